Background: an optimization exercise with open tools, aiming at small area and a short achievable clock period. Do not read the settings as production practice. The RTL was checked by simulation tests, not by an equivalence proof against the original design. Order is by start time. A run may have started before the one above it ended, and the first run may already hold edits. The series may have gaps, and a smaller design here may also do less where the tests do not look. Power figures rest on the tool's default switching activity, not on a simulated workload.

## flow/design.v

```verilog
module AccumulateConfigLogic(
    input clk,
    input reset,
    input [63:0] instruction,
    input [63:0] data_in,
    output reg [63:0] accumulate_result,
    output reg bp_signal  
);
    reg [31:0] capacity_counter;
    reg [27:0] sum_candidate_counter;
    reg accumulate_enabled;
    wire [3:0] opcode = instruction[63:60];
    wire op_cfg = (opcode == 4'h1);
    wire op_acc = (opcode == 4'h2);
    wire op_dis = (opcode == 4'h3);
    wire can_acc = accumulate_enabled && (|capacity_counter) && (|sum_candidate_counter);
    wire do_acc = op_acc && can_acc;
    always @(posedge clk or posedge reset) begin
        if (reset) begin
            capacity_counter <= 32'd10;
            sum_candidate_counter <= 28'd5;
            accumulate_result <= 64'd0;
            bp_signal <= 1'b0;
            accumulate_enabled <= 1'b0;
        end else begin
            if (op_cfg) begin
                capacity_counter <= instruction[31:0];
                sum_candidate_counter <= instruction[59:32];
            end else if (do_acc) begin
                capacity_counter <= capacity_counter - 32'd1;
                sum_candidate_counter <= sum_candidate_counter - 28'd1;
            end
            if (do_acc)
                accumulate_result <= accumulate_result + data_in;
            if (op_cfg)
                accumulate_enabled <= 1'b1;
            else if (op_dis)
                accumulate_enabled <= 1'b0;
            if (op_cfg)
                bp_signal <= 1'b0;
            else if (op_acc)
                bp_signal <= !can_acc;
        end
    end
endmodule
module ProcessCore(
    input clk,
    input reset,
    input [63:0] instruction,
    output reg [63:0] mem_address,
    output reg mem_read_enable,
    output reg [63:0] data_to_accumulate,
    output reg accumulate_enable,
    output reg backpressure,
    output reg [63:0] to_on_switch_buffer,
    input [63:0] from_on_switch_buffer,
    output [63:0] accumulate_result,
    output reg write_enable_swap_reg,
    input [63:0] from_accumulate_logic,
    input [3:0] sum_sel,
    output reg [63:0] sum_value,
    output reg [31:0] sum_count
);
reg [3:0] opcode;
reg [43:0] address_field;
reg [15:0] data_field;
reg [15:0] sum_valid;
reg [63:0] SumValue[0:15];
reg [31:0] SumCandidateCounter[0:15];
reg [63:0] cur_sum;
reg [31:0] cur_cnt;
wire [3:0] upd_idx = data_field[3:0];
wire [3:0] nxt_idx = instruction[3:0];
wire [63:0] new_sum = cur_sum + from_accumulate_logic;
wire [31:0] new_cnt = cur_cnt + 32'd1;
wire nxt_fwd = accumulate_enable && (upd_idx == nxt_idx);
wire [63:0] nxt_sum_tab = sum_valid[nxt_idx] ? SumValue[nxt_idx] : 64'd0;
wire [31:0] nxt_cnt_tab = sum_valid[nxt_idx] ? SumCandidateCounter[nxt_idx] : 32'd0;
integer i;
always @(posedge clk) begin
    for (i = 0; i < 16; i = i + 1) begin
        if (accumulate_enable && upd_idx == i) begin
            SumValue[i] <= new_sum;
            SumCandidateCounter[i] <= new_cnt;
        end
    end
end
always @(posedge clk or posedge reset) begin
    if (reset) begin
        sum_valid <= 16'd0;
        cur_sum <= 64'd0;
        cur_cnt <= 32'd0;
        sum_value <= 64'd0;
        sum_count <= 32'd0;
    end else begin
        if (accumulate_enable)
            sum_valid[upd_idx] <= 1'b1;
        cur_sum <= nxt_fwd ? new_sum : nxt_sum_tab;
        cur_cnt <= nxt_fwd ? new_cnt : nxt_cnt_tab;
        sum_value <= sum_valid[sum_sel] ? SumValue[sum_sel] : 64'd0;
        sum_count <= sum_valid[sum_sel] ? SumCandidateCounter[sum_sel] : 32'd0;
    end
end
wire bp_from_accumulate_logic;
AccumulateConfigLogic accumulateConfigLogic(
    .clk(clk),
    .reset(reset),
    .instruction(instruction),
    .data_in(from_accumulate_logic),
    .accumulate_result(accumulate_result),
    .bp_signal(bp_from_accumulate_logic)
);
always @(posedge clk or posedge reset) begin
    if (reset) begin
        mem_read_enable <= 1'b0;
        mem_address <= 64'd0;
        data_to_accumulate <= 64'd0;
        accumulate_enable <= 1'b0;
        backpressure <= 1'b0;
        to_on_switch_buffer <= 64'd0;
        write_enable_swap_reg <= 1'b0;
        opcode <= 4'd0;
        address_field <= 44'd0;
        data_field <= 16'd0;
    end else begin
        opcode <= instruction[63:60];
        address_field <= instruction[59:16];
        data_field <= instruction[15:0];
        case (opcode)
            4'd1: begin
                mem_read_enable <= 1'b1;
                mem_address <= {address_field, 20'b0};
            end
            4'd2: write_enable_swap_reg <= 1'b1;
            4'd3: begin
                accumulate_enable <= 1'b1;
                data_to_accumulate <= {48'b0, data_field};
            end
            4'd4: ;
            4'd5: to_on_switch_buffer <= {48'b0, data_field};
            default: begin
                mem_read_enable <= 1'b0;
                write_enable_swap_reg <= 1'b0;
                accumulate_enable <= 1'b0;
            end
        endcase
        backpressure <= bp_from_accumulate_logic;
    end
end
endmodule
```

## flow/run.sh

```bash
#!/bin/bash
# synth_recipe.tcl (not shown) runs the flow's synth.tcl, then flattens the netlist and writes it again
# the make line also repeats each setting of config.mk as NAME=value (left out here)
make -C /OpenROAD-flow-scripts/flow DESIGN_CONFIG=/design/flow/config.mk WORK_HOME=/design/flow/orfs CLKGATE_MAP_FILE= SYNTH_SCRIPT=/design/flow/synth_recipe.tcl finish
```

## flow/config.mk

```make
export PLATFORM = sky130hd
export DESIGN_NAME = ProcessCore
export DESIGN_NICKNAME = ProcessCore
export VERILOG_FILES = /design/flow/design.v
export SDC_FILE = /design/flow/constraint.sdc
export NUM_CORES = 4
export LEC_CHECK = 0
export ABC_CLOCK_PERIOD_IN_PS = 2000
export CAP_MARGIN = 20
export CORE_MARGIN = 2
export CORE_UTILIZATION = 40
export SETUP_SLACK_MARGIN = 3.5
export SLEW_MARGIN = 20
```

## flow/constraint.sdc

```tcl
create_clock -name core_clock -period 6.0 [get_ports {clk}]
set_input_delay 1.2000 -clock core_clock [delete_from_list [all_inputs] [get_ports {clk}]]
set_output_delay 1.2000 -clock core_clock [all_outputs]
set_load 0.01 [all_outputs]
```

==> run summary, run 1 <==
* launch instance of the worst min-delay path: accumulateConfigLogic.bp_signal$_DFFE_PP0P_
* drt drc: 0
* class of the worst hold path: reg2reg
* mean number of vias per cell: 6.86
* Net count, final: 8199
* portion of the clock cycle consumed by the worst path in the final layout: 56.4%
* final period demand of the worst path: 3.38 ns
* routed wirelength normalized by instance count: 35.8 microns
* DP HPWL: 186 mm
* number of max-capacitance violations reported: 0
* outcome: timing/DRC/antenna clean
* highest ir drop seen on vdd: 308 uV
* depth of the worst hold-timing path: 0
* number of flops mapped to enable cells by yosys: 1536
* post-synthesis sequential element count: 2014
* number of different library cells in the post-synthesis netlist: 103
* post-synth design cell area: 0.0895 sq mm
* num rows: 173
* number of DRC violations after detailed-routing iteration 0: 13200
* critical path endpoint category: flop
* overall die width: 477 microns
* clock share of power: 32.4%
* unrepaired setup endpoints after global routing: yes
* Comb pwr share: 27.3%
* Crit Path Category: in2reg
* part of the Yosys area used for sequential elements: 64.9%
* placement-stage worst setup slack: 0.535 ns
* Routed Antenna Nets: 0
* highest clock frequency the design can meet: 295 MHz
* sum of overflow across all layers after global routing: 0
* core box area: 0.222 sq mm
* critical path data arrival time: 3.99 ns
* largest net degree at the start of global routing: 97
* number of primary I/O pins: 554
* area post-placement: 0.0978 sq mm
* global-route usage over all layers: 32.4%
* Async S/R FF share, synth: 23.7%
* detailed-route via count: 75700
* Ys Warns: 4
* die height: 477 microns
* startpoint of the most critical register-to-register path: cur_sum[14]$_DFF_PP0_
* initial core utilization: 40.3%
* share of power burned in registers: 40.3%
* Layout Skew: 0.0543 ns
* cell-internal power: 29.6 mW
* Longest Clk Path Bufs: 3
* leakage power: 42.8 nW
* worst-case headroom to the max-slew limit: 24.1%
* required time at the worst-slack endpoint: 6.60 ns
* latest clock arrival within the worst-skew pair: 0.90 ns
* Sw Share: 30.3%
* Hold Vio Cnt, Final: 0
* global-route wire length before repair: 534 mm
* gate count of the mapped netlist: 6812
* max FFs per register: 1024
* number of hold buffers added after CTS: 0
* proportion of layout cells with a drive suffix above 1: 30.9%
* area growth from synthesis to layout: 32.7%
* pwr dens: 358 mW/mm^2
* Final Instance Area: 0.119 sq mm
* most instantiated flip-flop cell in the synthesis netlist: edfxtp_1
* CTS Sinks: 2014
* Die Outline Area: 0.228 sq mm
* via count of the first global-routing pass: 72300
* Filler cells: 17900
* Tot Pwr: 42.5 mW
* Worst Reg-to-Reg Cells: 12
* TritonCTS clock tree: done
* endpoints failing setup: 0
* registers with the most flip-flops: SumValue: 1024 flops, SumCandidateCounter: 512 flops
* total of buffers placed on input and output ports: 373
* highest net fanout along the worst path: 8
* number of search-and-repair iterations in the first detailed-routing pass: 9
* clock tree root buffer cell: clkbuf_16
* H-tree depth: 4
* average cell area after synthesis: 13.1 sq um
* TritonCTS buffer count: 212
* net load switching power: 12.9 mW
* number of antenna violations at the first check in global routing: 18
* Worst setup SP type: input pin
* worst setup path startpoint: from_accumulate_logic[19]
* DRT Wirelength: 395 mm
* CTS clock-pin slew for the worst setup and hold paths: 0.06 ns
* placer's final routability congestion estimate: 0.928
* total count of max-transition violations in the final report: 0
* Worst Tran Pin Value: 1.14 ns
* setup slack after layout: 2.62 ns
* Reg with most FFs: SumValue
## path summary, 6_finish.rpt
kind	end	slack, ns
max in group asynchronous	cur_cnt[0]$_DFF_PP0_	3.96
worst max register to register	SumValue[11][40]$_DFFE_PP_	2.64
min in group asynchronous	accumulateConfigLogic.accumulate_result[24]$_DFFE_PP0P_	0.82
worst min register to register	backpressure$_DFF_PP0_	0.46
worst max-delay path	SumValue[12][60]$_DFFE_PP_	2.62
worst min-delay path	backpressure$_DFF_PP0_	0.46
## power by group through the flow
stage | sequential [mW] | combinational [mW] | clock, mW
CTS | 17.1 | 9.70 | 13.8
detailed placement | 17.4 | 7.26 | 0
floorplan | 17.4 | 4.10 | 0
finish | 17.1 | 11.6 | 13.8
global route | 17.2 | 12.1 | 14.4
global placement | 17.3 | 7.16 | 0
## synth_stat cells, types with 10 or more instances
| cell type | count | area [sq um] |
|---|---|---|
| a211oi_1 | 14 | 105 |
| a21o_1 | 69 | 518 |
| a21oi_1 | 377 | 1890 |
| a221o_1 | 11 | 110 |
| a221oi_1 | 191 | 1670 |
| a22o_1 | 189 | 1660 |
| a22oi_1 | 969 | 7270 |
| a31oi_1 | 22 | 138 |
| and2_1 | 20 | 125 |
| and3_1 | 17 | 106 |
| buf_1 | 77 | 289 |
| buf_2 | 94 | 470 |
| buf_4 | 118 | 886 |
| clkbuf_1 | 289 | 1080 |
| dfrtp_1 | 474 | 11900 |
| edfxtp_1 | 1536 | 46100 |
| ha_1 | 135 | 1690 |
| inv_1 | 44 | 165 |
| mux2_2 | 79 | 890 |
| nand2_1 | 339 | 1270 |
| nand2b_1 | 23 | 144 |
| nand3_1 | 232 | 1160 |
| nand4_1 | 233 | 1460 |
| nor2_1 | 263 | 987 |
| nor2b_1 | 16 | 100 |
| nor3_1 | 74 | 370 |
| nor4_1 | 11 | 68.8 |
| o211ai_1 | 18 | 135 |
| o21a_1 | 15 | 113 |
| o21ai_0 | 139 | 696 |
| o21ai_1 | 43 | 215 |
| o21bai_1 | 28 | 210 |
| o22ai_1 | 197 | 1230 |
| o2bb2ai_1 | 10 | 87.6 |
| o31ai_1 | 71 | 533 |
| or3_1 | 13 | 81.3 |
| xnor2_1 | 104 | 911 |
| xor2_1 | 76 | 666 |
## worst max-delay path: stages
cell and delay (ns):
buf_2 0.16, ha_4 0.23, a21oi_1 0.37, o211ai_1 0.22, a221o_1 0.41, o21ai_4 0.27
o31ai_4 0.12, a31oi_4 0.26, nand2_2 0.13, a41oi_2 0.21, xnor2_2 0.10, buf_6 0.15
buf_8 0.14
## cell type report
class | count | area (sq um) | share of cell area [%]
flip-flops and latches | 2014 | 58100 | 48.9
clock buffers | 270 | 5820 | 4.90
well taps | 2975 | 3720 | 3.13
inverters | 44 | 169 | 0.142
repair buffers | 1305 | 14700 | 12.4
multi-input cells | 4287 | 34800 | 29.3
diodes | 9 | 22.5 | 0.0189
clock inverters | 131 | 1480 | 1.25
## cell usage in the layout, fill, tap and decap left out, types with 33 or more instances in the layout
cell type,instances
edfxtp_1,1536
a22oi_1,968
buf_4,461
dfrtp_1,454
a21oi_1,307
buf_6,303
nand2_1,256
clkbuf_16,235
nand4_1,233
nand3_1,220
a22o_1,189
nor2_1,184
a221oi_1,179
buf_2,172
buf_12,150
o22ai_1,135
conb_1,116
ha_4,85
mux2_2,79
o21ai_1,69
a21o_1,69
o31ai_1,65
buf_16,63
clkdlybuf4s50_1,63
o21ai_2,60
nor2_4,55
a21oi_2,54
xnor2_1,51
nand2_2,50
o22ai_2,50
o21ai_0,49
xor2_1,48
clkinv_2,44
inv_1,40
ha_1,38
clkbuf_1,35
nor3_4,33
## metrics by stage
stage	util, %	hold WS (ns)	setup TNS [ns]	cells
after floorplan	-	0.375	-793.24	6927
after global placement	44.0	0.453	0	9932
after detailed placement	44.0	0.461	0	9934
after CTS	51.5	0.474	0	10800
after global routing	53.5	0.487	0	11000
final	53.5	0.465	0	11000
## metal layers
layer	global-route usage, %	share of wire, %
met3	8.76	15
met2	49.1	43
met4	18.7	7.6
met5	0	0.016
met1	41.8	34
## what timing repair did
action,4_1_cts,5_1_grt
gates cloned,89,27
endpoints found under the hold margin,0,0
pin swaps,279,258
gates resized for setup,2267,558
setup endpoints to repair,3230,1993
setup buffers,402,173
## cell families (layout without fill, tap and decap cells)
| group | Yosys count | count (layout) | synth area share (%) |
|---|---|---|---|
| flip-flops | 2014 | 2014 | 64.9 |
| buffers and inverters | 634 | 1750 | 3.36 |
| AND/OR/NAND/NOR | 1297 | 1304 | 7.17 |
| XOR/XNOR | 180 | 181 | 1.76 |
| AO/OA/AOI/OAI | 2454 | 2454 | 19.6 |
| adder cells (fa/ha/maj) | 137 | 137 | 1.93 |
| other | 1 | 125 | 0.00419 |
| multiplexers | 95 | 95 | 1.28 |
==> run 2, diff against run 1 <==
--- a/flow/design.v
+++ b/flow/design.v
@@ -1,3 +1,32 @@
+module sk_carry #(parameter W = 64, parameter L = 6) (
+    input  [W-1:0] a,
+    input  [W-1:0] b,
+    input          cin,
+    output [W-1:0] c,
+    output         cout
+);
+    reg [W:0] g, p, gn, pn;
+    integer l, i, j;
+    always @* begin
+        g = {a & b, cin};
+        p = {a ^ b, 1'b0};
+        for (l = 0; l < L; l = l + 1) begin
+            gn = g;
+            pn = p;
+            for (i = 0; i <= W; i = i + 1) begin
+                if (i & (1 << l)) begin
+                    j = ((i >> l) << l) - 1;
+                    gn[i] = g[i] | (p[i] & g[j]);
+                    pn[i] = p[i] & p[j];
+                end
+            end
+            g = gn;
+            p = pn;
+        end
+    end
+    assign c = g[W-1:0];
+    assign cout = g[W];
+endmodule
 module AccumulateConfigLogic(
     input clk,
     input reset,
@@ -15,6 +44,13 @@
     wire op_dis = (opcode == 4'h3);
     wire can_acc = accumulate_enabled && (|capacity_counter) && (|sum_candidate_counter);
     wire do_acc = op_acc && can_acc;
+    wire [63:0] acc_p = accumulate_result ^ data_in;
+    wire [63:0] acc_c;
+    wire acc_cout;
+    sk_carry #(64, 7) acc_carry (.a(accumulate_result), .b(data_in), .cin(1'b0), .c(acc_c), .cout(acc_cout));
+    wire [63:0] acc_t0 = do_acc ? acc_p : accumulate_result;
+    wire [63:0] acc_t1 = do_acc ? ~acc_p : accumulate_result;
+    wire [63:0] acc_next = (acc_c & acc_t1) | (~acc_c & acc_t0);
     always @(posedge clk or posedge reset) begin
         if (reset) begin
             capacity_counter <= 32'd10;
@@ -30,8 +66,7 @@
                 capacity_counter <= capacity_counter - 32'd1;
                 sum_candidate_counter <= sum_candidate_counter - 28'd1;
             end
-            if (do_acc)
-                accumulate_result <= accumulate_result + data_in;
+            accumulate_result <= acc_next;
             if (op_cfg)
                 accumulate_enabled <= 1'b1;
             else if (op_dis)
@@ -67,37 +102,60 @@
 reg [15:0] sum_valid;
 reg [63:0] SumValue[0:15];
 reg [31:0] SumCandidateCounter[0:15];
-reg [63:0] cur_sum;
+reg [31:0] cur_lo;
+reg [31:0] cur_hi;
 reg [31:0] cur_cnt;
+reg        pend_en;
+reg [3:0]  pend_idx;
+reg [31:0] pend_lo;
+reg        pend_k;
+reg [31:0] pend_xhi;
+reg [31:0] pend_chi;
 wire [3:0] upd_idx = data_field[3:0];
 wire [3:0] nxt_idx = instruction[3:0];
-wire [63:0] new_sum = cur_sum + from_accumulate_logic;
+wire [31:0] x_lo = from_accumulate_logic[31:0];
+wire [31:0] x_hi = from_accumulate_logic[63:32];
+wire [31:0] lo_c;
+wire lo_k;
+sk_carry #(32, 6) lo_carry (.a(cur_lo), .b(x_lo), .cin(1'b0), .c(lo_c), .cout(lo_k));
+wire [31:0] lo_new = cur_lo ^ x_lo ^ lo_c;
+wire [31:0] hi_new = pend_chi + pend_xhi + {31'd0, pend_k};
+wire [63:0] pend_sum = {hi_new, pend_lo};
 wire [31:0] new_cnt = cur_cnt + 32'd1;
-wire nxt_fwd = accumulate_enable && (upd_idx == nxt_idx);
+wire nxt_fwd1 = accumulate_enable && (upd_idx == nxt_idx);
+wire nxt_fwd2 = pend_en && (pend_idx == nxt_idx);
+wire cur_fwd = pend_en && (pend_idx == upd_idx);
 wire [63:0] nxt_sum_tab = sum_valid[nxt_idx] ? SumValue[nxt_idx] : 64'd0;
 wire [31:0] nxt_cnt_tab = sum_valid[nxt_idx] ? SumCandidateCounter[nxt_idx] : 32'd0;
+wire rd_fwd = pend_en && (pend_idx == sum_sel);
 integer i;
 always @(posedge clk) begin
     for (i = 0; i < 16; i = i + 1) begin
-        if (accumulate_enable && upd_idx == i) begin
-            SumValue[i] <= new_sum;
+        if (pend_en && pend_idx == i)
+            SumValue[i] <= pend_sum;
+        if (accumulate_enable && upd_idx == i)
             SumCandidateCounter[i] <= new_cnt;
-        end
-    end
+    end
+    cur_lo <= nxt_fwd1 ? lo_new : nxt_fwd2 ? pend_lo : nxt_sum_tab[31:0];
+    cur_hi <= nxt_fwd2 ? hi_new : nxt_sum_tab[63:32];
+    cur_cnt <= nxt_fwd1 ? new_cnt : nxt_cnt_tab;
+    pend_idx <= upd_idx;
+    pend_lo <= lo_new;
+    pend_k <= lo_k;
+    pend_xhi <= x_hi;
+    pend_chi <= cur_fwd ? hi_new : cur_hi;
 end
 always @(posedge clk or posedge reset) begin
     if (reset) begin
+        pend_en <= 1'b0;
         sum_valid <= 16'd0;
-        cur_sum <= 64'd0;
-        cur_cnt <= 32'd0;
         sum_value <= 64'd0;
         sum_count <= 32'd0;
     end else begin
+        pend_en <= accumulate_enable;
         if (accumulate_enable)
             sum_valid[upd_idx] <= 1'b1;
-        cur_sum <= nxt_fwd ? new_sum : nxt_sum_tab;
-        cur_cnt <= nxt_fwd ? new_cnt : nxt_cnt_tab;
-        sum_value <= sum_valid[sum_sel] ? SumValue[sum_sel] : 64'd0;
+        sum_value <= rd_fwd ? pend_sum : (sum_valid[sum_sel] ? SumValue[sum_sel] : 64'd0);
         sum_count <= sum_valid[sum_sel] ? SumCandidateCounter[sum_sel] : 32'd0;
     end
 end
@@ -110,6 +168,10 @@
     .accumulate_result(accumulate_result),
     .bp_signal(bp_from_accumulate_logic)
 );
+always @(posedge clk) begin
+    address_field <= instruction[59:16];
+    data_field <= instruction[15:0];
+end
 always @(posedge clk or posedge reset) begin
     if (reset) begin
         mem_read_enable <= 1'b0;
@@ -120,12 +182,8 @@
         to_on_switch_buffer <= 64'd0;
         write_enable_swap_reg <= 1'b0;
         opcode <= 4'd0;
-        address_field <= 44'd0;
-        data_field <= 16'd0;
     end else begin
         opcode <= instruction[63:60];
-        address_field <= instruction[59:16];
-        data_field <= instruction[15:0];
         case (opcode)
             4'd1: begin
                 mem_read_enable <= 1'b1;
--- a/flow/config.mk
+++ b/flow/config.mk
@@ -11,3 +11,4 @@
 export CORE_UTILIZATION = 40
 export SETUP_SLACK_MARGIN = 3.5
 export SLEW_MARGIN = 20
+export TNS_END_PERCENT = 5
==> run 2 against run 1 <==
Sequential power up 6%. Core utilization shrank 4.2 points. Critical endpoint is now pend_chi[26]$_DFF_P_. Combinational power fell by 42%. Critical path depth down 1. Still clean on timing, DRC and antenna. Register-to-register slack worse by 0.41 ns.
==> run summary, run 2 <==
* sum of overflow across all layers after global routing: 0, unchanged
* critical path endpoint category: flop
* cells along the critical path: fa_2 -> fa_2 -> a211o_1 -> a21o_1 -> a211oi_4 -> o31ai_4 -> a2111oi_4 -> buf_4 -> o21ai_2 -> a31oi_4 -> xnor2_4 -> mux2_4
* Largest delay share family, worst path: compound AO/OA/AOI/OAI gates
* clock share of power: 36.8%, +4.4 points
* area growth from synthesis to layout: 22.8%
* Bufs and invs on worst path: 1, -2
* H-tree depth: 4, unchanged
* Most common cell on crit path: fa_2
* number of search-and-repair iterations in the first detailed-routing pass: 10, +1
* proportion of layout cells with a drive suffix above 1: 17.5%, -13 points
* post-synthesis compound-gate area fraction: 19.0%, -0.57 points
* Net count, final: 7678, -6.4%
* Layout Skew: 0.0628 ns, +0.00844 ns
* unrepaired setup endpoints after global routing: yes
* Worst Tran Pin Value: 1.22 ns, +0.0839 ns
* library cell with the highest instance count after synthesis: edfxtp_1
* main combinational cell family by area after synthesis: compound AO/OA/AOI/OAI gates
* average cell area after synthesis: 13.3 sq um, +1.4%
* longest individual stage delay on the worst path: 0.41 ns, about the same
* TritonCTS buffer count: 221, +4.2%
* overall die width: 478 microns, +0.23%
* pwr dens: 356 mW/mm^2, -0.57%
* critical path data arrival time: 4.51 ns, +0.52 ns
* post-synthesis sequential element count: 2116, +5.1%
* clock tree root buffer cell: clkbuf_16
* TritonCTS clock tree: done
* total of buffers placed on input and output ports: 373, unchanged
* Comb pwr share: 17.2%, -10 points
* post-route insts no fill: 10500, -4.5%
* placer's final routability congestion estimate: 0.891, -3.9%
* number of DRC violations after detailed-routing iteration 0: 12000, -9.5%
* global-route wire length before repair: 488 mm, -8.6%
* top-area cell type share of the netlist area: 51.3%, -0.24 points
* number of hold buffers added after CTS: 0, unchanged
* Synth top cells by count: edfxtp_1 (1536), a22oi_1 (989), clkbuf_1 (370)
* number of primary I/O pins: 554, unchanged
* Routed Antenna Nets: 0, unchanged
* Die Outline Area: 0.229 sq mm, +0.46%
* worst hold slack after final layout: 0.437 ns, -0.0280 ns
* highest net fanout along the worst path: 5, -3
* mux cell area share after synthesis: 1.70%, +0.41 points
* latest clock arrival within the worst-skew pair: 0.89 ns, about the same
* highest clock frequency the design can meet: 265 MHz, -10%
* number of max-capacitance violations reported: 0, unchanged
* count of placed standard cells including taps: 9895, -0.39%
* commonest non-fill, non-tap cell in the layout: edfxtp_1
* Async S/R FF share, synth: 15.3%, -8.5 points
* Filler cells: 19000, +6.4%
* final period demand of the worst path: 3.77 ns, +0.383 ns
* total count of max-transition violations in the final report: 0, unchanged
* cell with the biggest individual delay on the critical path: fa_2
* post-synth design cell area: 0.0900 sq mm, +0.47%
* highest ir drop seen on vdd: 323 uV, +4.7%
* Crit Path Category: reg2reg
* number of antenna violations at the first check in global routing: 18, unchanged
* number of flops mapped to enable cells by yosys: 1536, unchanged
* largest net degree at the start of global routing: 126, +30%
* drt drc: 0, unchanged
* net load switching power: 10.8 mW, -16%
* cell-internal power: 28.5 mW, -3.9%
* share of synthesized cell area in and, or, nand and nor gates: 6.72%, -0.46 points
* worst-case headroom to the max-slew limit: 18.1%, -5.9 points
* portion of the clock cycle consumed by the worst path in the final layout: 62.8%, +6.4 points
* endpoints failing setup: 0, unchanged
* DRT Wirelength: 357 mm, -9.5%
* Longest Clk Path Bufs: 3, unchanged
* via count of the first global-routing pass: 68500, -5.2%
* num rows: 174, +0.58%
* post-synth top area cell: edfxtp_1
* registers with the most flip-flops: SumValue: 1024 flops, SumCandidateCounter: 512 flops, sum_value: 64 flops
* share of power burned in registers: 45.9%, +5.6 points
* setup TNS: 0 ns, unchanged
* max FFs per register: 1024, unchanged
* leading cell types in the layout, fill and taps excluded: edfxtp_1 (1536), a22oi_1 (988), clkdlybuf4s50_1 (323)
* placement-stage worst setup slack: 0.783 ns, +0.249 ns
* gate count of the mapped netlist: 6750, -0.91%
* DP HPWL: 185 mm, -0.67%
* leakage power: 38.3 nW, -11%
* initial core utilization: 40.1%, -0.16 points
* top post-synthesis cells by area: edfxtp_1 (51%), dfrtp_1 (8.9%), a22oi_1 (8.3%)
* core box area: 0.224 sq mm, +0.87%
* Worst setup SP type: flop
* Ys Warns: 6, +2
* CTS Sinks: 2116, +5.1%
* routed wirelength normalized by instance count: 33.9 microns, -5.3%
* mean number of vias per cell: 6.71, -2.2%
* CTS clock-pin slew for the worst setup and hold paths: 0.07 ns, about the same
* setup slack after layout: 2.23 ns, -0.383 ns
* die height: 478 microns, +0.23%
* number of different library cells in the post-synthesis netlist: 91, -12%
* Tot Pwr: 39.3 mW, -7.6%
* Sw Share: 27.6%, -2.8 points
* required time at the worst-slack endpoint: 6.74 ns, +0.14 ns
* Reg with most FFs: SumValue
* share of synthesized cell area in full adder, half adder and majority cells: 1.99%, +0.061 points
* outcome: timing/DRC/antenna clean
* Hold Vio Cnt, Final: 0, unchanged
* part of the Yosys area used for sequential elements: 66.0%, +1.1 points
* xor/xnor share of the synthesized area: 1.36%, -0.40 points
* detailed-route via count: 70700, -6.6%
* global-route usage over all layers: 29.1%, -3.2 points
* most instantiated flip-flop cell in the synthesis netlist: edfxtp_1
* class of the worst hold path: reg2reg
run 2: cell types whose count changed after synthesis, sizes merged, moves of 20 or more:
cell / change
a21oi: -96
a22oi: +20
buf: -90
clkbuf: +78
dfrtp: -155
dfxtp: +257
inv: +24
mux2: +28
nand2: -33
nor2: -65
o221ai: +59
o22ai: -65
xnor2: -26
run 2: logic make-up (layout without fill, tap and decap cells):
family / count (synthesis) / count (layout)
AO/OA/AOI/OAI: 2366 / 2366
adder cells (fa/ha/maj): 139 / 139
XOR/XNOR: 140 / 141
buffers and inverters: 646 / 1317
flip-flops: 2116 / 2116
AND/OR/NAND/NOR: 1215 / 1217
other: 1 / 123
multiplexers: 127 / 127
run 2: repair_timing:
action | in CTS | in global routing
pin swaps | 73 | 85
gates resized for setup | 323 | 268
buffers inserted | 85 | 101
endpoints found under the setup margin | 2473 | 2409
gates cloned | 5 | 21
run 2: power groups by stage:
stage	registers [mW]	clock network, mW	logic, mW
floorplan	18.1	0	3.04
global placement	18.2	0	5.51
detailed placement	18.2	0	5.60
CTS	18.0	14.6	6.05
global route	18.2	15.2	7.20
finish	18.1	14.5	6.78
run 2: per-layer routing:
layer	track usage (%)	up-vias	share of wire [%]	wire length, microns
met5	0	-	0.043	154
met4	12.9	14	5.7	20500
met3	8.96	1406	15	55200
met2	43.5	6441	43	152000
met1	39.0	34500	36	129000
li1	-	28300	-	-
run 2: path summary, 6_finish.rpt:
check                                                       startpoint                                                endpoint  slack, ns  cells past startpoint
max                                                     pend_k$_DFF_P_                                    pend_chi[26]$_DFF_P_       2.23                     12
min                        accumulateConfigLogic.bp_signal$_DFFE_PP0P_                                  backpressure$_DFF_PP0_       0.44                      0
max reg2reg                                             pend_k$_DFF_P_                                    pend_chi[26]$_DFF_P_       2.23                     12
min reg2reg                accumulateConfigLogic.bp_signal$_DFFE_PP0P_                                  backpressure$_DFF_PP0_       0.44                      0
max in group asynchronous                                        reset                                  sum_count[1]$_DFF_PP0_       4.35                      3
min in group asynchronous                                        reset  accumulateConfigLogic.accumulate_result[0]$_DFFE_PP0P_       0.83                      3
run 2: through the flow:
stage	area (sq um)	utilization, %
after floorplan	90400	-
after global placement	98400	43.9
after detailed placement	98400	43.9
after CTS	108000	48.2
after global routing	110000	49.3
final	111000	49.3
run 2: cell type report:
type	count	area (sq um)	area share, %
Antenna cell	7	17.5	0.0159
Clock buffer	278	6040	5.47
Clock inverter	143	1680	1.52
Inverter	68	265	0.240
Multi-Input combinational cell	4106	30800	27.9
Sequential cell	2116	59400	53.7
Tap cell	2992	3740	3.39
Timing Repair Buffer	826	8540	7.73
Timing Repair inverter	2	15.0	0.0136
run 2: worst register-to-register path, stage by stage, from the launching register on:
cell	delay (ns)
dfxtp_4	0.38
fa_2	0.42
fa_2	0.37
a211o_1	0.29
a21o_1	0.22
a211oi_4	0.32
o31ai_4	0.14
a2111oi_4	0.32
buf_4	0.20
o21ai_2	0.11
a31oi_4	0.28
xnor2_4	0.20
mux2_4	0.36
==> run 3, diff against run 2 <==
--- a/flow/design.v
+++ b/flow/design.v
@@ -42,8 +42,34 @@
     wire op_cfg = (opcode == 4'h1);
     wire op_acc = (opcode == 4'h2);
     wire op_dis = (opcode == 4'h3);
-    wire can_acc = accumulate_enabled && (|capacity_counter) && (|sum_candidate_counter);
+    reg can_acc;
     wire do_acc = op_acc && can_acc;
+    wire [31:0] cap_borrow;
+    wire [27:0] scc_borrow;
+    genvar gi;
+    generate
+        for (gi = 0; gi < 32; gi = gi + 1) begin : cb
+            if (gi == 0) begin : z
+                assign cap_borrow[gi] = 1'b1;
+            end else begin : nz
+                assign cap_borrow[gi] = ~|capacity_counter[gi-1:0];
+            end
+        end
+        for (gi = 0; gi < 28; gi = gi + 1) begin : sb
+            if (gi == 0) begin : z
+                assign scc_borrow[gi] = 1'b1;
+            end else begin : nz
+                assign scc_borrow[gi] = ~|sum_candidate_counter[gi-1:0];
+            end
+        end
+    endgenerate
+    wire [31:0] cap_dec = capacity_counter ^ cap_borrow;
+    wire [27:0] scc_dec = sum_candidate_counter ^ scc_borrow;
+    wire cap_dec_nz = |capacity_counter[31:1];
+    wire scc_dec_nz = |sum_candidate_counter[27:1];
+    wire next_en = op_cfg ? 1'b1 : op_dis ? 1'b0 : accumulate_enabled;
+    wire next_cap_nz = op_cfg ? (|instruction[31:0]) : do_acc ? cap_dec_nz : (|capacity_counter);
+    wire next_scc_nz = op_cfg ? (|instruction[59:32]) : do_acc ? scc_dec_nz : (|sum_candidate_counter);
     wire [63:0] acc_p = accumulate_result ^ data_in;
     wire [63:0] acc_c;
     wire acc_cout;
@@ -55,6 +81,7 @@
         if (reset) begin
             capacity_counter <= 32'd10;
             sum_candidate_counter <= 28'd5;
+            can_acc <= 1'b0;
             accumulate_result <= 64'd0;
             bp_signal <= 1'b0;
             accumulate_enabled <= 1'b0;
@@ -63,9 +90,10 @@
                 capacity_counter <= instruction[31:0];
                 sum_candidate_counter <= instruction[59:32];
             end else if (do_acc) begin
-                capacity_counter <= capacity_counter - 32'd1;
-                sum_candidate_counter <= sum_candidate_counter - 28'd1;
-            end
+                capacity_counter <= cap_dec;
+                sum_candidate_counter <= scc_dec;
+            end
+            can_acc <= next_en && next_cap_nz && next_scc_nz;
             accumulate_result <= acc_next;
             if (op_cfg)
                 accumulate_enabled <= 1'b1;
@@ -115,18 +143,38 @@
 wire [3:0] nxt_idx = instruction[3:0];
 wire [31:0] x_lo = from_accumulate_logic[31:0];
 wire [31:0] x_hi = from_accumulate_logic[63:32];
-wire [31:0] lo_c;
-wire lo_k;
-sk_carry #(32, 6) lo_carry (.a(cur_lo), .b(x_lo), .cin(1'b0), .c(lo_c), .cout(lo_k));
-wire [31:0] lo_new = cur_lo ^ x_lo ^ lo_c;
-wire [31:0] hi_new = pend_chi + pend_xhi + {31'd0, pend_k};
-wire [63:0] pend_sum = {hi_new, pend_lo};
-wire [31:0] new_cnt = cur_cnt + 32'd1;
 wire nxt_fwd1 = accumulate_enable && (upd_idx == nxt_idx);
 wire nxt_fwd2 = pend_en && (pend_idx == nxt_idx);
 wire cur_fwd = pend_en && (pend_idx == upd_idx);
 wire [63:0] nxt_sum_tab = sum_valid[nxt_idx] ? SumValue[nxt_idx] : 64'd0;
 wire [31:0] nxt_cnt_tab = sum_valid[nxt_idx] ? SumCandidateCounter[nxt_idx] : 32'd0;
+wire [31:0] lo_c;
+wire lo_k;
+sk_carry #(32, 6) lo_carry (.a(cur_lo), .b(x_lo), .cin(1'b0), .c(lo_c), .cout(lo_k));
+wire [31:0] lo_p = cur_lo ^ x_lo;
+wire [31:0] lo_new = (lo_c & ({32{accumulate_enable}} & ~lo_p)) | (~lo_c & ({32{accumulate_enable}} & lo_p));
+wire [31:0] nxt_lo_alt = nxt_fwd2 ? pend_lo : nxt_sum_tab[31:0];
+wire [31:0] nxt_lo_t0 = nxt_fwd1 ? lo_p : nxt_lo_alt;
+wire [31:0] nxt_lo_t1 = nxt_fwd1 ? ~lo_p : nxt_lo_alt;
+wire [31:0] nxt_lo = (lo_c & nxt_lo_t1) | (~lo_c & nxt_lo_t0);
+wire [31:0] hi_c;
+wire hi_cout;
+sk_carry #(32, 6) hi_carry (.a(pend_chi), .b(pend_xhi), .cin(pend_k), .c(hi_c), .cout(hi_cout));
+wire [31:0] hi_p = pend_chi ^ pend_xhi;
+wire [31:0] hi_new = (hi_c & ({32{pend_en}} & ~hi_p)) | (~hi_c & ({32{pend_en}} & hi_p));
+wire [63:0] pend_sum = {hi_new, pend_lo};
+wire [31:0] cnt_carry;
+genvar gi;
+generate
+    for (gi = 0; gi < 32; gi = gi + 1) begin : cc
+        if (gi == 0) begin : z
+            assign cnt_carry[gi] = 1'b1;
+        end else begin : nz
+            assign cnt_carry[gi] = &cur_cnt[gi-1:0];
+        end
+    end
+endgenerate
+wire [31:0] new_cnt = {32{accumulate_enable}} & (cur_cnt ^ cnt_carry);
 wire rd_fwd = pend_en && (pend_idx == sum_sel);
 integer i;
 always @(posedge clk) begin
@@ -136,7 +184,7 @@
         if (accumulate_enable && upd_idx == i)
             SumCandidateCounter[i] <= new_cnt;
     end
-    cur_lo <= nxt_fwd1 ? lo_new : nxt_fwd2 ? pend_lo : nxt_sum_tab[31:0];
+    cur_lo <= nxt_lo;
     cur_hi <= nxt_fwd2 ? hi_new : nxt_sum_tab[63:32];
     cur_cnt <= nxt_fwd1 ? new_cnt : nxt_cnt_tab;
     pend_idx <= upd_idx;
--- a/flow/config.mk
+++ b/flow/config.mk
@@ -9,6 +9,6 @@
 export CAP_MARGIN = 20
 export CORE_MARGIN = 2
 export CORE_UTILIZATION = 40
-export SETUP_SLACK_MARGIN = 3.5
+export SETUP_SLACK_MARGIN = 3.2
 export SLEW_MARGIN = 20
-export TNS_END_PERCENT = 5
+export TNS_END_PERCENT = 20
==> run 3 against run 2 <==
Still clean. Sequential power decreased by 7%. Core utilization about the same. Clock power about the same. Non-clock buffer count increased by 29. Largest cell class unchanged.
==> run summary, run 3 <==
* outcome: timing/DRC/antenna clean
* clock tree root buffer cell: clkbuf_16
* commonest non-fill, non-tap cell in the layout: edfxtp_1
* clock share of power: 38.1%, +1.3 points
* largest net degree at the start of global routing: 119, -5.6%
* top-area cell type share of the netlist area: 51.3%, about the same
* worst-case hold path end point: backpressure$_DFF_PP0_
* Crit Path Category: reg2reg
* latest clock arrival within the worst-skew pair: 0.93 ns, +0.04 ns
* post-synthesis sequential element count: 2117, +0.047%
* footprint of the flip-flops and latches: 0.0594 sq mm, +0.11%
* Worst Tran Pin Value: 1.34 ns, +0.120 ns
* pwr dens: 338 mW/mm^2, -5.0%
* Async S/R FF share, synth: 15.3%, +0.040 points
* part of the Yosys area used for sequential elements: 66.0%, about the same
* number of search-and-repair iterations in the first detailed-routing pass: 7, -3
* setup TNS: 0 ns, unchanged
* die height: 478 microns, about the same
* Comb pwr share: 16.8%, -0.4 points
* worst hold slack after final layout: 0.419 ns, -0.0176 ns
* Layout Skew: 0.107 ns, +0.0441 ns
* worst-case headroom to the max-slew limit: 10.7%, -7.5 points
* depth of the worst hold-timing path: 0, unchanged
* cell with the biggest individual delay on the critical path: dfxtp_4
* main combinational cell family by area after synthesis: compound AO/OA/AOI/OAI gates
* endpoints failing setup: 0, unchanged
* count of placed standard cells including taps: 9882, -0.13%
* global-route usage over all layers: 30.7%, +1.5 points
* critical path data arrival time: 4.12 ns, -0.39 ns
* Synth top cells by count: edfxtp_1 (1536), a22oi_1 (922), clkbuf_1 (355)
* H-tree depth: 4, unchanged
* worst reg2reg setup slack: 2.57 ns, +0.34 ns
* routed wirelength normalized by instance count: 34.7 microns, +2.5%
* initial core utilization: 40.1%, about the same
* mux cell area share after synthesis: 1.67%, -0.025 points
* Bufs and invs on worst path: 3, +2
* proportion of layout cells with a drive suffix above 1: 18.1%, +0.53 points
* Final Instance Area: 0.110 sq mm, -0.10%
* share of power burned in registers: 45.2%, -0.7 points
* cell-internal power: 27.3 mW, -4.0%
* highest net fanout along the worst path: 5, unchanged
* area growth from synthesis to layout: 22.7%, about the same
* drt drc: 0, unchanged
* post-synthesis compound-gate area fraction: 18.3%, -0.72 points
* max FFs per register: 1024, unchanged
* global-route wire length before repair: 507 mm, +3.9%
* Net count, final: 7701, +0.30%
* highest clock frequency the design can meet: 292 MHz, +9.9%
* Reg with most FFs: SumValue
* gate count of the mapped netlist: 6738, -0.18%
* TritonCTS clock tree: done
* longest individual stage delay on the worst path: 0.42 ns, about the same
* required time at the worst-slack endpoint: 6.70 ns, -0.04 ns
* average cell area after synthesis: 13.3 sq um, +0.16%
* Filler cells: 19200, +0.73%
* startpoint of the most critical register-to-register path: pend_xhi[0]$_DFF_P_
* highest ir drop seen on vdd: 263 uV, -19%
* leading cell types in the layout, fill and taps excluded: edfxtp_1 (1536), a22oi_1 (922), buf_4 (343)
* class of the worst hold path: reg2reg
* Worst setup SP type: flop
* DP HPWL: 196 mm, +5.9%
* TritonCTS buffer count: 220, -0.45%
* worst setup path startpoint: pend_xhi[0]$_DFF_P_
* DRT Wirelength: 367 mm, +2.7%
* via count of the first global-routing pass: 69200, +0.93%
* most instantiated flip-flop cell in the synthesis netlist: edfxtp_1
* number of different library cells in the post-synthesis netlist: 83, -8.8%
* total count of max-transition violations in the final report: 0, unchanged
* number of flops mapped to enable cells by yosys: 1536, unchanged
* leakage power: 38.2 nW, -0.20%
* placer's final routability congestion estimate: 0.888, -0.34%
* Largest delay share family, worst path: compound AO/OA/AOI/OAI gates
* sum of overflow across all layers after global routing: 0, unchanged
* core box area: 0.224 sq mm, unchanged
* detailed-route via count: 71100, +0.53%
* registers with the most flip-flops: SumValue: 1024 flops, SumCandidateCounter: 512 flops, sum_value: 64 flops
* post-synth top area cell: edfxtp_1
* cells along the critical path: ha_4 -> a21oi_4 -> o211ai_1 -> a32o_2 -> a21o_4 -> a211oi_4 -> o31ai_4 -> buf_12 -> a21oi_4 -> buf_12 -> o21bai_4 -> xnor2_2 -> buf_6 -> o21ai_4
* num rows: 174, unchanged
* Longest Clk Path Bufs: 3, unchanged
* final period demand of the worst path: 3.43 ns, -0.340 ns
* multi-input combinational cell area: 0.0306 sq mm, -0.79%
* number of DRC violations after detailed-routing iteration 0: 12500, +4.2%
* number of primary I/O pins: 554, unchanged
* unrepaired setup endpoints after global routing: yes
* overall die width: 478 microns, about the same
* number of max-capacitance violations reported: 0, unchanged
* portion of the clock cycle consumed by the worst path in the final layout: 57.1%, -5.7 points
* Sw Share: 26.8%, -0.81 points
* Routed Antenna Nets: 0, unchanged
* CTS clock-pin slew for the worst setup and hold paths: 0.06 ns, about the same
* launch instance of the worst min-delay path: accumulateConfigLogic.bp_signal$_DFFE_PP0P_
* Ys Warns: 6, unchanged
* area post-placement: 0.0983 sq mm, -0.17%
* critical path endpoint category: flop
* post-synth design cell area: 0.0899 sq mm, about the same
* share of synthesized cell area in full adder, half adder and majority cells: 2.03%, +0.039 points
* CTS Sinks: 2117, +0.047%
* Die Outline Area: 0.229 sq mm, about the same
* Hold Vio Cnt, Final: 0, unchanged
* Worst Reg-to-Reg Cells: 14, +2
* library cell with the highest instance count after synthesis: edfxtp_1
* capture point of the worst reg-to-reg path: sum_value[63]$_DFF_PP0_
* total of buffers placed on input and output ports: 373, unchanged
* number of antenna violations at the first check in global routing: 17, -1
* xor/xnor share of the synthesized area: 1.70%, +0.34 points
* post-route insts no fill: 10600, +0.21%
* top post-synthesis cells by area: edfxtp_1 (51%), dfrtp_1 (8.9%), a22oi_1 (7.7%)
* net load switching power: 10.0 mW, -7.8%
* mean number of vias per cell: 6.73, +0.33%
* number of hold buffers added after CTS: 0, unchanged
* share of synthesized cell area in and, or, nand and nor gates: 7.00%, +0.28 points
run 3: layout make-up:
cell class | count | share of cell area, %
timing repair buffer | 855 | 8.01
tap | 2992 | 3.39
sequential | 2117 | 53.8
antenna | 13 | 0.0295
timing repair inverter | 1 | 0.00680
multi-input combinational | 4104 | 27.7
clock inverter | 129 | 1.32
clock buffer | 291 | 5.49
inverter | 58 | 0.211
run 3: cell families (layout without fill, tap and decap cells):
logic type	after synthesis	count (layout)
AOI/OAI and AO/OA	2271	2271
DFF	2117	2117
and+or+nand+nor	1255	1270
buffers and inverters	647	1334
xor gates and xnor gates	175	175
adders and majority gates	146	146
muxes	126	126
other	1	129
run 3: per-stage QoR:
step	power (mW)	setup slack, ns	utilization, %
global route	38.5	2.56	49.2
CTS	36.9	2.69	48.7
global placement	22.2	0.905	43.8
detailed placement	22.2	0.915	43.8
floorplan	20.0	0.481	-
finish	37.3	2.57	49.2
run 3: worst max path at each step:
| stage | depth (start not counted) | to | slack [ns] |
|---|---|---|---|
| floorplan | 1 | async pin | 0.48 |
| CTS | 1 | sum_value[43] | 2.69 |
| finish | 14 | sum_value[63]$_DFF_PP0_ | 2.57 |
| detailed placement | 12 | flop | 0.92 |
| global route | 13 | pend_chi[10]$_DFF_P_ | 2.56 |
| global placement | 12 | flop | 0.91 |
run 3: metal layers:
metal  part of all wire (%)  wire (microns)  global-route usage [%]  vias up
met5                  0.037             136                       0        -
met4                    6.5           23800                    16.2       20
met3                     15           54200                    9.69     1638
met2                     43          159000                    46.2     6376
met1                     35          129000                    39.5    34900
li1                       -               -                       -    28200
run 3: what timing repair did:
action	CTS	global route
setup buffers	146	73
endpoints found under the hold margin	0	0
pin swaps	111	64
endpoints found under the setup margin	2080	2028
gates resized for setup	456	197
cloned	16	10
run 3: power by group through the flow:
stage	clock network, mW	logic, mW	registers, mW
CTS	14.3	5.81	16.9
finish	14.2	6.26	16.9
global placement	0	5.06	17.1
global route	14.9	6.65	16.9
detailed placement	0	5.13	17.1
floorplan	0	2.87	17.1
==> run 4, diff against run 3 <==
--- a/flow/design.v
+++ b/flow/design.v
@@ -130,38 +130,38 @@
 reg [15:0] sum_valid;
 reg [63:0] SumValue[0:15];
 reg [31:0] SumCandidateCounter[0:15];
-reg [31:0] cur_lo;
-reg [31:0] cur_hi;
+reg [39:0] cur_lo;
+reg [23:0] cur_hi;
 reg [31:0] cur_cnt;
 reg        pend_en;
 reg [3:0]  pend_idx;
-reg [31:0] pend_lo;
+reg [39:0] pend_lo;
 reg        pend_k;
-reg [31:0] pend_xhi;
-reg [31:0] pend_chi;
+reg [23:0] pend_xhi;
+reg [23:0] pend_chi;
 wire [3:0] upd_idx = data_field[3:0];
 wire [3:0] nxt_idx = instruction[3:0];
-wire [31:0] x_lo = from_accumulate_logic[31:0];
-wire [31:0] x_hi = from_accumulate_logic[63:32];
+wire [39:0] x_lo = from_accumulate_logic[39:0];
+wire [23:0] x_hi = from_accumulate_logic[63:40];
 wire nxt_fwd1 = accumulate_enable && (upd_idx == nxt_idx);
 wire nxt_fwd2 = pend_en && (pend_idx == nxt_idx);
 wire cur_fwd = pend_en && (pend_idx == upd_idx);
 wire [63:0] nxt_sum_tab = sum_valid[nxt_idx] ? SumValue[nxt_idx] : 64'd0;
 wire [31:0] nxt_cnt_tab = sum_valid[nxt_idx] ? SumCandidateCounter[nxt_idx] : 32'd0;
-wire [31:0] lo_c;
+wire [39:0] lo_c;
 wire lo_k;
-sk_carry #(32, 6) lo_carry (.a(cur_lo), .b(x_lo), .cin(1'b0), .c(lo_c), .cout(lo_k));
-wire [31:0] lo_p = cur_lo ^ x_lo;
-wire [31:0] lo_new = (lo_c & ({32{accumulate_enable}} & ~lo_p)) | (~lo_c & ({32{accumulate_enable}} & lo_p));
-wire [31:0] nxt_lo_alt = nxt_fwd2 ? pend_lo : nxt_sum_tab[31:0];
-wire [31:0] nxt_lo_t0 = nxt_fwd1 ? lo_p : nxt_lo_alt;
-wire [31:0] nxt_lo_t1 = nxt_fwd1 ? ~lo_p : nxt_lo_alt;
-wire [31:0] nxt_lo = (lo_c & nxt_lo_t1) | (~lo_c & nxt_lo_t0);
-wire [31:0] hi_c;
+sk_carry #(40, 6) lo_carry (.a(cur_lo), .b(x_lo), .cin(1'b0), .c(lo_c), .cout(lo_k));
+wire [39:0] lo_p = cur_lo ^ x_lo;
+wire [39:0] lo_new = (lo_c & ({40{accumulate_enable}} & ~lo_p)) | (~lo_c & ({40{accumulate_enable}} & lo_p));
+wire [39:0] nxt_lo_alt = nxt_fwd2 ? pend_lo : nxt_sum_tab[39:0];
+wire [39:0] nxt_lo_t0 = nxt_fwd1 ? lo_p : nxt_lo_alt;
+wire [39:0] nxt_lo_t1 = nxt_fwd1 ? ~lo_p : nxt_lo_alt;
+wire [39:0] nxt_lo = (lo_c & nxt_lo_t1) | (~lo_c & nxt_lo_t0);
+wire [23:0] hi_c;
 wire hi_cout;
-sk_carry #(32, 6) hi_carry (.a(pend_chi), .b(pend_xhi), .cin(pend_k), .c(hi_c), .cout(hi_cout));
-wire [31:0] hi_p = pend_chi ^ pend_xhi;
-wire [31:0] hi_new = (hi_c & ({32{pend_en}} & ~hi_p)) | (~hi_c & ({32{pend_en}} & hi_p));
+sk_carry #(24, 5) hi_carry (.a(pend_chi), .b(pend_xhi), .cin(pend_k), .c(hi_c), .cout(hi_cout));
+wire [23:0] hi_p = pend_chi ^ pend_xhi;
+wire [23:0] hi_new = (hi_c & ({24{pend_en}} & ~hi_p)) | (~hi_c & ({24{pend_en}} & hi_p));
 wire [63:0] pend_sum = {hi_new, pend_lo};
 wire [31:0] cnt_carry;
 genvar gi;
@@ -185,7 +185,7 @@
             SumCandidateCounter[i] <= new_cnt;
     end
     cur_lo <= nxt_lo;
-    cur_hi <= nxt_fwd2 ? hi_new : nxt_sum_tab[63:32];
+    cur_hi <= nxt_fwd2 ? hi_new : nxt_sum_tab[63:40];
     cur_cnt <= nxt_fwd1 ? new_cnt : nxt_cnt_tab;
     pend_idx <= upd_idx;
     pend_lo <= lo_new;
--- a/flow/config.mk
+++ b/flow/config.mk
@@ -8,7 +8,10 @@
 export ABC_CLOCK_PERIOD_IN_PS = 2000
 export CAP_MARGIN = 20
 export CORE_MARGIN = 2
-export CORE_UTILIZATION = 40
-export SETUP_SLACK_MARGIN = 3.2
+export CORE_UTILIZATION = 60
+export CTS_BUF_LIST = sky130_fd_sc_hd__clkbuf_16 sky130_fd_sc_hd__clkbuf_8
+export CTS_CLUSTER_DIAMETER = 60
+export CTS_CLUSTER_SIZE = 30
+export PLACE_DENSITY = 0.7
+export SETUP_SLACK_MARGIN = 3.1
 export SLEW_MARGIN = 20
-export TNS_END_PERCENT = 20
==> run 4 against run 3 <==
Critical path type is now in2reg. Largest power group unchanged. Fmax increased by 2.2%. Core utilization increased by 23 points. Still clean on timing, DRC and antenna. Total power decreased by 8.3%. Sequential power about the same.
==> run summary, run 4 <==
* share of synthesized cell area in full adder, half adder and majority cells: 2.04%, +0.013 points
* Crit Path Category: in2reg
* DP HPWL: 183 mm, -6.5%
* clock tree root buffer cell: clkbuf_16
* number of different library cells in the post-synthesis netlist: 77, -7.2%
* number of flops mapped to enable cells by yosys: 1536, unchanged
* pwr dens: 320 mW/mm^2, -5.5%
* placer's final routability congestion estimate: 0.942, +6.1%
* via count of the first global-routing pass: 68000, -1.7%
* number of search-and-repair iterations in the first detailed-routing pass: 10, +3
* worst-case headroom to the max-slew limit: 8.03%, -2.6 points
* library cell with the highest instance count after synthesis: edfxtp_1
* highest net fanout along the worst path: 3, -2
* core box area: 0.148 sq mm, -34%
* endpoints failing setup: 0, unchanged
* registers with the most flip-flops: SumValue: 1024 flops, SumCandidateCounter: 512 flops, sum_value: 64 flops
* Layout Skew: 0.0441 ns, -0.0628 ns
* Longest Clk Path Bufs: 3, unchanged
* TritonCTS buffer count: 139, -37%
* Worst Tran Pin Value: 1.38 ns, +0.0393 ns
* max FFs per register: 1024, unchanged
* global-route wire length before repair: 481 mm, -5.2%
* main combinational cell family by area after synthesis: compound AO/OA/AOI/OAI gates
* initial core utilization: 60.5%, +20 points
* sum of overflow across all layers after global routing: 0, unchanged
* part of the Yosys area used for sequential elements: 66.3%, +0.24 points
* post-synth top area cell: edfxtp_1
* number of primary I/O pins: 554, unchanged
* required time at the worst-slack endpoint: 6.74 ns, +0.04 ns
* CTS clock-pin slew for the worst setup and hold paths: 0.09 ns, +0.03 ns
* top-area cell type share of the netlist area: 51.6%, +0.32 points
* cell-internal power: 24.4 mW, -11%
* latest clock arrival within the worst-skew pair: 0.84 ns, -0.09 ns
* Ys Warns: 7, +1
* portion of the clock cycle consumed by the worst path in the final layout: 55.9%, -1.2 points
* final period demand of the worst path: 3.35 ns, -0.0747 ns
* post-synth design cell area: 0.0894 sq mm, -0.62%
* CTS Sinks: 2109, -0.38%
* area growth from synthesis to layout: 19.9%
* largest net degree at the start of global routing: 92, -23%
* DRT Wirelength: 348 mm, -5.0%
* Async S/R FF share, synth: 15.4%, +0.058 points
* leading cell types in the layout, fill and taps excluded: edfxtp_1 (1536), a22oi_1 (1017), buf_4 (350)
* Net count, final: 7645, -0.73%
* Comb pwr share: 19.3%, +2.5 points
* routed wirelength normalized by instance count: 37.2 microns, +7.1%
* number of max-capacitance violations reported: 0, unchanged
* mean number of vias per cell: 7.65, +14%
* critical path endpoint category: flop
* worst hold slack after final layout: 0.425 ns, +0.00521 ns
* setup TNS: 0 ns, unchanged
* net load switching power: 9.82 mW, -1.8%
* total of buffers placed on input and output ports: 373, unchanged
* share of synthesized cell area in and, or, nand and nor gates: 6.99%, -0.0092 points
* die height: 390 microns, -18%
* top post-synthesis cells by area: edfxtp_1 (52%), dfrtp_1 (9.0%), a22oi_1 (8.6%)
* total count of max-transition violations in the final report: 0, unchanged
* H-tree depth: 4, unchanged
* post-synthesis compound-gate area fraction: 18.3%, about the same
* worst reg2reg setup slack: 2.73 ns, +0.16 ns
* Synth top cells by count: edfxtp_1 (1536), a22oi_1 (1018), clkbuf_1 (394)
* xor/xnor share of the synthesized area: 1.77%, +0.070 points
* average cell area after synthesis: 13.3 sq um, -0.67%
* leakage power: 37.8 nW, -1.2%
* critical path data arrival time: 4.09 ns, -0.03 ns
* Hold Vio Cnt, Final: 0, unchanged
* detailed-route via count: 71600, +0.81%
* share of power burned in registers: 49.2%, +4.0 points
* highest ir drop seen on vdd: 307 uV, +17%
* Worst setup SP type: input pin
* Die Outline Area: 0.152 sq mm, -33%
* unrepaired setup endpoints after global routing: yes
* class of the worst hold path: reg2reg
* number of DRC violations after detailed-routing iteration 0: 14100, +13%
* highest clock frequency the design can meet: 298 MHz, +2.2%
* gate count of the mapped netlist: 6741, +0.045%
* proportion of layout cells with a drive suffix above 1: 18.6%, +0.52 points
* TritonCTS clock tree: done
* mux cell area share after synthesis: 1.40%, -0.27 points
* most instantiated flip-flop cell in the synthesis netlist: edfxtp_1
* drt drc: 0, unchanged
* Sw Share: 28.7%, +1.9 points
* num rows: 141, -19%
* overall die width: 390 microns, -18%
* Reg with most FFs: SumValue
* post-synthesis sequential element count: 2109, -0.38%
* Tot Pwr: 34.2 mW, -8.3%
* number of antenna violations at the first check in global routing: 22, +5
* Routed Antenna Nets: 0, unchanged
* global-route usage over all layers: 44.0%, +13 points
* number of hold buffers added after CTS: 0, unchanged
* clock share of power: 31.5%, -6.6 points
* commonest non-fill, non-tap cell in the layout: edfxtp_1
* outcome: timing/DRC/antenna clean
==> run 4: path summary, 6_finish.rpt <==
kind / from / end / depth (start not counted)
worst max-delay path: from_accumulate_logic[43] / flop / 12
worst min-delay path: cur_hi[20]$_DFF_P_ / pend_chi[20]$_DFF_P_ / 2
worst max register to register: flop / flop / 12
worst min register to register: cur_hi[20]$_DFF_P_ / pend_chi[20]$_DFF_P_ / 2
max in group asynchronous: reset / async pin / 3
min in group asynchronous: reset / pend_en$_DFF_PP0_ / 2
==> run 4: metal layers <==
metal | vias to the layer above | part of all wire [%] | global-route usage (%)
li1 | 28000 | - | -
met5 | - | 0.18 | 0.319
met4 | 28 | 7.1 | 22.5
met1 | 34200 | 33 | 57.7
met2 | 7511 | 41 | 61.5
met3 | 1939 | 19 | 20.0
==> run 4: area by class of cell <==
class,instances,area [sq um]
Tap cell,1930,2410
Multi-Input combinational cell,4112,31200
Clock buffer,153,3790
Clock inverter,107,1280
Inverter,60,262
Fill cell,9486,40700
Timing Repair inverter,6,40.0
Timing Repair Buffer,873,8880
Antenna cell,16,40.0
Sequential cell,2109,59200
==> run 4: power groups by stage <==
stage	registers, mW	logic, mW	clock network (mW)
6_report	16.8	6.61	10.8
5_1_grt	16.9	6.94	11.3
4_1_cts	16.8	5.73	10.8
3_5_place_dp	17.1	5.04	0
3_3_place_gp	17.0	4.95	0
2_1_floorplan	17.1	2.83	0
==> run 4: through the flow <==
step	setup slack [ns]	cell area [sq um]	std cells	utilization, %
detailed placement	0.918	96500	8816	65.3
finish	2.65	107000	9366	72.5
global route	2.59	107000	9355	72.5
CTS	2.73	105000	9279	71.3
global placement	0.897	96500	8816	65.3
floorplan	0.481	90000	6856	-
==> run 4: logic make-up (layout without fill, tap and decap cells) <==
kind of cell               after synthesis  in the layout
adders and majority gates              146            146
xor gates and xnor gates               181            181
AOI/OAI and AO/OA                     2305           2305
other                                    1            132
and+or+nand+nor                       1250           1260
muxes                                  104            104
DFF                                   2109           2109
buffers and inverters                  645           1199
==> run 4: repair_timing <==
action	4_1_cts	5_1_grt
cloned	21	14
pin swaps	157	96
resized for setup	900	255
setup endpoints to repair	1756	595
setup buffers	182	56
==> run 4: worst max-delay path: stages <==
cell and delay (ns):
clkdlybuf4s15_2 0.23, ha_4 0.29, nand4_1 0.27, nor2_4 0.25, nand2_1 0.12, o22ai_4 0.23, nor3_4 0.10, o31a_1 0.29
o311a_1 0.32, or4b_4 0.53, o211ai_2 0.10, xor2_1 0.16
==> run 5, diff against run 4 <==
--- a/flow/design.v
+++ b/flow/design.v
@@ -130,39 +130,45 @@
 reg [15:0] sum_valid;
 reg [63:0] SumValue[0:15];
 reg [31:0] SumCandidateCounter[0:15];
-reg [39:0] cur_lo;
-reg [23:0] cur_hi;
+reg [31:0] cur_lo;
+reg [31:0] cur_hi;
 reg [31:0] cur_cnt;
 reg        pend_en;
 reg [3:0]  pend_idx;
-reg [39:0] pend_lo;
+reg [31:0] pend_lo;
 reg        pend_k;
-reg [23:0] pend_xhi;
-reg [23:0] pend_chi;
+reg [31:0] pend_hi0;
+reg [31:0] pend_hi1;
+reg [15:0] cnt_we;
+reg [15:0] sum_we;
 wire [3:0] upd_idx = data_field[3:0];
 wire [3:0] nxt_idx = instruction[3:0];
-wire [39:0] x_lo = from_accumulate_logic[39:0];
-wire [23:0] x_hi = from_accumulate_logic[63:40];
+wire [31:0] x_lo = from_accumulate_logic[31:0];
+wire [31:0] x_hi = from_accumulate_logic[63:32];
 wire nxt_fwd1 = accumulate_enable && (upd_idx == nxt_idx);
 wire nxt_fwd2 = pend_en && (pend_idx == nxt_idx);
 wire cur_fwd = pend_en && (pend_idx == upd_idx);
 wire [63:0] nxt_sum_tab = sum_valid[nxt_idx] ? SumValue[nxt_idx] : 64'd0;
 wire [31:0] nxt_cnt_tab = sum_valid[nxt_idx] ? SumCandidateCounter[nxt_idx] : 32'd0;
-wire [39:0] lo_c;
+wire [31:0] hi_new = pend_k ? pend_hi1 : pend_hi0;
+wire [63:0] pend_sum = {hi_new, pend_lo};
+wire [31:0] lo_c;
 wire lo_k;
-sk_carry #(40, 6) lo_carry (.a(cur_lo), .b(x_lo), .cin(1'b0), .c(lo_c), .cout(lo_k));
-wire [39:0] lo_p = cur_lo ^ x_lo;
-wire [39:0] lo_new = (lo_c & ({40{accumulate_enable}} & ~lo_p)) | (~lo_c & ({40{accumulate_enable}} & lo_p));
-wire [39:0] nxt_lo_alt = nxt_fwd2 ? pend_lo : nxt_sum_tab[39:0];
-wire [39:0] nxt_lo_t0 = nxt_fwd1 ? lo_p : nxt_lo_alt;
-wire [39:0] nxt_lo_t1 = nxt_fwd1 ? ~lo_p : nxt_lo_alt;
-wire [39:0] nxt_lo = (lo_c & nxt_lo_t1) | (~lo_c & nxt_lo_t0);
-wire [23:0] hi_c;
-wire hi_cout;
-sk_carry #(24, 5) hi_carry (.a(pend_chi), .b(pend_xhi), .cin(pend_k), .c(hi_c), .cout(hi_cout));
-wire [23:0] hi_p = pend_chi ^ pend_xhi;
-wire [23:0] hi_new = (hi_c & ({24{pend_en}} & ~hi_p)) | (~hi_c & ({24{pend_en}} & hi_p));
-wire [63:0] pend_sum = {hi_new, pend_lo};
+sk_carry #(32, 6) lo_carry (.a(cur_lo), .b(x_lo), .cin(1'b0), .c(lo_c), .cout(lo_k));
+wire [31:0] lo_p = cur_lo ^ x_lo;
+wire [31:0] lo_new = (lo_c & ({32{accumulate_enable}} & ~lo_p)) | (~lo_c & ({32{accumulate_enable}} & lo_p));
+wire [31:0] nxt_lo_alt = nxt_fwd2 ? pend_lo : nxt_sum_tab[31:0];
+wire [31:0] nxt_lo_t0 = nxt_fwd1 ? lo_p : nxt_lo_alt;
+wire [31:0] nxt_lo_t1 = nxt_fwd1 ? ~lo_p : nxt_lo_alt;
+wire [31:0] nxt_lo = (lo_c & nxt_lo_t1) | (~lo_c & nxt_lo_t0);
+wire [31:0] hi_base = cur_fwd ? hi_new : cur_hi;
+wire [31:0] hi_p = hi_base ^ x_hi;
+wire [31:0] hi_c0, hi_c1;
+wire hi_k0, hi_k1;
+sk_carry #(32, 6) hi_carry0 (.a(hi_base), .b(x_hi), .cin(1'b0), .c(hi_c0), .cout(hi_k0));
+sk_carry #(32, 6) hi_carry1 (.a(hi_base), .b(x_hi), .cin(1'b1), .c(hi_c1), .cout(hi_k1));
+wire [31:0] hi0 = (hi_c0 & ({32{accumulate_enable}} & ~hi_p)) | (~hi_c0 & ({32{accumulate_enable}} & hi_p));
+wire [31:0] hi1 = (hi_c1 & ({32{accumulate_enable}} & ~hi_p)) | (~hi_c1 & ({32{accumulate_enable}} & hi_p));
 wire [31:0] cnt_carry;
 genvar gi;
 generate
@@ -176,33 +182,40 @@
 endgenerate
 wire [31:0] new_cnt = {32{accumulate_enable}} & (cur_cnt ^ cnt_carry);
 wire rd_fwd = pend_en && (pend_idx == sum_sel);
+wire opcode_other = !(opcode == 4'd1 || opcode == 4'd2 || opcode == 4'd3 ||
+                      opcode == 4'd4 || opcode == 4'd5);
+wire acc_en_next = (opcode == 4'd3) || (accumulate_enable && !opcode_other);
 integer i;
 always @(posedge clk) begin
     for (i = 0; i < 16; i = i + 1) begin
-        if (pend_en && pend_idx == i)
+        if (sum_we[i])
             SumValue[i] <= pend_sum;
-        if (accumulate_enable && upd_idx == i)
+        if (cnt_we[i])
             SumCandidateCounter[i] <= new_cnt;
     end
     cur_lo <= nxt_lo;
-    cur_hi <= nxt_fwd2 ? hi_new : nxt_sum_tab[63:40];
+    cur_hi <= nxt_fwd2 ? hi_new : nxt_sum_tab[63:32];
     cur_cnt <= nxt_fwd1 ? new_cnt : nxt_cnt_tab;
     pend_idx <= upd_idx;
     pend_lo <= lo_new;
     pend_k <= lo_k;
-    pend_xhi <= x_hi;
-    pend_chi <= cur_fwd ? hi_new : cur_hi;
+    pend_hi0 <= hi0;
+    pend_hi1 <= hi1;
 end
 always @(posedge clk or posedge reset) begin
     if (reset) begin
         pend_en <= 1'b0;
+        cnt_we <= 16'd0;
+        sum_we <= 16'd0;
         sum_valid <= 16'd0;
         sum_value <= 64'd0;
         sum_count <= 32'd0;
     end else begin
         pend_en <= accumulate_enable;
-        if (accumulate_enable)
-            sum_valid[upd_idx] <= 1'b1;
+        for (i = 0; i < 16; i = i + 1)
+            cnt_we[i] <= acc_en_next && (nxt_idx == i);
+        sum_we <= cnt_we;
+        sum_valid <= sum_valid | cnt_we;
         sum_value <= rd_fwd ? pend_sum : (sum_valid[sum_sel] ? SumValue[sum_sel] : 64'd0);
         sum_count <= sum_valid[sum_sel] ? SumCandidateCounter[sum_sel] : 32'd0;
     end
==> run 5 against run 4 <==
Still clean on timing, DRC and antenna. Critical path depth rose by 6. Area after synthesis grew 2.2%. Clock-buffer cell count rose by 6. Wire length about the same. Register-to-register slack got worse by 0.42 ns. First-iteration DRC count fell by 9.8%. Clock power about the same. Non-clock buffer count down 75. Critical path type is now reg2reg. Largest cell class unchanged.
==> run summary, run 5 <==
* overall die width: 394 microns, +1.1%
* pwr dens: 319 mW/mm^2, -0.18%
* Routed Antenna Nets: 0, unchanged
* number of antenna violations at the first check in global routing: 20, -9.1%
* Die Outline Area: 0.155 sq mm, +2.2%
* average cell area after synthesis: 13.3 sq um, +0.16%
* largest net degree at the start of global routing: 161, +75%
* initial core utilization: 60.3%, -0.16 points
* post-synthesis sequential element count: 2149, +1.9%
* gate count of the mapped netlist: 6881, +2.1%
* number of search-and-repair iterations in the first detailed-routing pass: 10, unchanged
* Layout Skew: 0.0470 ns, +0.00298 ns
* part of the Yosys area used for sequential elements: 65.9%, -0.40 points
* clock tree root buffer cell: clkbuf_16
* core box area: 0.152 sq mm, +2.5%
* CTS clock-pin slew for the worst setup and hold paths: 0.08 ns, about the same
* global-route usage over all layers: 43.7%, -0.34 points
* Ys Warns: 6, -1
* worst-case headroom to the max-slew limit: 15.4%, +7.4 points
* fraction of met2 tracks used by global routing: 62.9%, +1.3 points
* global-route wire length before repair: 489 mm, +1.8%
* portion of the clock cycle consumed by the worst path in the final layout: 61.5%, +5.6 points
* via count of the first global-routing pass: 69700, +2.6%
* endpoints failing setup: 0, unchanged
* max FFs per register: 1024, unchanged
* DP HPWL: 176 mm, -3.7%
* highest ir drop seen on vdd: 337 uV, +9.7%
* Net count, final: 7691, +0.60%
* Worst Tran Pin Value: 1.27 ns, -0.109 ns
* number of max-capacitance violations reported: 0, unchanged
* die height: 394 microns, +1.1%
* TritonCTS buffer count: 145, +4.3%
* sum of overflow across all layers after global routing: 0, unchanged
* num rows: 143, +1.4%
* setup TNS: 0 ns, unchanged
* total of buffers placed on input and output ports: 373, unchanged
* number of flops mapped to enable cells by yosys: 1536, unchanged
* top-area cell type share of the netlist area: 50.5%, -1.1 points
* Hold Vio Cnt, Final: 0, unchanged
* top post-synthesis cells by area: edfxtp_1 (50%), dfrtp_1 (9.6%), a22oi_1 (6.6%)
* most used routing layer: met2
* outcome: timing/DRC/antenna clean
* met1 Use GR: 56.0%, -1.8 points
* final core utilization: 71.6%, -0.90 points
* routed wirelength normalized by instance count: 36.6 microns, -1.5%
* Reg with most FFs: SumValue
* critical path endpoint category: flop
* class of the worst hold path: reg2reg
* CTS Sinks: 2149, +1.9%
* number of primary I/O pins: 554, unchanged
* unrepaired setup endpoints after global routing: yes
* most instantiated flip-flop cell in the synthesis netlist: edfxtp_1
* met3 track utilization from global routing: 16.9%, -3.1 points
* TritonCTS clock tree: done
* leakage power: 38.4 nW, +1.7%
* number of DRC violations after detailed-routing iteration 0: 12700, -9.8%
* critical path data arrival time: 4.35 ns, +0.26 ns
* Longest Clk Path Bufs: 3, unchanged
* proportion of layout cells with a drive suffix above 1: 17.9%, -0.73 points
* placer's final routability congestion estimate: 0.909, -3.5%
* DRT Wirelength: 349 mm, about the same
* drt drc: 0, unchanged
* detailed-route via count: 71800, +0.23%
* required time at the worst-slack endpoint: 6.66 ns, -0.08 ns
* library cell with the highest instance count after synthesis: edfxtp_1
* post-synth design cell area: 0.0914 sq mm, +2.2%
* Crit Path Category: reg2reg
* H-tree depth: 4, unchanged
* post-synth top area cell: edfxtp_1
* mean number of vias per cell: 7.55, -1.3%
* highest clock frequency the design can meet: 271 MHz, -9.1%
* area growth from synthesis to layout: 18.7%
* number of different library cells in the post-synthesis netlist: 89, +16%
* Worst setup SP type: flop
* Synth top cells by count: edfxtp_1 (1536), a22oi_1 (801), clkbuf_1 (361)
* registers with the most flip-flops: SumValue: 1024 flops, SumCandidateCounter: 512 flops, sum_value: 64 flops
* latest clock arrival within the worst-skew pair: 0.84 ns, about the same
* commonest non-fill, non-tap cell in the layout: edfxtp_1
* highest net fanout along the worst path: 22, +19
* leading cell types in the layout, fill and taps excluded: edfxtp_1 (1536), a22oi_1 (800), nand2_1 (317)
* total count of max-transition violations in the final report: 0, unchanged
* Async S/R FF share, synth: 16.6%, +1.2 points
* final period demand of the worst path: 3.69 ns, +0.337 ns
## run 5: cell families (layout without fill, tap and decap cells)
kind of cell	count (synthesis)	count (layout)	share of synthesized area, %
XOR/XNOR	171	171	1.64
flip-flops	2149	2149	65.9
multiplexers	130	131	1.65
buffers and inverters	681	1148	3.30
AND/OR/NAND/NOR	1292	1298	7.05
adder cells (fa/ha/maj)	145	145	1.99
AO/OA/AOI/OAI	2312	2312	18.5
other	1	128	0.00410
## run 5: area by class of cell
class	count	area, sq um
Inverter	81	308
Antenna cell	12	30.0
Tap cell	2030	2540
Sequential cell	2149	60300
Clock inverter	110	1320
Timing Repair Buffer	798	8250
Multi-Input combinational cell	4173	31800
Fill cell	10100	43100
Clock buffer	159	3950
## run 5: what timing repair did
item | CTS | global route
setup endpoints to repair | 888 | 477
gates cloned | 24 | 1
buffers inserted | 158 | 60
hold buffers | 0 | 0
resized for setup | 738 | 207
pin swaps | 109 | 115
## run 5: where the power goes
group          internal (mW)  switching, mW  leakage [nW]  total (mW)
registers               16.5          0.547          20.3        17.0
clock network           5.37           5.75          2.59        11.1
logic                   2.88           3.57          15.5        6.45
## run 5: worst paths after layout
kind | start | endpoint | slack, ns | cells past startpoint
worst max-delay path | pend_idx[2]$_DFF_P_ | pend_hi1[27]$_DFF_P_ | 2.31 | 18
worst min-delay path | data_field[2]$_DFF_P_ | pend_idx[2]$_DFF_P_ | 0.41 | 0
worst max register to register | pend_idx[2]$_DFF_P_ | pend_hi1[27]$_DFF_P_ | 2.31 | 18
worst min register to register | data_field[2]$_DFF_P_ | pend_idx[2]$_DFF_P_ | 0.41 | 0
max in group asynchronous | reset | data_to_accumulate[13]$_DFFE_PP0P_ | 3.85 | 3
min in group asynchronous | reset | sum_value[29]$_DFF_PP0_ | 0.84 | 2
## run 5: through the flow
step	setup WS, ns	area [sq um]	instances	hold WS, ns	total power, mW
2_1_floorplan	0.0329	93000	6996	0.371	20.6
3_3_place_gp	0.763	98800	8987	0.392	22.6
3_5_place_dp	0.937	98800	8988	0.402	22.8
4_1_cts	2.31	107000	9439	0.413	34.0
5_1_grt	2.17	108000	9502	0.422	35.6
6_report	2.31	108000	9512	0.414	34.6
## run 5: per-layer routing
layer	wire, microns	vias to the layer above
li1	-	28400
met1	114000	34300
met2	146000	7168
met3	61800	1931
met4	26900	16
met5	144	-
## run 5: critical path: stages (launching register included)
cell,delay [ns]
dfxtp_4,0.36
xor2_2,0.18
nor4_4,0.32
buf_12,0.21
buf_16,0.18
nor2_1,0.07
a21oi_2,0.13
inv_1,0.06
ha_1,0.22
nor2b_4,0.14
o21ai_2,0.08
a21o_1,0.19
a21boi_2,0.24
o21ai_4,0.12
a21o_4,0.27
a211oi_4,0.35
o21ai_1,0.13
a21boi_0,0.18
nor3_1,0.07
==> run 6, diff against run 5 <==
--- a/flow/design.v
+++ b/flow/design.v
@@ -16,6 +16,35 @@
             for (i = 0; i <= W; i = i + 1) begin
                 if (i & (1 << l)) begin
                     j = ((i >> l) << l) - 1;
+                    gn[i] = g[i] | (p[i] & g[j]);
+                    pn[i] = p[i] & p[j];
+                end
+            end
+            g = gn;
+            p = pn;
+        end
+    end
+    assign c = g[W-1:0];
+    assign cout = g[W];
+endmodule
+module ks_carry #(parameter W = 64, parameter L = 6) (
+    input  [W-1:0] a,
+    input  [W-1:0] b,
+    input          cin,
+    output [W-1:0] c,
+    output         cout
+);
+    reg [W:0] g, p, gn, pn;
+    integer l, i, j;
+    always @* begin
+        g = {a & b, cin};
+        p = {a ^ b, 1'b0};
+        for (l = 0; l < L; l = l + 1) begin
+            gn = g;
+            pn = p;
+            for (i = 0; i <= W; i = i + 1) begin
+                if (i >= (1 << l)) begin
+                    j = i - (1 << l);
                     gn[i] = g[i] | (p[i] & g[j]);
                     pn[i] = p[i] & p[j];
                 end
@@ -73,7 +102,7 @@
     wire [63:0] acc_p = accumulate_result ^ data_in;
     wire [63:0] acc_c;
     wire acc_cout;
-    sk_carry #(64, 7) acc_carry (.a(accumulate_result), .b(data_in), .cin(1'b0), .c(acc_c), .cout(acc_cout));
+    ks_carry #(64, 7) acc_carry (.a(accumulate_result), .b(data_in), .cin(1'b0), .c(acc_c), .cout(acc_cout));
     wire [63:0] acc_t0 = do_acc ? acc_p : accumulate_result;
     wire [63:0] acc_t1 = do_acc ? ~acc_p : accumulate_result;
     wire [63:0] acc_next = (acc_c & acc_t1) | (~acc_c & acc_t0);
@@ -147,7 +176,6 @@
 wire [31:0] x_hi = from_accumulate_logic[63:32];
 wire nxt_fwd1 = accumulate_enable && (upd_idx == nxt_idx);
 wire nxt_fwd2 = pend_en && (pend_idx == nxt_idx);
-wire cur_fwd = pend_en && (pend_idx == upd_idx);
 wire [63:0] nxt_sum_tab = sum_valid[nxt_idx] ? SumValue[nxt_idx] : 64'd0;
 wire [31:0] nxt_cnt_tab = sum_valid[nxt_idx] ? SumCandidateCounter[nxt_idx] : 32'd0;
 wire [31:0] hi_new = pend_k ? pend_hi1 : pend_hi0;
@@ -161,25 +189,27 @@
 wire [31:0] nxt_lo_t0 = nxt_fwd1 ? lo_p : nxt_lo_alt;
 wire [31:0] nxt_lo_t1 = nxt_fwd1 ? ~lo_p : nxt_lo_alt;
 wire [31:0] nxt_lo = (lo_c & nxt_lo_t1) | (~lo_c & nxt_lo_t0);
-wire [31:0] hi_base = cur_fwd ? hi_new : cur_hi;
-wire [31:0] hi_p = hi_base ^ x_hi;
+wire [31:0] hi_p = cur_hi ^ x_hi;
 wire [31:0] hi_c0, hi_c1;
 wire hi_k0, hi_k1;
-sk_carry #(32, 6) hi_carry0 (.a(hi_base), .b(x_hi), .cin(1'b0), .c(hi_c0), .cout(hi_k0));
-sk_carry #(32, 6) hi_carry1 (.a(hi_base), .b(x_hi), .cin(1'b1), .c(hi_c1), .cout(hi_k1));
+sk_carry #(32, 6) hi_carry0 (.a(cur_hi), .b(x_hi), .cin(1'b0), .c(hi_c0), .cout(hi_k0));
+sk_carry #(32, 6) hi_carry1 (.a(cur_hi), .b(x_hi), .cin(1'b1), .c(hi_c1), .cout(hi_k1));
 wire [31:0] hi0 = (hi_c0 & ({32{accumulate_enable}} & ~hi_p)) | (~hi_c0 & ({32{accumulate_enable}} & hi_p));
 wire [31:0] hi1 = (hi_c1 & ({32{accumulate_enable}} & ~hi_p)) | (~hi_c1 & ({32{accumulate_enable}} & hi_p));
-wire [31:0] cnt_carry;
-genvar gi;
-generate
-    for (gi = 0; gi < 32; gi = gi + 1) begin : cc
-        if (gi == 0) begin : z
-            assign cnt_carry[gi] = 1'b1;
-        end else begin : nz
-            assign cnt_carry[gi] = &cur_cnt[gi-1:0];
-        end
-    end
-endgenerate
+reg [31:0] cnt_carry;
+reg [31:0] cnt_pre, cnt_pn;
+integer cl, ci;
+always @* begin
+    cnt_pre = cur_cnt;
+    for (cl = 0; cl < 5; cl = cl + 1) begin
+        cnt_pn = cnt_pre;
+        for (ci = 0; ci < 32; ci = ci + 1)
+            if (ci & (1 << cl))
+                cnt_pn[ci] = cnt_pre[ci] & cnt_pre[((ci >> cl) << cl) - 1];
+        cnt_pre = cnt_pn;
+    end
+    cnt_carry = {cnt_pre[30:0], 1'b1};
+end
 wire [31:0] new_cnt = {32{accumulate_enable}} & (cur_cnt ^ cnt_carry);
 wire rd_fwd = pend_en && (pend_idx == sum_sel);
 wire opcode_other = !(opcode == 4'd1 || opcode == 4'd2 || opcode == 4'd3 ||
@@ -194,7 +224,7 @@
             SumCandidateCounter[i] <= new_cnt;
     end
     cur_lo <= nxt_lo;
-    cur_hi <= nxt_fwd2 ? hi_new : nxt_sum_tab[63:32];
+    cur_hi <= nxt_fwd1 ? (lo_k ? hi1 : hi0) : nxt_fwd2 ? hi_new : nxt_sum_tab[63:32];
     cur_cnt <= nxt_fwd1 ? new_cnt : nxt_cnt_tab;
     pend_idx <= upd_idx;
     pend_lo <= lo_new;
==> run 6 against run 5 <==
Still clean. Non-clock buffer count is 86 higher. Largest cell class unchanged. Hold slack better by 0.022 ns. Area after synthesis up 2.1%. Fmax grew 15%. Critical path type is now in2reg. Clock skew down 0.0060 ns. Cell count is 3.9% higher. Wire length is 5.7% higher. Sequential share of layout area decreased by 1.0 points. Sequential power about the same. Critical path depth is 8 lower.
==> run summary, run 6 <==
* outcome: timing/DRC/antenna clean
* depth of the worst hold-timing path: 0, unchanged
* post-route insts no fill: 9879, +3.9%
* placer's final routability congestion estimate: 0.934, +2.8%
* area post-placement: 0.101 sq mm, +2.1%
* Net count, final: 8037, +4.5%
* highest clock frequency the design can meet: 311 MHz, +15%
* via count of the first global-routing pass: 70900, +1.7%
* endpoints failing setup: 0, unchanged
* number of different library cells in the post-synthesis netlist: 92, +3.4%
* portion of the clock cycle consumed by the worst path in the final layout: 53.5%, -8.0 points
* clock share of power: 30.2%, -1.9 points
* count of placed standard cells including taps: 9313, +3.6%
* TritonCTS buffer count: 141, -2.8%
* Ys Warns: 6, unchanged
* number of primary I/O pins: 554, unchanged
* Routed Antenna Nets: 0, unchanged
* capture point of the worst reg-to-reg path: cur_hi[17]$_DFF_P_
* startpoint of the most critical register-to-register path: cur_lo[13]$_DFF_P_
* worst-case hold path end point: pend_idx[3]$_DFF_P_
* Crit Path Category: in2reg
* die height: 398 microns, +1.1%
* class of the worst hold path: reg2reg
* Reg with most FFs: SumValue
* setup TNS: 0 ns, unchanged
* num rows: 144, +0.70%
* cells along the critical path: clkbuf_4 -> buf_12 -> buf_4 -> nor3_4 -> buf_6 -> a22o_1 -> a221oi_2 -> nand4_1 -> a22o_1 -> a311o_1
* launch instance of the worst min-delay path: data_field[3]$_DFF_P_
* setup slack after layout: 2.79 ns, +0.478 ns
* worst-case headroom to the max-slew limit: 18.8%, +3.4 points
* footprint of the flip-flops and latches: 0.0603 sq mm, about the same
* CTS Sinks: 2149, unchanged
* total count of max-transition violations in the final report: 0, unchanged
* highest ir drop seen on vdd: 359 uV, +6.5%
* largest net degree at the start of global routing: 170, +5.6%
* initial core utilization: 60.5%, +0.22 points
* most instantiated flip-flop cell in the synthesis netlist: edfxtp_1
* Layout Skew: 0.0410 ns, -0.00601 ns
* post-synthesis sequential element count: 2149, unchanged
* Final Instance Area: 0.110 sq mm, +1.9%
* Comb pwr share: 21.6%, +3.0 points
* cell with the biggest individual delay on the critical path: nand4_1
* longest individual stage delay on the worst path: 0.44 ns, +0.08 ns
* Filler cells: 10200, +1.5%
* area growth from synthesis to layout: 18.4%
* global-route wire length before repair: 505 mm, +3.3%
* Sw Share: 30.1%, +1.6 points
* Async S/R FF share, synth: 16.6%, unchanged
* Longest Clk Path Bufs: 3, unchanged
* gate count of the mapped netlist: 7180, +4.3%
* number of search-and-repair iterations in the first detailed-routing pass: 8, -2
* part of the Yosys area used for sequential elements: 64.5%, -1.4 points
* total of buffers placed on input and output ports: 373, unchanged
* Worst setup SP type: input pin
* unrepaired setup endpoints after global routing: yes
* DP HPWL: 199 mm, +13%
* multi-input combinational cell area: 0.0335 sq mm, +5.4%
* CTS clock-pin slew for the worst setup and hold paths: 0.09 ns, about the same
* Worst Reg-to-Reg Cells: 13, -5
* top-area cell type share of the netlist area: 49.4%, -1.1 points
* critical path data arrival time: 3.90 ns, -0.45 ns
* share of power burned in registers: 48.2%, -1.0 points
* required time at the worst-slack endpoint: 6.69 ns, +0.03 ns
* proportion of layout cells with a drive suffix above 1: 18.3%, +0.39 points
* number of flops mapped to enable cells by yosys: 1536, unchanged
* H-tree depth: 4, unchanged
* net load switching power: 10.8 mW, +9.2%
* library cell with the highest instance count after synthesis: edfxtp_1
* leakage power: 39.4 nW, +2.6%
* average cell area after synthesis: 13.0 sq um, -2.1%
* drt drc: 0, unchanged
* global-route usage over all layers: 44.5%, +0.85 points
* clock tree root buffer cell: clkbuf_16
* cell-internal power: 25.0 mW, +1.1%
* DRT Wirelength: 368 mm, +5.7%
* top post-synthesis cells by area: edfxtp_1 (49%), dfrtp_1 (9.4%), a22oi_1 (7.2%)
* worst reg2reg setup slack: 2.98 ns, +0.67 ns
* Worst Tran Pin Value: 1.22 ns, -0.0517 ns
* pwr dens: 324 mW/mm^2, +1.5%
* overall die width: 398 microns, +1.1%
* Die Outline Area: 0.159 sq mm, +2.1%
* Hold Vio Cnt, Final: 0, unchanged
* registers with the most flip-flops: SumValue: 1024 flops, SumCandidateCounter: 512 flops, sum_value: 64 flops
* commonest non-fill, non-tap cell in the layout: edfxtp_1
* max FFs per register: 1024, unchanged
* post-synth top area cell: edfxtp_1
* detailed-route via count: 75600, +5.2%
* post-synth design cell area: 0.0934 sq mm, +2.1%
* latest clock arrival within the worst-skew pair: 0.84 ns, about the same
* TritonCTS clock tree: done
* number of DRC violations after detailed-routing iteration 0: 15500, +22%
* number of antenna violations at the first check in global routing: 18, -10%
* critical path endpoint category: flop
* leading cell types in the layout, fill and taps excluded: edfxtp_1 (1536), a22oi_1 (886), buf_4 (368)
* highest net fanout along the worst path: 37, +68%
* Most common cell on crit path: a22o_1
* placement-stage worst setup slack: 0.707 ns, -0.230 ns
* core box area: 0.154 sq mm, +1.8%
* Synth top cells by count: edfxtp_1 (1536), a22oi_1 (890), dfrtp_1 (352)
* final core utilization: 71.6%, about the same
* routed wirelength normalized by instance count: 37.3 microns, +1.8%
* final period demand of the worst path: 3.21 ns, -0.478 ns
* mean number of vias per cell: 7.65, +1.3%
* sum of overflow across all layers after global routing: 0, unchanged
* number of max-capacitance violations reported: 0, unchanged
[run 6: power by group through the flow]
stage	registers, mW	logic [mW]	clock network, mW
after CTS	17.2	7.04	10.7
after global placement	17.6	6.54	0
after detailed placement	17.6	6.64	0
after global routing	17.3	8.18	11.3
final	17.2	7.74	10.8
after floorplan	17.6	4.09	0
[run 6: final cells by class]
type,instances,area share [%]
sequential,2149,54.6
multi-input combinational,4446,30.3
timing repair buffer,884,8.02
clock buffer,150,3.37
tap,2044,2.31
clock inverter,111,1.13
inverter,75,0.258
antenna,20,0.0453
[run 6: logic make-up (layout without fill, tap and decap cells)]
kind of cell,count (synthesis),count (layout),synth area share [%]
other,1,136,0.00402
xor gates and xnor gates,152,152,1.43
adders and majority gates,142,142,1.90
and+or+nand+nor,1379,1385,7.44
muxes,192,192,2.30
AOI/OAI and AO/OA,2458,2459,18.9
buffers and inverters,707,1220,3.52
DFF,2149,2149,64.5
[run 6: how the worst max path moves through the flow]
stage | startpoint | end | slack [ns] | depth (start not counted)
2_1_floorplan | reset | async pin | 0.03 | 1
3_3_place_gp | instruction[0] | cur_cnt[28]$_DFF_P_ | 0.58 | 10
3_5_place_dp | instruction[0] | cur_lo[4]$_DFF_P_ | 0.71 | 11
4_1_cts | from_accumulate_logic[27] | flop | 2.95 | 10
5_1_grt | from_accumulate_logic[5] | cur_hi[19]$_DFF_P_ | 2.89 | 14
6_report | instruction[2] | cur_hi[8]$_DFF_P_ | 2.79 | 10
[run 6: metrics by stage]
step | hold slack, ns | power (mW)
floorplan | 0.368 | 21.7
global placement | 0.406 | 24.1
detailed placement | 0.407 | 24.2
CTS | 0.426 | 35.0
global route | 0.449 | 36.8
finish | 0.436 | 35.8
[run 6: worst max-delay path: cells and delay by family]
kind,cells,cell delay (ns)
buffers and inverters,4,0.80
and+or+nand+nor,2,0.50
AOI/OAI and AO/OA,4,1.31
[run 6: routing by layer]
| metal | track usage (%) | vias to the layer above | wire length [microns] |
|---|---|---|---|
| met3 | 16.5 | 1862 | 68000 |
| met5 | 0 | - | 96 |
| met2 | 62.3 | 7812 | 150000 |
| li1 | - | 29600 | - |
| met4 | 26.2 | 16 | 27700 |
| met1 | 59.6 | 36300 | 123000 |
[run 6: timing repair]
item,CTS,global route
gates resized for setup,766,268
pin swaps,84,116
setup buffers,140,116
cloned,16,12
endpoints found under the setup margin,827,305
hold buffers,0,0
==> run 7, diff against run 6 <==
==> flow/flow/run.sh (new file) <==
#!/bin/bash
# The standard layout (standard.sh: ORFS from the standard synthesis
# to the routed layout), except that the port buffers inserted before global
# placement are plain buffers (buf_4) instead of the default delay-type buffer.
# The full output of the ORFS make run is kept in standard_make.log; ORFS also
# keeps each step's log under orfs/logs/.
set -euo pipefail
export BUFFER_PORTS_ARGS="-buffer_cell sky130_fd_sc_hd__buf_4"
bash standard.sh > standard_make.log 2>&1
==> flow/standard.sh (new file) <==
#!/bin/bash
# synth_recipe.tcl (not shown) runs the flow's synth.tcl, then flattens the netlist and writes it again
# the make line also repeats each setting of config.mk as NAME=value (left out here)
make -C /OpenROAD-flow-scripts/flow DESIGN_CONFIG=/design/flow/config.mk WORK_HOME=/design/flow/orfs CLKGATE_MAP_FILE= SYNTH_SCRIPT=/design/flow/synth_recipe.tcl "${@:-finish}"
removed: flow/run.sh
==> run 7 against run 6 <==
Still clean. Register-to-register slack worse by 0.07 ns. Wire length shrank 2.8%. Design area shrank 1.6%. Sequential power hardly changed. Sequential share of layout area is 0.87 points higher. Non-clock buffer count fell by 83. Hold slack lost 0.026 ns. Total power is 0.75% higher. Global-route usage fell by 0.81 points. Largest cell class unchanged.
==> run summary, run 7 <==
* outcome: timing/DRC/antenna clean
* launch instance of the worst min-delay path: data_field[2]$_DFF_P_
* die height: 398 microns, unchanged
* required time at the worst-slack endpoint: 6.71 ns, +0.02 ns
* largest net degree at the start of global routing: 115, -32%
* commonest non-fill, non-tap cell in the layout: edfxtp_1
* DP HPWL: 199 mm, about the same
* number of flops mapped to enable cells by yosys: 1536, unchanged
* cells along the critical path: ha_1 -> nor3_1 -> nor2_1 -> o41a_4 -> buf_6 -> nor2_4 -> and2_4 -> a311o_1
* Filler cells: 10500, +2.6%
* number of search-and-repair iterations in the first detailed-routing pass: 10, +2
* class of the worst hold path: reg2reg
* placement-stage worst setup slack: 1.34 ns, +0.633 ns
* post-synthesis sequential element count: 2149, unchanged
* Comb pwr share: 20.6%, -1.0 points
* worst-case hold path end point: pend_idx[2]$_DFF_P_
* final period demand of the worst path: 3.09 ns, -0.124 ns
* cell with the biggest individual delay on the critical path: nor2_1
* Ys Warns: 6, unchanged
* cell-internal power: 25.2 mW, +0.96%
* CTS clock-pin slew for the worst setup and hold paths: 0.09 ns, about the same
* number of primary I/O pins: 554, unchanged
* gate count of the mapped netlist: 7180, unchanged
* critical path data arrival time: 3.80 ns, -0.10 ns
* Reg with most FFs: SumValue
* registers with the most flip-flops: SumValue: 1024 flops, SumCandidateCounter: 512 flops, sum_value: 64 flops
* highest net fanout along the worst path: 7, -81%
* clock tree root buffer cell: clkbuf_16
* CTS Sinks: 2149, unchanged
* final core utilization: 70.5%, -1.1 points
* number of max-capacitance violations reported: 0, unchanged
* overall die width: 398 microns, unchanged
* number of different library cells in the post-synthesis netlist: 92, unchanged
* Worst setup SP type: flop
* global-route usage over all layers: 43.7%, -0.81 points
* Crit Path Category: reg2reg
* Worst Reg-to-Reg Cells: 8, -5
* initial core utilization: 60.5%, unchanged
* pwr dens: 331 mW/mm^2, +2.4%
* max FFs per register: 1024, unchanged
* clock share of power: 31.4%, +1.2 points
* longest individual stage delay on the worst path: 0.66 ns, +0.22 ns
* proportion of layout cells with a drive suffix above 1: 20.8%, +2.6 points
* TritonCTS buffer count: 143, +1.4%
* latest clock arrival within the worst-skew pair: 0.85 ns, about the same
* total count of max-transition violations in the final report: 0, unchanged
* top post-synthesis cells by area: edfxtp_1 (49%), dfrtp_1 (9.4%), a22oi_1 (7.2%)
* endpoints failing setup: 0, unchanged
* worst-case headroom to the max-slew limit: 12.3%, -6.6 points
* average cell area after synthesis: 13.0 sq um, unchanged
* Worst Tran Pin Value: 1.31 ns, +0.0973 ns
* placer's final routability congestion estimate: 0.969, +3.7%
* worst reg2reg setup slack: 2.91 ns, -0.07 ns
* Async S/R FF share, synth: 16.6%, unchanged
* global-route wire length before repair: 497 mm, -1.5%
* highest ir drop seen on vdd: 334 uV, -6.8%
* Synth top cells by count: edfxtp_1 (1536), a22oi_1 (890), dfrtp_1 (352)
* num rows: 144, unchanged
* post-synth design cell area: 0.0934 sq mm, unchanged
* area growth from synthesis to layout: 16.5%
* setup slack after layout: 2.91 ns, +0.124 ns
* setup TNS: 0 ns, unchanged
* Hold Vio Cnt, Final: 0, unchanged
* number of DRC violations after detailed-routing iteration 0: 14300, -7.5%
* top-area cell type share of the netlist area: 49.4%, unchanged
* leading cell types in the layout, fill and taps excluded: edfxtp_1 (1536), a22oi_1 (884), buf_4 (687)
* routed wirelength normalized by instance count: 36.6 microns, -1.9%
* sum of overflow across all layers after global routing: 0, unchanged
* post-synth top area cell: edfxtp_1
* mean number of vias per cell: 7.60, -0.62%
* unrepaired setup endpoints after global routing: yes
* number of antenna violations at the first check in global routing: 7, -11
* share of power burned in registers: 48.0%, -0.2 points
* TritonCTS clock tree: done
* capture point of the worst reg-to-reg path: cur_hi[8]$_DFF_P_
* core box area: 0.154 sq mm, unchanged
* via count of the first global-routing pass: 70200, -1.0%
* Net count, final: 7959, -0.97%
* Sw Share: 30.0%, -0.15 points
* H-tree depth: 4, unchanged
* number of hold buffers added after CTS: 0, unchanged
* leakage power: 38.6 nW, -2.0%
* Layout Skew: 0.0489 ns, +0.00783 ns
* detailed-route via count: 74400, -1.5%
* total of buffers placed on input and output ports: 373, unchanged
* part of the Yosys area used for sequential elements: 64.5%, unchanged
* DRT Wirelength: 358 mm, -2.8%
* net load switching power: 10.8 mW, +0.27%
* Routed Antenna Nets: 0, unchanged
* highest clock frequency the design can meet: 324 MHz, +4.0%
* startpoint of the most critical register-to-register path: cur_lo[30]$_DFF_P_
* critical path endpoint category: flop
* library cell with the highest instance count after synthesis: edfxtp_1
* depth of the worst hold-timing path: 0, unchanged
* Die Outline Area: 0.159 sq mm, unchanged
* drt drc: 0, unchanged
* Longest Clk Path Bufs: 3, unchanged
* most instantiated flip-flop cell in the synthesis netlist: edfxtp_1
* portion of the clock cycle consumed by the worst path in the final layout: 51.4%, -2.1 points
==> run 7: cell counts after synthesis <==
Identical to the previous run, type by type.
==> run 7: repair_timing <==
item	in CTS	in global routing
gates cloned	11	5
setup buffers	129	67
pin swaps	54	84
resized for setup	144	185
endpoints found under the hold margin	0	0
setup endpoints to repair	534	358
==> run 7: layout make-up <==
cell class	count	area (sq um)	share of cell area, %
diodes	6	15.0	0.0138
clock buffers	157	3910	3.59
clock inverters	111	1390	1.27
inverters	75	285	0.262
multi-input cells	4449	33100	30.4
flip-flops and latches	2149	60300	55.4
well taps	2044	2560	2.35
repair buffers	801	7240	6.66
==> run 7: metrics by stage <==
| stage | cells | total power, mW | hold WS (ns) | area, sq um |
|---|---|---|---|---|
| 2_1_floorplan | 7295 | 21.7 | 0.368 | 95200 |
| 3_3_place_gp | 9302 | 23.9 | 0.398 | 99700 |
| 3_5_place_dp | 9305 | 24.1 | 0.399 | 99800 |
| 4_1_cts | 9713 | 35.3 | 0.418 | 107000 |
| 5_1_grt | 9786 | 37.1 | 0.426 | 109000 |
| 6_report | 9792 | 36.0 | 0.410 | 109000 |
==> run 7: worst max-delay path: cells and delay by family (launching register included) <==
kind / cells / cell delay (ns)
DFF: 1 / 0.50
buffers and inverters: 1 / 0.17
and+or+nand+nor: 4 / 0.95
adders and majority gates: 1 / 0.55
AOI/OAI and AO/OA: 2 / 0.76
==> run 7: layer usage <==
layer  track usage [%]  share of wire, %
met1              58.5                34
met2              61.5                41
met3              17.0                18
met4              23.6               7.1
met5                 0            0.0095
==> run 7: worst max path at each step <==
stage               depth (start not counted)                      end               start
finish                                      8        cur_hi[8]$_DFF_P_  cur_lo[30]$_DFF_P_
global route                                9        cur_hi[8]$_DFF_P_      instruction[2]
CTS                                         9  sum_value[41]$_DFF_PP0_          sum_sel[0]
detailed placement                          9        cur_lo[7]$_DFF_P_      instruction[0]
global placement                            9        cur_lo[7]$_DFF_P_      instruction[0]
floorplan                                   1                async pin               reset
==> run 7: cells by family after synthesis <==
| kind of cell | after synthesis | synth area share [%] |
|---|---|---|
| compound gates | 2458 | 18.9 |
| xor+xnor | 152 | 1.43 |
| fa+ha+maj | 142 | 1.90 |
| buf+inv | 707 | 3.52 |
| flops | 2149 | 64.5 |
| mux | 192 | 2.30 |
| other cells | 1 | 0.00402 |
| simple gates | 1379 | 7.44 |
==> run 7: power by group through the flow <==
stage	combinational, mW	sequential, mW	clock (mW)
2_1_floorplan	4.09	17.6	0
3_3_place_gp	6.37	17.6	0
3_5_place_dp	6.46	17.6	0
4_1_cts	6.74	17.3	11.3
5_1_grt	7.83	17.4	11.8
6_report	7.41	17.3	11.3
==> run 8, diff against run 7 <==
--- a/flow/design.v
+++ b/flow/design.v
@@ -1,19 +1,18 @@
-module sk_carry #(parameter W = 64, parameter L = 6) (
+module sk_prefix #(parameter W = 32, parameter L = 5) (
     input  [W-1:0] a,
     input  [W-1:0] b,
-    input          cin,
-    output [W-1:0] c,
-    output         cout
-);
-    reg [W:0] g, p, gn, pn;
+    output [W-1:0] G,
+    output [W-1:0] P
+);
+    reg [W-1:0] g, p, gn, pn;
     integer l, i, j;
     always @* begin
-        g = {a & b, cin};
-        p = {a ^ b, 1'b0};
+        g = a & b;
+        p = a ^ b;
         for (l = 0; l < L; l = l + 1) begin
             gn = g;
             pn = p;
-            for (i = 0; i <= W; i = i + 1) begin
+            for (i = 0; i < W; i = i + 1) begin
                 if (i & (1 << l)) begin
                     j = ((i >> l) << l) - 1;
                     gn[i] = g[i] | (p[i] & g[j]);
@@ -24,37 +23,8 @@
             p = pn;
         end
     end
-    assign c = g[W-1:0];
-    assign cout = g[W];
-endmodule
-module ks_carry #(parameter W = 64, parameter L = 6) (
-    input  [W-1:0] a,
-    input  [W-1:0] b,
-    input          cin,
-    output [W-1:0] c,
-    output         cout
-);
-    reg [W:0] g, p, gn, pn;
-    integer l, i, j;
-    always @* begin
-        g = {a & b, cin};
-        p = {a ^ b, 1'b0};
-        for (l = 0; l < L; l = l + 1) begin
-            gn = g;
-            pn = p;
-            for (i = 0; i <= W; i = i + 1) begin
-                if (i >= (1 << l)) begin
-                    j = i - (1 << l);
-                    gn[i] = g[i] | (p[i] & g[j]);
-                    pn[i] = p[i] & p[j];
-                end
-            end
-            g = gn;
-            p = pn;
-        end
-    end
-    assign c = g[W-1:0];
-    assign cout = g[W];
+    assign G = g;
+    assign P = p;
 endmodule
 module AccumulateConfigLogic(
     input clk,
@@ -100,9 +70,9 @@
     wire next_cap_nz = op_cfg ? (|instruction[31:0]) : do_acc ? cap_dec_nz : (|capacity_counter);
     wire next_scc_nz = op_cfg ? (|instruction[59:32]) : do_acc ? scc_dec_nz : (|sum_candidate_counter);
     wire [63:0] acc_p = accumulate_result ^ data_in;
-    wire [63:0] acc_c;
-    wire acc_cout;
-    ks_carry #(64, 7) acc_carry (.a(accumulate_result), .b(data_in), .cin(1'b0), .c(acc_c), .cout(acc_cout));
+    wire [63:0] acc_G, acc_P;
+    sk_prefix #(64, 6) acc_prefix (.a(accumulate_result), .b(data_in), .G(acc_G), .P(acc_P));
+    wire [63:0] acc_c = {acc_G[62:0], 1'b0};
     wire [63:0] acc_t0 = do_acc ? acc_p : accumulate_result;
     wire [63:0] acc_t1 = do_acc ? ~acc_p : accumulate_result;
     wire [63:0] acc_next = (acc_c & acc_t1) | (~acc_c & acc_t0);
@@ -180,9 +150,10 @@
 wire [31:0] nxt_cnt_tab = sum_valid[nxt_idx] ? SumCandidateCounter[nxt_idx] : 32'd0;
 wire [31:0] hi_new = pend_k ? pend_hi1 : pend_hi0;
 wire [63:0] pend_sum = {hi_new, pend_lo};
-wire [31:0] lo_c;
-wire lo_k;
-sk_carry #(32, 6) lo_carry (.a(cur_lo), .b(x_lo), .cin(1'b0), .c(lo_c), .cout(lo_k));
+wire [31:0] lo_G, lo_P;
+sk_prefix #(32, 5) lo_prefix (.a(cur_lo), .b(x_lo), .G(lo_G), .P(lo_P));
+wire [31:0] lo_c = {lo_G[30:0], 1'b0};
+wire lo_k = lo_G[31];
 wire [31:0] lo_p = cur_lo ^ x_lo;
 wire [31:0] lo_new = (lo_c & ({32{accumulate_enable}} & ~lo_p)) | (~lo_c & ({32{accumulate_enable}} & lo_p));
 wire [31:0] nxt_lo_alt = nxt_fwd2 ? pend_lo : nxt_sum_tab[31:0];
@@ -190,10 +161,10 @@
 wire [31:0] nxt_lo_t1 = nxt_fwd1 ? ~lo_p : nxt_lo_alt;
 wire [31:0] nxt_lo = (lo_c & nxt_lo_t1) | (~lo_c & nxt_lo_t0);
 wire [31:0] hi_p = cur_hi ^ x_hi;
-wire [31:0] hi_c0, hi_c1;
-wire hi_k0, hi_k1;
-sk_carry #(32, 6) hi_carry0 (.a(cur_hi), .b(x_hi), .cin(1'b0), .c(hi_c0), .cout(hi_k0));
-sk_carry #(32, 6) hi_carry1 (.a(cur_hi), .b(x_hi), .cin(1'b1), .c(hi_c1), .cout(hi_k1));
+wire [31:0] hi_G, hi_P;
+sk_prefix #(32, 5) hi_prefix (.a(cur_hi), .b(x_hi), .G(hi_G), .P(hi_P));
+wire [31:0] hi_c0 = {hi_G[30:0], 1'b0};
+wire [31:0] hi_c1 = {hi_G[30:0] | hi_P[30:0], 1'b1};
 wire [31:0] hi0 = (hi_c0 & ({32{accumulate_enable}} & ~hi_p)) | (~hi_c0 & ({32{accumulate_enable}} & hi_p));
 wire [31:0] hi1 = (hi_c1 & ({32{accumulate_enable}} & ~hi_p)) | (~hi_c1 & ({32{accumulate_enable}} & hi_p));
 reg [31:0] cnt_carry;
==> flow/run.sh (new file) <==
#!/bin/bash
# synth_recipe.tcl (not shown) runs the flow's synth.tcl, then flattens the netlist and writes it again
# the make line also repeats each setting of config.mk as NAME=value (left out here)
make -C /OpenROAD-flow-scripts/flow DESIGN_CONFIG=/design/flow/config.mk WORK_HOME=/design/flow/orfs CLKGATE_MAP_FILE= SYNTH_SCRIPT=/design/flow/synth_recipe.tcl finish
removed: flow/flow/run.sh
removed: flow/standard.sh
==> run 8 against run 7 <==
Global-route usage decreased by 0.76 points. First-iteration DRC count decreased by 8.4%. Cell count decreased by 2.4%. Non-clock buffer count increased by 64. Highest routed layer unchanged. Total power decreased by 4.6%. Sequential cell count unchanged. Hold slack got worse by 0.0074 ns. Synthesized cell count decreased by 4.3%. Via count decreased by 3.5%. Area after synthesis decreased by 2.0%. Combinational power decreased by 11%. Register-to-register slack improved by 0.12 ns.
==> run summary, run 8 <==
* number of different library cells in the post-synthesis netlist: 92, unchanged
* gate count of the mapped netlist: 6869, -4.3%
* H-tree depth: 4, unchanged
* number of search-and-repair iterations in the first detailed-routing pass: 8, -2
* Tot Pwr: 34.4 mW, -4.6%
* core box area: 0.152 sq mm, -1.6%
* Hold Vio Cnt, Final: 0, unchanged
* setup TNS: 0 ns, unchanged
* part of the Yosys area used for sequential elements: 65.8%, +1.3 points
* Worst setup SP type: input pin
* overall die width: 394 microns, -1.0%
* highest ir drop seen on vdd: 360 uV, +7.7%
* Crit Path Category: in2reg
* sum of overflow across all layers after global routing: 0, unchanged
* required time at the worst-slack endpoint: 6.70 ns, about the same
* class of the worst hold path: reg2reg
* post-synthesis sequential element count: 2149, unchanged
* TritonCTS clock tree: done
* via count of the first global-routing pass: 70100, -0.12%
* library cell with the highest instance count after synthesis: edfxtp_1
* Layout Skew: 0.0442 ns, -0.00464 ns
* routed wirelength normalized by instance count: 36.1 microns, -1.3%
* average cell area after synthesis: 13.3 sq um, +2.4%
* post-synth top area cell: edfxtp_1
* number of max-capacitance violations reported: 0, unchanged
* count of placed standard cells including taps: 9032, -2.9%
* Longest Clk Path Bufs: 3, unchanged
* drt drc: 0, unchanged
* Reg with most FFs: SumValue
* leading cell types in the layout, fill and taps excluded: edfxtp_1 (1536), a22oi_1 (973), buf_4 (367)
* mean number of vias per cell: 7.52, -1.1%
* portion of the clock cycle consumed by the worst path in the final layout: 50.7%, -0.79 points
* largest net degree at the start of global routing: 159, +38%
* number of primary I/O pins: 554, unchanged
* outcome: timing/DRC/antenna clean
* clock tree root buffer cell: clkbuf_16
* initial core utilization: 60.3%, -0.24 points
* Async S/R FF share, synth: 16.6%, unchanged
* Bufs and invs on worst path: 3, +2
* area growth from synthesis to layout: 18.7%
* latest clock arrival within the worst-skew pair: 0.84 ns, about the same
* registers with the most flip-flops: SumValue: 1024 flops, SumCandidateCounter: 512 flops, sum_value: 64 flops
* Net count, final: 7739, -2.8%
* Largest delay share family, worst path: buffers and inverters
* cells along the critical path: buf_4 -> buf_6 -> nand2_8 -> nor2_4 -> buf_12 -> a22oi_1 -> nand4_1 -> o22ai_1 -> o21ai_0 -> a221o_1
* detailed-route via count: 71800, -3.5%
* top post-synthesis cells by area: edfxtp_1 (50%), dfrtp_1 (9.6%), a22oi_1 (8.0%)
* number of flops mapped to enable cells by yosys: 1536, unchanged
* global-route wire length before repair: 485 mm, -2.6%
* number of antenna violations at the first check in global routing: 12, +5
* leakage power: 38.3 nW, -0.63%
* proportion of layout cells with a drive suffix above 1: 18.8%, -2.0 points
* Filler cells: 10100, -3.2%
* Routed Antenna Nets: 0, unchanged
* number of DRC violations after detailed-routing iteration 0: 13100, -8.4%
* area post-placement: 0.0992 sq mm, -0.63%
* highest clock frequency the design can meet: 329 MHz, +1.6%
* DP HPWL: 188 mm, -5.5%
* CTS Sinks: 2149, unchanged
* TritonCTS buffer count: 142, -0.70%
* global-route usage over all layers: 42.9%, -0.76 points
* final period demand of the worst path: 3.04 ns, -0.0473 ns
* post-route insts no fill: 9553, -2.4%
* pwr dens: 317 mW/mm^2, -4.4%
* DRT Wirelength: 345 mm, -3.7%
* Worst Tran Pin Value: 1.23 ns, -0.0800 ns
* Ys Warns: 6, unchanged
* commonest non-fill, non-tap cell in the layout: edfxtp_1
* num rows: 143, -0.69%
* top-area cell type share of the netlist area: 50.4%, +1.0 points
* Die Outline Area: 0.156 sq mm, -2.0%
* total of buffers placed on input and output ports: 373, unchanged
* post-synth design cell area: 0.0915 sq mm, -2.0%
* most instantiated flip-flop cell in the synthesis netlist: edfxtp_1
* highest net fanout along the worst path: 55, +48
* unrepaired setup endpoints after global routing: yes
* max FFs per register: 1024, unchanged
* total count of max-transition violations in the final report: 0, unchanged
* placer's final routability congestion estimate: 0.932, -3.8%
* CTS clock-pin slew for the worst setup and hold paths: 0.08 ns, about the same
* cell with the biggest individual delay on the critical path: buf_12
* Final Instance Area: 0.109 sq mm, -0.20%
* die height: 394 microns, -1.0%
* endpoints failing setup: 0, unchanged
* worst-case headroom to the max-slew limit: 17.7%, +5.4 points
* longest individual stage delay on the worst path: 0.50 ns, -0.16 ns
* Synth top cells by count: edfxtp_1 (1536), a22oi_1 (974), clkbuf_1 (356)
* critical path endpoint category: flop
* critical path data arrival time: 3.74 ns, -0.06 ns
==> run 8: cell count changes in the layout (fill, tap and decap cells not counted), moves of 48 or more <==
cell | previous run | this run
buf_4 | 687 | 367
dlygate4sd2_1 | 0 | 232
a22oi_1 | 884 | 973
o21ai_0 | 154 | 79
clkdlybuf4s50_1 | 0 | 72
a21oi_1 | 295 | 238
mux2i_1 | 82 | 27
a221oi_1 | 245 | 193
a22o_1 | 244 | 196
==> run 8: final cells by class <==
class                           count  area, sq um  share of cell area [%]
Antenna cell                        5         12.5                  0.0115
Clock buffer                      149         3720                    3.43
Clock inverter                    114         1320                    1.22
Inverter                           66          262                   0.241
Multi-Input combinational cell   4175        31900                    29.4
Sequential cell                  2149        60300                    55.5
Tap cell                         2030         2540                    2.34
Timing Repair Buffer              865         8480                    7.81
==> run 8: final timing paths <==
path	endpoint	slack [ns]	from	cells after the start
worst max-delay path	cur_hi[11]$_DFF_P_	2.96	instruction[3]	10
worst min-delay path	pend_idx[2]$_DFF_P_	0.40	data_field[2]$_DFF_P_	0
worst max register to register	flop	3.03	flop	12
worst min register to register	pend_idx[2]$_DFF_P_	0.40	data_field[2]$_DFF_P_	0
max in group asynchronous	mem_address[31]$_DFFE_PP0P_	3.88	reset	4
min in group asynchronous	sum_value[27]$_DFF_PP0_	0.89	reset	2
==> run 8: power breakdown <==
group | internal [mW] | switching [mW]
combinational | 2.95 | 3.64
clock | 5.16 | 5.65
sequential | 16.5 | 0.515
==> run 8: layer usage <==
metal | track usage, % | share of wire (%) | vias up | routed length (microns)
met5 | 0 | 0.023 | - | 80
met4 | 26.9 | 8.3 | 14 | 28600
met3 | 14.6 | 16 | 1997 | 55900
met2 | 63.6 | 43 | 6906 | 147000
met1 | 54.5 | 33 | 34500 | 113000
li1 | - | - | 28400 | -
==> run 8: cell families after synthesis <==
| family | count (synthesis) | share of synthesized area (%) |
|---|---|---|
| multiplexers | 151 | 1.91 |
| other | 1 | 0.00410 |
| buffers and inverters | 665 | 3.31 |
| adder cells (fa/ha/maj) | 142 | 1.94 |
| AO/OA/AOI/OAI | 2304 | 18.3 |
| flip-flops | 2149 | 65.8 |
| AND/OR/NAND/NOR | 1270 | 6.91 |
| XOR/XNOR | 187 | 1.79 |
==> run 8: metrics by stage <==
stage	utilization (%)	setup slack, ns	hold slack (ns)
finish	71.5	2.96	0.403
global route	71.5	2.90	0.409
CTS	70.6	3.02	0.403
detailed placement	65.4	0.926	0.391
global placement	65.4	0.932	0.390
floorplan	-	0.0329	0.368
==> run 8: what timing repair did <==
action                                   CTS  global route
pin swaps                                145           138
hold buffers                               0             0
gates cloned                               8             3
setup buffers                            177            65
gates resized for setup                  807           211
endpoints found under the setup margin  1034           296
==> run 9, diff against run 8 <==
==> flow/flow/run.sh (new file) <==
#!/bin/bash
# The standard layout (standard.sh: ORFS from the standard synthesis
# to the routed layout), except that the port buffers inserted before global
# placement are plain buffers (buf_4) instead of the default delay-type buffer.
# The full output of the ORFS make run is kept in standard_make.log; ORFS also
# keeps each step's log under orfs/logs/.
set -euo pipefail
export BUFFER_PORTS_ARGS="-buffer_cell sky130_fd_sc_hd__buf_4"
bash standard.sh > standard_make.log 2>&1
==> flow/standard.sh (new file) <==
#!/bin/bash
# synth_recipe.tcl (not shown) runs the flow's synth.tcl, then flattens the netlist and writes it again
# the make line also repeats each setting of config.mk as NAME=value (left out here)
make -C /OpenROAD-flow-scripts/flow DESIGN_CONFIG=/design/flow/config.mk WORK_HOME=/design/flow/orfs CLKGATE_MAP_FILE= SYNTH_SCRIPT=/design/flow/synth_recipe.tcl "${@:-finish}"
removed: flow/run.sh
==> run 9 against run 8 <==
Still clean. Combinational power decreased by 6.8%. Clock skew increased by 0.0066 ns. Non-clock buffer count decreased by 68. Area after synthesis unchanged. Hold slack improved by 0.010 ns. Fmax decreased by 2.0%. Via count decreased by 1.1%. Design area decreased by 1.7%. Wire length decreased by 1.9%. Die area unchanged. Critical path type unchanged. Largest power group unchanged.
==> run summary, run 9 <==
* outcome: timing/DRC/antenna clean
* post-synthesis sequential element count: 2149, unchanged
* TritonCTS buffer count: 141, -0.70%
* Net count, final: 7672, -0.87%
* max FFs per register: 1024, unchanged
* num rows: 143, unchanged
* detailed-route via count: 71100, -1.1%
* critical path data arrival time: 3.78 ns, +0.04 ns
* global-route usage over all layers: 42.3%, -0.68 points
* setup TNS: 0 ns, unchanged
* via count of the first global-routing pass: 68700, -2.0%
* number of DRC violations after detailed-routing iteration 0: 12300, -6.1%
* core box area: 0.152 sq mm, unchanged
* Bufs and invs on worst path: 3, unchanged
* longest individual stage delay on the worst path: 0.54 ns, +0.04 ns
* leading cell types in the layout, fill and taps excluded: edfxtp_1 (1536), a22oi_1 (973), buf_4 (670)
* worst reg2reg setup slack: 3.02 ns, about the same
* number of different library cells in the post-synthesis netlist: 92, unchanged
* class of the worst hold path: reg2reg
* drt drc: 0, unchanged
* pwr dens: 319 mW/mm^2, +0.71%
* average cell area after synthesis: 13.3 sq um, unchanged
* registers with the most flip-flops: SumValue: 1024 flops, SumCandidateCounter: 512 flops, sum_value: 64 flops
* number of flops mapped to enable cells by yosys: 1536, unchanged
* library cell with the highest instance count after synthesis: edfxtp_1
* overall die width: 394 microns, unchanged
* Die Outline Area: 0.156 sq mm, unchanged
* Routed Antenna Nets: 0, unchanged
* Layout Skew: 0.0508 ns, +0.00657 ns
* Most common cell on crit path: buf_4
* top-area cell type share of the netlist area: 50.4%, unchanged
* Worst setup SP type: input pin
* leakage power: 37.5 nW, -2.1%
* Worst Reg-to-Reg Cells: 13, +1
* TritonCTS clock tree: done
* final period demand of the worst path: 3.10 ns, +0.0622 ns
* number of antenna violations at the first check in global routing: 14, +2
* CTS Sinks: 2149, unchanged
* portion of the clock cycle consumed by the worst path in the final layout: 51.7%, +1.0 points
* Synth top cells by count: edfxtp_1 (1536), a22oi_1 (974), clkbuf_1 (356)
* Hold Vio Cnt, Final: 0, unchanged
* routed wirelength normalized by instance count: 35.7 microns, -1.2%
* Ys Warns: 6, unchanged
* number of max-capacitance violations reported: 0, unchanged
* number of hold buffers added after CTS: 0, unchanged
* area growth from synthesis to layout: 16.7%
* Largest delay share family, worst path: buffers and inverters
* worst-case headroom to the max-slew limit: 19.8%, +2.1 points
* Worst Tran Pin Value: 1.20 ns, -0.0310 ns
* Final Instance Area: 0.107 sq mm, -1.7%
* global-route wire length before repair: 476 mm, -1.8%
* Worst path depth: 9, -1
* Async S/R FF share, synth: 16.6%, unchanged
* part of the Yosys area used for sequential elements: 65.8%, unchanged
* highest net fanout along the worst path: 32, -42%
* largest net degree at the start of global routing: 129, -19%
* Crit Path Category: in2reg
* gate count of the mapped netlist: 6869, unchanged
* die height: 394 microns, unchanged
* total of buffers placed on input and output ports: 373, unchanged
* launch instance of the worst min-delay path: cnt_we[2]$_DFF_PP0_
* latest clock arrival within the worst-skew pair: 0.85 ns, about the same
* number of search-and-repair iterations in the first detailed-routing pass: 9, +1
* initial core utilization: 60.3%, unchanged
* cells along the critical path: buf_4 -> nand2b_1 -> nor3_4 -> buf_4 -> clkbuf_8 -> a22oi_1 -> nand4_1 -> o22ai_1 -> o31ai_2
* most instantiated flip-flop cell in the synthesis netlist: edfxtp_1
* cell with the biggest individual delay on the critical path: clkbuf_8
* Reg with most FFs: SumValue
* highest ir drop seen on vdd: 291 uV, -19%
* clock tree root buffer cell: clkbuf_16
* depth of the worst hold-timing path: 0, unchanged
* total count of max-transition violations in the final report: 0, unchanged
* required time at the worst-slack endpoint: 6.68 ns, -0.02 ns
* proportion of layout cells with a drive suffix above 1: 21.5%, +2.6 points
* number of primary I/O pins: 554, unchanged
* mean number of vias per cell: 7.49, -0.42%
* placer's final routability congestion estimate: 0.931, -0.12%
* DRT Wirelength: 338 mm, -1.9%
* highest clock frequency the design can meet: 322 MHz, -2.0%
* H-tree depth: 4, unchanged
* sum of overflow across all layers after global routing: 0, unchanged
* commonest non-fill, non-tap cell in the layout: edfxtp_1
* worst-case hold path end point: sum_we[2]$_DFF_PP0_
* CTS clock-pin slew for the worst setup and hold paths: 0.09 ns, about the same
* area post-placement: 0.0979 sq mm, -1.2%
* unrepaired setup endpoints after global routing: yes
* post-synth top area cell: edfxtp_1
* post-synth design cell area: 0.0915 sq mm, unchanged
* top post-synthesis cells by area: edfxtp_1 (50%), dfrtp_1 (9.6%), a22oi_1 (8.0%)
* DP HPWL: 186 mm, -1.1%
* endpoints failing setup: 0, unchanged
* Longest Clk Path Bufs: 3, unchanged
* critical path endpoint category: flop
-- run 9: changes by cell type in the layout (fill, tap and decap cells not counted), moves of 9 or more --
cell and delta:
ha_4 -27, dlymetal6s2s_1 -9, dlygate4sd2_1 -232, buf_6 -29, buf_4 +303, ha_1 +24, buf_2 -11, clkdlybuf4s50_1 -72
-- run 9: layout make-up --
type / instances / area (sq um)
fill: 10200 / 45000
timing repair buffer: 797 / 7280
antenna: 7 / 17.5
clock inverter: 109 / 1290
sequential: 2149 / 60300
multi-input combinational: 4177 / 31300
inverter: 66 / 269
clock buffer: 154 / 3800
tap: 2030 / 2540
-- run 9: worst max path at each step --
stage,slack (ns),from,endpoint
floorplan,0.03,reset,async pin
global placement,1.42,instruction[0],cur_lo[13]$_DFF_P_
detailed placement,1.55,instruction[3],cur_cnt[0]$_DFF_P_
CTS,2.99,from_accumulate_logic[7],flop
global route,2.87,from_accumulate_logic[7],flop
finish,2.90,sum_sel[3],sum_value[30]$_DFF_PP0_
-- run 9: through the flow --
stage / cells / power [mW] / util [%] / hold WS, ns / setup slack (ns)
2_1_floorplan: 6984 / 20.6 / - / 0.368 / 0.0329
3_3_place_gp: 9002 / 22.5 / 64.5 / 0.369 / 1.42
3_5_place_dp: 9003 / 22.6 / 64.5 / 0.385 / 1.55
4_1_cts: 9408 / 33.5 / 69.3 / 0.416 / 2.99
5_1_grt: 9484 / 35.1 / 70.3 / 0.419 / 2.87
6_report: 9489 / 34.1 / 70.4 / 0.413 / 2.90
-- run 9: where the power goes --
part	leakage, nW	switching [mW]	internal (mW)	total [mW]
registers	20.5	0.546	16.5	17.0
clock network	2.48	5.58	5.33	10.9
logic	14.6	3.41	2.72	6.13
total	37.5	9.54	24.5	34.1
-- run 9: logic make-up (layout without fill, tap and decap cells) --
family | Yosys count | in the layout | synth area share, %
fa+ha+maj | 142 | 142 | 1.94
xor+xnor | 187 | 187 | 1.79
buf+inv | 665 | 1126 | 3.31
other cells | 1 | 123 | 0.00410
simple gates | 1270 | 1277 | 6.91
compound gates | 2304 | 2304 | 18.3
mux | 151 | 151 | 1.91
flops | 2149 | 2149 | 65.8
-- run 9: metal layers --
metal	up-vias	wire (microns)	part of all wire, %	GRT usage (%)
met1	34100	112000	33	54.2
met5	-	207	0.061	0
met3	1812	56300	17	14.8
li1	28300	-	-	-
met4	16	26400	7.8	25.5
met2	6866	144000	43	62.1
-- run 9: timing repair --
item,4_1_cts,5_1_grt
endpoints found under the setup margin,684,258
pin swaps,74,103
buffers inserted,134,70
gates cloned,8,4
resized for setup,146,190
==> run 10, diff against run 9 <==
--- a/flow/config.mk
+++ b/flow/config.mk
@@ -8,10 +8,10 @@
 export ABC_CLOCK_PERIOD_IN_PS = 2000
 export CAP_MARGIN = 20
 export CORE_MARGIN = 2
-export CORE_UTILIZATION = 60
+export CORE_UTILIZATION = 65
 export CTS_BUF_LIST = sky130_fd_sc_hd__clkbuf_16 sky130_fd_sc_hd__clkbuf_8
 export CTS_CLUSTER_DIAMETER = 60
 export CTS_CLUSTER_SIZE = 30
-export PLACE_DENSITY = 0.7
+export PLACE_DENSITY = 0.75
 export SETUP_SLACK_MARGIN = 3.1
 export SLEW_MARGIN = 20
==> run 10 against run 9 <==
Still clean. Die area decreased by 7.6%. Fmax decreased by 0.18%. Combinational power increased by 4.6%. Sequential share of layout area about the same. First-iteration DRC count increased by 9.4%. Clock-buffer cell count increased by 1. Highest routed layer unchanged.
==> run summary, run 10 <==
* overall die width: 379 microns, -3.9%
* drt drc: 0, unchanged
* via count of the first global-routing pass: 69900, +1.7%
* most instantiated flip-flop cell in the synthesis netlist: edfxtp_1
* post-synth design cell area: 0.0915 sq mm, unchanged
* leading cell types in the layout, fill and taps excluded: edfxtp_1 (1536), a22oi_1 (973), buf_4 (693)
* registers with the most flip-flops: SumValue: 1024 flops, SumCandidateCounter: 512 flops, sum_value: 64 flops
* number of antenna violations at the first check in global routing: 14, unchanged
* largest net degree at the start of global routing: 121, -6.2%
* footprint of the flip-flops and latches: 0.0603 sq mm, about the same
* Worst Tran Pin Value: 1.22 ns, +0.0131 ns
* Layout Skew: 0.0537 ns, +0.00288 ns
* share of power burned in registers: 49.2%, -0.8 points
* depth of the worst hold-timing path: 0, unchanged
* core box area: 0.140 sq mm, -8.0%
* clock tree root buffer cell: clkbuf_16
* setup TNS: 0 ns, unchanged
* worst-case hold path end point: pend_idx[3]$_DFF_P_
* worst hold slack after final layout: 0.407 ns, -0.00527 ns
* DP HPWL: 180 mm, -3.1%
* placer's final routability congestion estimate: 0.940, +0.95%
* leakage power: 37.7 nW, +0.38%
* gate count of the mapped netlist: 6869, unchanged
* routed wirelength normalized by instance count: 36.5 microns, +2.4%
* net load switching power: 9.80 mW, +2.8%
* launch instance of the worst min-delay path: data_field[3]$_DFF_P_
* latest clock arrival within the worst-skew pair: 0.84 ns, about the same
* area growth from synthesis to layout: 16.8%, about the same
* required time at the worst-slack endpoint: 6.64 ns, -0.04 ns
* top-area cell type share of the netlist area: 50.4%, unchanged
* part of the Yosys area used for sequential elements: 65.8%, unchanged
* highest net fanout along the worst path: 33, +3.1%
* TritonCTS clock tree: done
* Async S/R FF share, synth: 16.6%, unchanged
* Longest Clk Path Bufs: 3, unchanged
* global-route wire length before repair: 473 mm, -0.64%
* proportion of layout cells with a drive suffix above 1: 21.8%, +0.38 points
* Worst Reg-to-Reg Cells: 12, -1
* Worst setup SP type: input pin
* post-synth top area cell: edfxtp_1
* number of search-and-repair iterations in the first detailed-routing pass: 10, +1
* top post-synthesis cells by area: edfxtp_1 (50%), dfrtp_1 (9.6%), a22oi_1 (8.0%)
* Filler cells: 8320, -18%
* CTS Sinks: 2149, unchanged
* Sw Share: 28.3%, +0.34 points
* number of primary I/O pins: 554, unchanged
* Synth top cells by count: edfxtp_1 (1536), a22oi_1 (974), clkbuf_1 (356)
* num rows: 137, -4.2%
* number of hold buffers added after CTS: 0, unchanged
* detailed-route via count: 72200, +1.6%
* H-tree depth: 4, unchanged
* average cell area after synthesis: 13.3 sq um, unchanged
* Hold Vio Cnt, Final: 0, unchanged
* number of flops mapped to enable cells by yosys: 1536, unchanged
* pwr dens: 324 mW/mm^2, +1.5%
* DRT Wirelength: 341 mm, +0.92%
* Tot Pwr: 34.6 mW, +1.5%
* cell-internal power: 24.8 mW, +1.1%
* library cell with the highest instance count after synthesis: edfxtp_1
* highest clock frequency the design can meet: 322 MHz, -0.18%
* die height: 379 microns, -3.9%
* initial core utilization: 65.6%, +5.3 points
* Net count, final: 7684, +0.16%
* Crit Path Category: in2reg
* global-route usage over all layers: 45.8%, +3.5 points
* sum of overflow across all layers after global routing: 0, unchanged
* number of max-capacitance violations reported: 0, unchanged
* critical path endpoint category: flop
* post-synthesis sequential element count: 2149, unchanged
* worst reg2reg setup slack: 2.98 ns, -0.04 ns
* highest ir drop seen on vdd: 329 uV, +13%
* multi-input combinational cell area: 0.0314 sq mm, +0.45%
* CTS clock-pin slew for the worst setup and hold paths: 0.09 ns, about the same
* portion of the clock cycle consumed by the worst path in the final layout: 51.8%, +0.091 points
* number of DRC violations after detailed-routing iteration 0: 13500, +9.4%
* commonest non-fill, non-tap cell in the layout: edfxtp_1
* Die Outline Area: 0.144 sq mm, -7.6%
* Comb pwr share: 18.5%, +0.5 points
* endpoints failing setup: 0, unchanged
* class of the worst hold path: reg2reg
* Ys Warns: 6, unchanged
* critical path data arrival time: 3.74 ns, -0.04 ns
* Reg with most FFs: SumValue
* worst-case headroom to the max-slew limit: 18.9%, -0.87 points
* total count of max-transition violations in the final report: 0, unchanged
* mean number of vias per cell: 7.73, +3.2%
* number of different library cells in the post-synthesis netlist: 92, unchanged
* outcome: timing/DRC/antenna clean
* TritonCTS buffer count: 140, -0.71%
* clock share of power: 32.2%, +0.2 points
* total of buffers placed on input and output ports: 373, unchanged
* unrepaired setup endpoints after global routing: yes
* Routed Antenna Nets: 0, unchanged
* max FFs per register: 1024, unchanged
* final period demand of the worst path: 3.11 ns, +0.00549 ns
[run 10: cell counts after synthesis]
No cell type changed its count.
[run 10: critical path, stage by stage]
cell	delay (ns)
buf_4	0.32
nand2_1	0.36
nor3_4	0.33
clkbuf_16	0.31
a22oi_1	0.14
nand4_1	0.13
o22ai_1	0.13
o31ai_4	0.70
[run 10: how the worst max path moves through the flow]
stage,from,endpoint,slack [ns],depth (start not counted)
after CTS,flop,flop,2.97,12
after floorplan,reset,async pin,0.03,1
after global placement,from_accumulate_logic[10],flop,1.28,12
after detailed placement,instruction[0],cur_lo[8]$_DFF_P_,1.31,8
final,sum_sel[3],sum_value[59]$_DFF_PP0_,2.89,8
after global routing,from_accumulate_logic[33],cur_hi[25]$_DFF_P_,2.87,13
[run 10: cell families after synthesis]
| kind of cell | share of synthesized area, % |
|---|---|
| AO/OA/AOI/OAI | 18.3 |
| XOR/XNOR | 1.79 |
| adder cells (fa/ha/maj) | 1.94 |
| buffers and inverters | 3.31 |
| flip-flops | 65.8 |
| multiplexers | 1.91 |
| other | 0.00410 |
| AND/OR/NAND/NOR | 6.91 |
[run 10: stage by stage]
| stage | setup slack, ns | utilization [%] | area, sq um | instances |
|---|---|---|---|---|
| 2_1_floorplan | 0.0329 | - | 93100 | 6984 |
| 3_3_place_gp | 1.28 | 69.8 | 97400 | 8830 |
| 3_5_place_dp | 1.31 | 69.8 | 97400 | 8830 |
| 4_1_cts | 2.97 | 75.3 | 105000 | 9255 |
| 5_1_grt | 2.87 | 76.5 | 107000 | 9340 |
| 6_report | 2.89 | 76.5 | 107000 | 9348 |
[run 10: area by class of cell]
class	count	share of cell area (%)
sequential	2149	56.4
multi-input combinational	4176	29.4
timing repair buffer	811	6.78
clock buffer	155	3.57
tap	1876	2.20
clock inverter	107	1.34
inverter	66	0.252
antenna	8	0.0187
[run 10: timing repair]
item                       CTS  global route
gates resized for setup    178           195
pin swaps                   98           115
setup endpoints to repair  560           267
setup buffers              156            75
cloned                       7            10
[run 10: power by group through the flow]
stage	logic, mW	clock network [mW]	registers [mW]
2_1_floorplan	3.26	0	17.4
5_1_grt	6.80	11.6	17.1
6_report	6.41	11.2	17.0
4_1_cts	5.80	11.1	17.0
3_3_place_gp	5.18	0	17.3
3_5_place_dp	5.29	0	17.3
[run 10: routing by layer]
layer / global-route usage (%) / wire, microns / share of wire [%] / up-vias
met2: 67.4 / 143000 / 42 / 7582
met3: 16.3 / 61900 / 18 / 2144
met4: 27.8 / 28900 / 8.5 / 16
li1: - / - / - / 28300
met1: 58.5 / 107000 / 31 / 34200
met5: 0 / 104 / 0.030 / -

-- what the ideal ports hide --
No port has a modelled driver above. Below, the same layouts with a new extraction and two added sets of constraints.
Step 1 (the two cells are an assumption about what drives the block):
set clk [get_ports {clk}]
set_driving_cell -lib_cell sky130_fd_sc_hd__clkbuf_16 $clk
set_driving_cell -lib_cell sky130_fd_sc_hd__buf_2 [delete_from_list [all_inputs] $clk]
Step 2 also shifts input and output timing later by t, the mid clock arrival at the registers, as if the neighbouring blocks saw the same clock.
Three values: ideal ports, drivers, drivers and shift; two values: the first two.
run | t (ns) | setup WS [ns] | hold WS [ns] | worst register clock-pin slew, ns
run 1 | 0.959 | 2.616 / 2.645 / 1.699 | 0.465 / 0.465 / 0.465 | 0.07 / 0.07
run 2 | 0.963 | 2.233 / 2.233 / 1.820 | 0.437 / 0.437 / 0.437 | 0.07 / 0.07
run 3 | 0.971 | 2.573 / 2.573 / 2.017 | 0.419 / 0.419 / 0.419 | 0.07 / 0.07
run 4 | 0.905 | 2.648 / 2.703 / 1.798 | 0.425 / 0.425 / 0.425 | 0.11 / 0.11
run 5 | 0.897 | 2.311 / 2.311 / 1.977 | 0.414 / 0.414 / 0.414 | 0.11 / 0.11
run 6 | 0.913 | 2.789 / 2.784 / 1.871 | 0.436 / 0.436 / 0.436 | 0.11 / 0.11
run 7 | 0.919 | 2.913 / 2.910 / 1.991 | 0.410 / 0.410 / 0.410 | 0.10 / 0.10
run 8 | 0.899 | 2.961 / 2.934 / 2.114 | 0.403 / 0.403 / 0.403 | 0.10 / 0.10
run 9 | 0.903 | 2.899 / 2.955 / 2.052 | 0.413 / 0.413 / 0.413 | 0.10 / 0.10
run 10 | 0.898 | 2.893 / 2.917 / 2.019 | 0.407 / 0.407 / 0.407 | 0.11 / 0.11
After both steps every run listed still meets setup and hold. For run 7, which loses most, drivers alone change the setup slack by -0.003 ns; drivers and shift together by -0.922 ns.
